What follows belongs to an exercise in optimizing a design on an open flow for small area; a production flow would make more cautious choices. Only simulation tests tie the RTL to the original design; equivalence was not proved. Runs are listed by start time; runs that overlapped did not see each other's results, and the first one shown may already differ from the original design. Not every run is shown, and edits may drop behaviour that the tests do not exercise. The clock cells of runs 5 to 9 come from the design's own scripts or RTL, not from TritonCTS. The flow treats the clock pin as an ideal source. Dropping or thinning the clock tree relies on that and would not hold on a real chip.

==> flow/design.v <==
module traffic_light_controller(
  input clk, reset, e_str_sensor, w_str_sensor, e_left_sensor, 
        w_left_sensor, ns_sensor,              
  output logic [1:0] e_str_light, w_str_light, e_left_light, w_left_light, ns_light);      
  localparam logic [1:0] red = 2'b00, yellow = 2'b01, green = 2'b10;
  logic s, sb, e, eb, w, wb, l, lb, n, nb;	  
  assign s  = e_str_sensor || w_str_sensor;					  
  assign sb = e_left_sensor || w_left_sensor || ns_sensor;			      
  assign e  = e_left_sensor || e_str_sensor;					      
  assign eb = w_left_sensor || w_str_sensor || ns_sensor;			  
  assign w  = w_left_sensor || w_str_sensor;
  assign wb = e_left_sensor || e_str_sensor || ns_sensor;
  assign l  = e_left_sensor || w_left_sensor;
  assign lb = e_str_sensor || w_str_sensor || ns_sensor;
  assign n  = ns_sensor;
  assign nb = s || l; 
  typedef enum {GRRRR, YRRRR, ZRRRR, HRRRR, 	            
  	            RGRRR, RYRRR, RZRRR, RHRRR, 			    
	            RRGRR, RRYRR, RRZRR, RRHRR,				    
	            RRRGR, RRRYR, RRRZR, RRRHR, 			    
	            RRRRG, RRRRY, RRRRZ, RRRRH} tlc_states;     
	tlc_states    present_state, next_state;
	int     ctr5, next_ctr5,        
			ctr10, next_ctr10;      
  logic      ctr5en,      ctr10en;
  logic next_ctr5en, next_ctr10en;
  logic change_light;
  assign change_light = (next_ctr5 >= 5) || (next_ctr10 >= 10);
  always_ff @(posedge clk)
	if(reset) begin
	  present_state <= RRRRH;
	  ctr5          <= 'd0;
	  ctr10         <= 'd0;
      ctr5en        <= 0;
      ctr10en       <= 0;
	end  
	else begin
	  present_state <= next_state;
	  ctr5          <= next_ctr5;
	  ctr10         <= next_ctr10;
      ctr5en        <= next_ctr5en;
      ctr10en       <= next_ctr10en;
	end  
  always_comb begin
	next_state = RRRRH;                             
	next_ctr5  = 'd0; 							    
	next_ctr10 = 'd0;
    next_ctr5en  = 0;
    next_ctr10en = 0;
	case (present_state)
	GRRRR: begin
		next_ctr5en  = ctr5en  || (!s);
		next_ctr10en = ctr10en || (sb);
		next_ctr5  = next_ctr5en  ? ctr5  + 1 : ctr5;
		next_ctr10 = next_ctr10en ? ctr10 + 1 : ctr10;
		if ((next_ctr5 >= 5) || (next_ctr10 >= 10)) begin
			next_state = YRRRR;
			next_ctr5 = 0;
			next_ctr10 = 0;
		end else next_state = GRRRR;
	end
	RGRRR: begin
		next_ctr5en  = ctr5en  || (!e);
		next_ctr10en = ctr10en || (eb);
		next_ctr5  = next_ctr5en  ? ctr5  + 1 : ctr5;
		next_ctr10 = next_ctr10en ? ctr10 + 1 : ctr10;
		if ((next_ctr5 >= 5) || (next_ctr10 >= 10)) begin
			next_state = RYRRR;
			next_ctr5 = 0;
			next_ctr10 = 0;
		end else next_state = RGRRR;
	end
	RRGRR: begin
		next_ctr5en  = ctr5en  || (!w);
		next_ctr10en = ctr10en || (wb);
		next_ctr5  = next_ctr5en  ? ctr5  + 1 : ctr5;
		next_ctr10 = next_ctr10en ? ctr10 + 1 : ctr10;
		if ((next_ctr5 >= 5) || (next_ctr10 >= 10)) begin
			next_state = RRYRR;
			next_ctr5 = 0;
			next_ctr10 = 0;
		end else next_state = RRGRR;
	end
	RRRGR: begin
		next_ctr5en  = ctr5en  || (!l);
		next_ctr10en = ctr10en || (lb);
		next_ctr5  = next_ctr5en  ? ctr5  + 1 : ctr5;
		next_ctr10 = next_ctr10en ? ctr10 + 1 : ctr10;
		if ((next_ctr5 >= 5) || (next_ctr10 >= 10)) begin
			next_state = RRRYR;
			next_ctr5 = 0;
			next_ctr10 = 0;
		end else next_state = RRRGR;
	end
	RRRRG: begin
		next_ctr5en  = ctr5en  || (!n);
		next_ctr10en = ctr10en || (nb);
		next_ctr5  = next_ctr5en  ? ctr5  + 1 : ctr5;
		next_ctr10 = next_ctr10en ? ctr10 + 1 : ctr10;
		if ((next_ctr5 >= 5) || (next_ctr10 >= 10)) begin
			next_state = RRRRY;
			next_ctr5 = 0;
			next_ctr10 = 0;
		end else next_state = RRRRG;
	end
	  YRRRR: next_state = ZRRRR;
	  ZRRRR: next_state = HRRRR;
	  RYRRR: next_state = RZRRR;
	  RZRRR: next_state = RHRRR;
	  RRYRR: next_state = RRZRR;
	  RRZRR: next_state = RRHRR;
	  RRRYR: next_state = RRRZR;
	  RRRZR: next_state = RRRHR;
	  RRRRY: next_state = RRRRZ;
	  RRRRZ: next_state = RRRRH;
    HRRRR:
           if (e) next_state = RGRRR;
      else if (w) next_state = RRGRR;
      else if (l) next_state = RRRGR;
      else if (n) next_state = RRRRG;
	  else if (s) next_state = GRRRR;
      else        next_state = RRRRH;
    RHRRR:
           if (w) next_state = RRGRR;
      else if (l) next_state = RRRGR;
      else if (n) next_state = RRRRG;
	  else if (s) next_state = GRRRR;
	  else if (e) next_state = RGRRR;
      else        next_state = RRRRH;
    RRHRR:
           if (l) next_state = RRRGR;
      else if (n) next_state = RRRRG;
	  else if (s) next_state = GRRRR;
	  else if (e) next_state = RGRRR;
      else if (w) next_state = RRGRR;
      else        next_state = RRRRH;
    RRRHR:
           if (n) next_state = RRRRG;
	  else if (s) next_state = GRRRR;
	  else if (e) next_state = RGRRR;
      else if (w) next_state = RRGRR;
      else if (l) next_state = RRRGR;
      else        next_state = RRRRH;
    RRRRH:
           if (s) next_state = GRRRR;
      else if (e) next_state = RGRRR;
      else if (w) next_state = RRGRR;
      else if (l) next_state = RRRGR;
      else if (n) next_state = RRRRG;
      else        next_state = RRRRH;
    endcase
  end
	always_comb begin
	  e_str_light  = red;                 
	  w_str_light  = red;				  
	  e_left_light = red;
	  w_left_light = red;
	  ns_light     = red;
	  case(present_state)       
		GRRRR: begin
			e_str_light = green;
			w_str_light = green;
		end
		YRRRR,ZRRRR: begin
			e_str_light = yellow;
			w_str_light = yellow;
		end
		RGRRR: begin
			e_left_light = green;
			e_str_light  = green;
		end
		RYRRR,RZRRR: begin
			e_left_light = yellow;
			e_str_light  = yellow;
		end
		RRGRR: begin
			w_left_light = green;
			w_str_light  = green;
		end
		RRYRR,RRZRR: begin
			w_left_light = yellow;
			w_str_light  = yellow;
		end
		RRRGR: begin
			e_left_light = green;
			w_left_light = green;
		end
		RRRYR,RRRZR: begin
			e_left_light = yellow;
			w_left_light = yellow;
		end
		RRRRG: begin
			ns_light = green;
		end
		RRRRY,RRRRZ: begin
			ns_light = yellow;
		end
	  endcase
	end
endmodule
==> flow/run.sh <==
#!/bin/bash
# synth_recipe.tcl (not shown) runs the flow's synth.tcl, then flattens the netlist and writes it again
# the make line also repeats each setting of config.mk as NAME=value (left out here)
make -C /OpenROAD-flow-scripts/flow DESIGN_CONFIG=/design/flow/config.mk WORK_HOME=/design/flow/orfs CLKGATE_MAP_FILE= SYNTH_SCRIPT=/design/flow/synth_recipe.tcl finish
==> flow/config.mk <==
export PLATFORM = sky130hd
export DESIGN_NAME = traffic_light_controller
export DESIGN_NICKNAME = traffic_light_controller
export VERILOG_FILES = /design/flow/design.v
export SDC_FILE = /design/flow/constraint.sdc
export NUM_CORES = 4
export LEC_CHECK = 0
export CAP_MARGIN = 20
export CORE_MARGIN = 2
export CORE_UTILIZATION = 40
export SLEW_MARGIN = 20
==> flow/constraint.sdc <==
create_clock -name core_clock -period 10.0 [get_ports {clk}]
set_input_delay 2.0000 -clock core_clock [delete_from_list [all_inputs] [get_ports {clk}]]
set_output_delay 2.0000 -clock core_clock [all_outputs]
set_load 0.01 [all_outputs]
==> results of run 1 <==
[placed cells by master (no fill, tap or decap), types with 13 or more instances in the layout]
| cell type | count |
|---|---|
| xnor2_1 | 54 |
| nor2_1 | 163 |
| a21oi_1 | 134 |
| clkdlybuf4s50_1 | 16 |
| o211ai_1 | 16 |
| buf_4 | 68 |
| and2_1 | 22 |
| a22oi_1 | 16 |
| a211oi_1 | 42 |
| dfxtp_1 | 81 |
| or4_1 | 34 |
| and4_1 | 19 |
| nand2_1 | 146 |
| nor3_1 | 93 |
| nand3_1 | 87 |
| or3_1 | 42 |
| mux2i_1 | 14 |
| a31oi_1 | 45 |
| nor4_1 | 57 |
| nand4_1 | 82 |
| o22ai_1 | 21 |
| a311oi_1 | 13 |
| o41ai_1 | 14 |
| inv_1 | 28 |
| and3_1 | 23 |
| o21ai_0 | 85 |
| o31ai_1 | 25 |
[registers in the layout (all words and copies together), names as in the netlist]
name,cells
present_state,5
e_left_light,2
ctr5,32
w_str_light,2
ctr10,32
e_str_light,2
ctr10en,1
ctr5en,1
ns_light,2
w_left_light,2
[per-layer routing]
metal,wire length (um),global-route usage [%],vias to the layer above
met5,0,0,-
met4,6788,34.81,0
met3,7108,8.656,408
met2,28940,66.93,1304
met1,23720,49.33,7445
li1,-,-,6813
[layout make-up]
| cell class | count | share of cell area [%] |
|---|---|---|
| clock buffers | 11 | 1.942 |
| clock inverters | 4 | 0.4303 |
| inverters | 29 | 0.8707 |
| multi-input cells | 1506 | 74.58 |
| flip-flops and latches | 81 | 12.97 |
| well taps | 384 | 3.843 |
| repair buffers | 84 | 5.364 |
[worst max-delay path, cell delays in order]
cell and delay [ps]:
clkdlybuf4s50_1 860, or4_1 740, o21ai_0 490, nor3_1 280, o211ai_1 110, nor3_1 290, nor4bb_1 380, a31oi_1 360
nor3_2 760, a22oi_1 480, or3b_1 830, nand2_1 170, o32ai_1 240
[path summary, 6_finish.rpt]
kind                        from                   end  cells past startpoint
min reg2reg  ctr10[6]$_SDFF_PP0_   ctr10[6]$_SDFF_PP0_                      2
max                e_left_sensor  ctr10[26]$_SDFF_PP0_                     13
min          ctr10[6]$_SDFF_PP0_   ctr10[6]$_SDFF_PP0_                      2
max reg2reg   ctr5[4]$_SDFF_PP0_  ctr10[26]$_SDFF_PP0_                     12
[synth_stat cells (all sizes together) (26+ instances only)]
master	number	share of area, %
a21oi	135	5.7
clkbuf	162	5.2
inv	28	0.89
nand4	85	4.7
o31ai	26	1.6
nand2	147	4.7
nor3	96	4.2
o21ai	93	3.9
nor2	164	5.2
xnor2	54	4.0
nand3	90	4.0
or3	42	2.2
nor4	69	3.9
a211oi	42	2.7
or4	36	2.3
dfxtp	81	14
buf	44	2.1
a31oi	46	2.6
[kinds of logic (layout without fill, tap and decap cells)]
logic type	count (synthesis)	count (layout)	synth area share (%)
DFF	81	81	13.70
xor gates and xnor gates	65	65	4.810
buffers and inverters	235	128	8.140
AOI/OAI and AO/OA	567	567	32.84
and+or+nand+nor	856	856	38.91
muxes	15	15	1.279
adders and majority gates	3	3	0.3172
[per-stage QoR]
step	setup slack, ps	util [%]	cell area (um2)
after floorplan	4624	-	11840
after global placement	2491	42.12	12190
after detailed placement	2329	42.14	12190
after CTS	2683	43.16	12490
after global routing	2221	43.21	12500
final	2255	43.21	12500
==> results.txt, run 1 <==
gr usage total=between 40% and 50%; Slew headroom=28.55%; via count=15,970; final setup violation count=0; outcome=no timing/DRC/antenna violations; initial DRC count=around 2,500; CTS Buffer Depth=2; share of cells above drive strength 1=between 8 and 9%; Total Nets Final=approximately 1,700; final hold viol count=0; Hold Crit Class=reg2reg; Initial Utilization=between 40% and 50%; vias in the first global route=around 15,000; DRC Markers=0; area grow syn2layout=5.624%; cts repair resizes=0; gpl congestion=about 1.1; Port-buffer cells=16; #FFs+latches synth=just over 80; Syn Inst Count=1,822; multi-input logic area=~9300 um2; Final ANT Viol Nets=0; DIE AREA=just over 30,000 um2; worst hold margin=659.5 ps; unrepaired setup endpoints after global routing=no; Slew Viols, Final=0; Post-CTS Setup Inserts=0; Max Clk Rate=approximately 0.13 GHz; DIE WIDTH=about 180 um; CTS tree=yes; crit path capture type=flop; n_diodes=0; Post-Syn Area=around 12,000 um2; syn_nets=around 1,800; synth warn=1; root buf cell=clkbuf_16; first-pass GRT wire length=98,310 um; Worst Skew=approximately 20 ps; Final Non-Filler Cells=~2,100; CTS Sinks=approximately 80; Data required, critical path=10,280 ps; Layout fillers=~3,100; num rows=62; sequential cell area fraction in the yosys report=~14%; synth unique cells=approximately 100; kind of critical path=in2reg; area taken by flip-flops and latches=~1600 um2; Async S/R FF share, synth=0%; WL/cell=31.71 um; Critical Path Start Type=input pin; Placeable Area=slightly below 30,000 um2; dpl cells=2,083; Sum Neg Setup Slack=0 ps; grt total ovfl=0; clock latency (worst-skew pair)=between 300 and 400 ps; clk slew on worst S/H paths=approximately 70 ps; worst-margin pin slew=1066 ps; Detailed Place HPWL=approximately 47,000 um; fin crit period=approximately 7700 ps; Post-synth EDFFs=0; syn_area_per_cell=approximately 6.5 um2; fin crit share=77.45%; hold_buf cts=0; router iterations before antenna repair=6; H-tree depth=3; num ports=17; largest net degree at the start of global routing=between 40 and 50; height of the die=roughly 180 um; DR vias/cell=7.608; TritonCTS Buffers=9; crit path DAT=~8000 ps; Worst Path Max Fanout=16; FF-to-FF setup slack=roughly 3200 ps; ys flop type=dfxtp_1; max cap viols=0; initial antenna violation count=0; routed wire length=between 60,000 and 70,000 um
Power of run 1 is not shown: the default activity estimate is doubtful for this run.
==> run 2: changes to the inputs <==
==> flow/design.v (replaced) <==
module traffic_light_controller(
  input clk, reset, e_str_sensor, w_str_sensor, e_left_sensor,
        w_left_sensor, ns_sensor,
  output logic [1:0] e_str_light, w_str_light, e_left_light, w_left_light, ns_light);
  logic [3:0] t;
  logic [2:0] ph;
  logic les, lws, lel, lwl, lns;
  assign les = ~ph[2] & ~ph[1];
  assign lws = ~ph[2] & ~ph[0];
  assign lel = ph[0];
  assign lwl = ph[1];
  assign lns = ph[2];
  logic own, conf, any;
  assign own  = (les & e_str_sensor) | (lws & w_str_sensor) | (lel & e_left_sensor) |
                (lwl & w_left_sensor) | (lns & ns_sensor);
  assign conf = (~les & e_str_sensor) | (~lws & w_str_sensor) | (~lel & e_left_sensor) |
                (~lwl & w_left_sensor) | (~lns & ns_sensor);
  assign any  = e_str_sensor | w_str_sensor | e_left_sensor | w_left_sensor | ns_sensor;
  logic s, e, w, l, n;
  assign s = e_str_sensor | w_str_sensor;
  assign e = e_str_sensor | e_left_sensor;
  assign w = w_str_sensor | w_left_sensor;
  assign l = e_left_sensor | w_left_sensor;
  assign n = ns_sensor;
  logic is_h, yel, grn, early;
  assign is_h  = ~t[3] & ~t[2];
  assign yel   = t[3] & t[2] & t[1];
  assign grn   = ~is_h & ~yel;
  assign early = (~t[3] & t[2]) | (t[3] & ~t[2] & ~t[1]);
  logic [2:0] arb;
  always_comb begin
    arb = 3'b100;
    case (ph)
      3'b000:      if (e) arb = 3'b001; else if (w) arb = 3'b010; else if (l) arb = 3'b011;
                   else if (n) arb = 3'b100; else if (s) arb = 3'b000;
      3'b001:      if (w) arb = 3'b010; else if (l) arb = 3'b011; else if (n) arb = 3'b100;
                   else if (s) arb = 3'b000; else if (e) arb = 3'b001;
      3'b010:      if (l) arb = 3'b011; else if (n) arb = 3'b100; else if (s) arb = 3'b000;
                   else if (e) arb = 3'b001; else if (w) arb = 3'b010;
      3'b011:      if (n) arb = 3'b100; else if (s) arb = 3'b000; else if (e) arb = 3'b001;
                   else if (w) arb = 3'b010; else if (l) arb = 3'b011;
      default:     if (s) arb = 3'b000; else if (e) arb = 3'b001; else if (w) arb = 3'b010;
                   else if (l) arb = 3'b011; else if (n) arb = 3'b100;
    endcase
  end
  always_ff @(posedge clk) begin
    if (reset) begin
      t  <= 4'd0;
      ph <= 3'b100;
    end else if (is_h) begin
      t  <= any ? 4'd4 : 4'd0;
      ph <= arb;
    end else if (early && !own) begin
      t  <= 4'd10;
    end else if (t == 4'd4 && !conf) begin
      t  <= 4'd4;
    end else begin
      t  <= t + 4'd1;
    end
  end
  assign e_str_light  = {grn & les, yel & les};
  assign w_str_light  = {grn & lws, yel & lws};
  assign e_left_light = {grn & lel, yel & lel};
  assign w_left_light = {grn & lwl, yel & lwl};
  assign ns_light     = {grn & lns, yel & lns};
endmodule
--- a/flow/config.mk
+++ b/flow/config.mk
@@ -8,4 +8,4 @@
 export CAP_MARGIN = 20
-export CORE_MARGIN = 2
-export CORE_UTILIZATION = 40
+export CORE_AREA = 5 5 65 65
+export DIE_AREA = 0 0 70 70
 export SLEW_MARGIN = 20
==> run 2 against run 1 <==
Against the previous run:
- synthesized area is 95% lower
- register-to-register slack better by 5200 ps
- synthesized cell count is 95% lower
- core utilization is 19 points lower
- first-iteration DRC count is 99% lower
- maximum frequency is 100% higher
- worst hold slack worse by 160 ps
- clock skew is 19 ps lower
- still clean
- critical endpoint is now e_str_light[1]
- final cell count is 93% lower
- highest routed layer unchanged
- cell area is 93% lower
- critical path depth is 9 lower
==> results.txt, run 2 <==
outcome=no timing/DRC/antenna violations; Slew headroom=a little under three quarters; pre-CTS WS=6419 ps; Post-CTS Setup Inserts=0; Hold Path Origin=t[0]$_SDFF_PP0_; sequential cell area fraction in the yosys report=22.00%; crit path cell chain=nand3_1, o21ai_1, nor3_1, clkdlybuf4s50_1; ys flop type=dfxtp_1; Detailed Place HPWL=~1400 um; DR vias/cell=approximately 4.8; Worst Slack Setup Final=approximately 6000 ps; Post-synth EDFFs=0; routed wire length=~1800 um; syn_area_per_cell=roughly 6.8 um2; top cells by area, synth=dfxtp_1, nor2_1, nor3_1; Syn Inst Count=93; unrepaired setup endpoints after global routing=no; Total Nets Final=roughly 120; initial antenna violation count=0; #FFs+latches synth=7; FF-to-FF setup slack=around 8400 ps; final core utilization=~25%; fin crit share=38.36%; area taken by flip-flops and latches=roughly 140 um2; Hold Crit Class=reg2reg; final hold viol count=0; Slew Viols, Final=0; Crit path largest cell delay=about 500 ps; CTS tree=yes; max reg flops=4; clock latency (worst-skew pair)=between 200 and 250 ps; CTS Sinks=7; Worst Path Max Fanout=9; worst-margin pin slew=~430 ps; num rows=21; RR Startpoint=ph[1]$_SDFFE_PP0P_; crit path DAT=1840 ps; Post-Syn Area=about 640 um2; area leader, netlist=dfxtp_1; via count=733; largest net degree at the start of global routing=14; cts repair resizes=0; n_diodes=0; final setup violation count=0; hold_buf cts=0; CTS Buffer Depth=2; synth warn=1; multi-input logic area=434.2 um2; DIE WIDTH=about 70 um; grt total ovfl=0; clk slew on worst S/H paths=50 ps; Async S/R FF share, synth=0%; fin crit period=between 3000 and 4000 ps; router iterations before antenna repair=4; Sum Neg Setup Slack=0 ps; initial DRC count=32; commonest cells in the netlist=nor2_1, dfxtp_1, nor3_1; share of cells above drive strength 1=3.774%; area grow syn2layout=32.02%; H-tree depth=1; DRC Markers=0; CP Launch Point=t[2]$_SDFF_PP0_; max cap viols=0; synth unique cells=36; Layout fillers=about 400; Final ANT Viol Nets=0; Max Clk Rate=~0.26 GHz; crit path capture type=output port; most numerous cell in the Yosys netlist=nor2_1; most common cell after layout, fill and taps aside=clkdlybuf4s50_1; TritonCTS Buffers=3; Worst path slowest cell=dfxtp_1; height of the die=70 um; Port-buffer cells=16; Critical Path Start Type=flop; root buf cell=clkbuf_4; syn_nets=~100; gpl congestion=between 0.8 and 0.9; largest registers=t x4, ph x3; Worst Skew=around 0.9 ps; Initial Utilization=between 10% and 20%; first-pass GRT wire length=slightly below 3000 um; num ports=17; gr usage total=7.132%; commonest non-fill, non-tap cells in the layout=clkdlybuf4s50_1, nor2_1, nor3_1, dfxtp_1; Data required, critical path=8000 ps; DIE AREA=between 4000 and 5000 um2; WL/cell=around 12 um; Placeable Area=about 3400 um2; Largest Register=t; Yosys top cell area share=between 20% and 30%; vias in the first global route=640; kind of critical path=reg2out
[run 2: cell types whose count changed in the layout (fill, tap and decap cells not counted), moves of 41 or more]
cell / change
nor2_1: -150
nand2_1: -141
a21oi_1: -128
nor3_1: -86
nand3_1: -85
o21ai_0: -83
nand4_1: -81
dfxtp_1: -74
buf_4: -68
nor4_1: -57
xnor2_1: -52
a31oi_1: -43
or3_1: -42
a211oi_1: -41
[run 2: per-layer routing]
layer / global-route usage, % / vias to the layer above / routed length [um]
met1: 9.153 / 344 / 804
li1: - / 366 / -
met2: 11.12 / 21 / 871
met4: 2.553 / 0 / 10
met5: 0 / - / 0
met3: 2.296 / 2 / 116
[run 2: kinds of logic after synthesis]
logic type                 count (synthesis)  synth area share (%)
adders and majority gates                  2                 3.929
DFF                                        7                 22.00
and+or+nand+nor                           39                 30.26
buffers and inverters                     13                 9.822
AOI/OAI and AO/OA                         30                 31.24
xor gates and xnor gates                   2                 2.751
[run 2: critical path: cells and delay by family, from the launching register on]
kind | cells | cell delay (ps)
AO/OA/AOI/OAI | 1 | 270
buffers and inverters | 1 | 500
flip-flops | 1 | 500
AND/OR/NAND/NOR | 2 | 330
[run 2: layout make-up]
type	count	area share (%)
clock buffer	4	3.125
inverter	6	2.679
multi-input combinational	73	51.64
sequential	7	16.67
tap	46	6.845
timing repair buffer	16	19.05
[run 2: final timing paths]
path	end	cells past startpoint
setup / recovery	e_str_light[1]	4
hold / removal	t[0]$_SDFF_PP0_	1
setup reg to reg	t[2]$_SDFF_PP0_	4
hold reg to reg	t[0]$_SDFF_PP0_	1
[run 2: stage by stage]
stage / std cells / hold slack, ps / area (um2)
after floorplan: 93 / 450.3 / 636.9
after global placement: 148 / 479.5 / 814.5
after detailed placement: 148 / 497.8 / 814.5
after CTS: 152 / 504.9 / 840.8
after global routing: 152 / 525.6 / 840.8
final: 152 / 498.8 / 840.8
Power of run 2 is not shown: the default activity estimate is doubtful for this run.
==> run 3: changes to the inputs <==
==> flow/design.v (replaced) <==
module traffic_light_controller(
  input clk, reset, e_str_sensor, w_str_sensor, e_left_sensor,
        w_left_sensor, ns_sensor,
  output logic [1:0] e_str_light, w_str_light, e_left_light, w_left_light, ns_light);
  logic [3:0] t;
  logic [2:0] ph;
  wire a = e_str_sensor, b = w_str_sensor, c = e_left_sensor, d = w_left_sensor, n = ns_sensor;
  wire own  = (~ph[1] & ~ph[2] & a) | (~ph[0] & ~ph[2] & b) | (ph[0] & c) | (ph[1] & ph[2] & c) | (ph[1] & d) | (~ph[1] & ph[2] & n);
  wire conf = (ph[1] & a) | (ph[2] & a) | (ph[0] & b) | (ph[2] & b) | (~ph[1] & d) | (~ph[2] & n) | (ph[1] & n) | (~ph[0] & ~ph[2] & c) | (~ph[0] & ~ph[1] & c);
  wire anys = a | b | c | d | n;
  wire ish  = (~t[2] & ~t[3]);
  wire tn0 = ~((~t[1] & ~t[2]) | (~t[1] & ~t[3] & ~conf) | (t[0] & t[1]) | (~t[3] & ~own) | (t[0] & ~own) | (t[0] & ~t[3]) | (reset));
  wire tn1 = ~((~t[2] & ~t[3]) | (t[0] & t[1] & t[3]) | (~t[0] & ~t[3] & own) | (t[0] & t[3] & own) | (reset));
  wire tn2 = (t[0] & t[1] & ~t[3] & ~reset) | (t[0] & t[1] & ~t[2] & ~reset) | (~t[0] & t[2] & t[3] & ~reset) | (~t[3] & own & ~reset) | (~t[2] & ~t[3] & anys & ~reset);
  wire tn3 = ~((~t[2] & ~t[3]) | (~t[0] & ~t[1] & t[2] & t[3]) | (t[0] & t[1] & t[2] & t[3]) | (~t[1] & ~t[3] & own) | (reset));
  wire pn0 = ~((~ph[0] & ~ish) | (ph[0] & ish) | (ph[1] & ~ph[2]) | (ph[2] & a) | (ph[2] & b) | (ph[1] & n) | (reset) | (~a & ~c & ish));
  wire pn1 = ~((~ph[1] & ~ish) | (ph[1] & ~c & ~d & ish) | (~ph[0] & ~ph[1] & c) | (~ph[0] & ~ph[1] & a) | (ph[2] & a & ish) | (ph[2] & b & ish) | (ph[2] & c & ish) | (ph[1] & ph[2] & n & ish) | (reset) | (~b & ~c & ~d & ish));
  wire pn2 = (ph[2] & ~ish) | (~a & ~b & ~c & ~d & ish) | (ph[0] & ~b & c & ~d & ish) | (ph[1] & ~ph[2] & c & ish) | (ph[1] & ~ph[2] & d & ish) | (ph[0] & ~b & ~d & n & ish) | (ph[1] & n & ish) | (reset);
  always_ff @(posedge clk) begin
    t  <= {tn3, tn2, tn1, tn0};
    ph <= {pn2, pn1, pn0};
  end
  assign e_str_light = {~((~t[2] & ~t[3]) | (t[1] & t[2] & t[3]) | (ph[1]) | (ph[2])), (t[1] & t[2] & t[3] & ~ph[1] & ~ph[2])};
  assign w_str_light = {~((~t[2] & ~t[3]) | (t[1] & t[2] & t[3]) | (ph[0]) | (ph[2])), (t[1] & t[2] & t[3] & ~ph[0] & ~ph[2])};
  assign e_left_light = {~((~t[2] & ~t[3]) | (t[1] & t[2] & t[3]) | (~ph[0] & ~ph[2]) | (~ph[0] & ~ph[1])), (t[1] & t[2] & t[3] & ph[1] & ph[2]) | (t[1] & t[2] & t[3] & ph[0])};
  assign w_left_light = {~((~ph[1]) | (~t[2] & ~t[3]) | (t[1] & t[2] & t[3])), (t[1] & t[2] & t[3] & ph[1])};
  assign ns_light = {~((~ph[2]) | (~t[2] & ~t[3]) | (t[1] & t[2] & t[3]) | (ph[1])), (t[1] & t[2] & t[3] & ~ph[1] & ph[2])};
endmodule
==> flow/flow/run.sh (new file) <==
#!/bin/bash
# The standard ORFS layout, except that the port buffers use the smallest buffer cell
# (sky130_fd_sc_hd__buf_1) rather than the one buffer_ports picks by default.
set -euo pipefail
bash standard.sh 'BUFFER_PORTS_ARGS=-buffer_cell sky130_fd_sc_hd__buf_1' finish > orfs_make.log 2>&1
==> flow/standard.sh (new file) <==
#!/bin/bash
# synth_recipe.tcl (not shown) runs the flow's synth.tcl, then flattens the netlist and writes it again
# the make line also repeats each setting of config.mk as NAME=value (left out here)
make -C /OpenROAD-flow-scripts/flow DESIGN_CONFIG=/design/flow/config.mk WORK_HOME=/design/flow/orfs CLKGATE_MAP_FILE= SYNTH_SCRIPT=/design/flow/synth_recipe.tcl "${@:-finish}"
--- a/flow/config.mk
+++ b/flow/config.mk
@@ -9,2 +9,3 @@
 export CORE_AREA = 5 5 65 65
+export CTS_BUF_LIST = sky130_fd_sc_hd__clkbuf_2
 export DIE_AREA = 0 0 70 70
removed: flow/run.sh
==> run 3 against run 2 <==
Against the previous run:
- clock-buffer cell count unchanged
- global-route usage fell by 0.41 points
- cell area down 21%
- final cell count decreased by 4.6%
- register-to-register slack got worse by 610 ps
- synthesized cell count down 12%
- synthesized area shrank 16%
- die area is the same
- critical path depth is the same
- highest routed layer unchanged
- critical path type unchanged
- first-iteration DRC count is 150% higher
- setup slack improved by 400 ps
==> results.txt, run 3 <==
Port-buffer cells=16; Data required, critical path=~8000 ps; CTS Sinks=7; num rows=21; gpl congestion=~0.81; area leader, netlist=dfxtp_1; Largest Register=t; Detailed Place HPWL=around 1200 um; hold_buf cts=0; initial DRC count=about 80; synth warn=1; root buf cell=clkbuf_2; Async S/R FF share, synth=0%; clk slew on worst S/H paths=roughly 70 ps; top cells by area, synth=dfxtp_1, nor2_1, a21oi_1; kind of critical path=reg2out; multi-input logic area=~370 um2; WL/cell=about 11 um; largest registers=t x4, ph x3; gr usage total=under 10%; clock latency (worst-skew pair)=roughly 230 ps; area grow syn2layout=23.60%; Hold Crit Class=reg2reg; syn_area_per_cell=between 6 and 7 um2; largest net degree at the start of global routing=15; Final ANT Viol Nets=0; area taken by flip-flops and latches=about 140 um2; Post-synth EDFFs=0; crit path DAT=1430 ps; router iterations before antenna repair=5; Worst Path Max Fanout=10; unrepaired setup endpoints after global routing=no; commonest cells in the netlist=nor2_1, a21oi_1, dfxtp_1, nand2_1, nor3_1; most numerous cell in the Yosys netlist=nor2_1; DIE AREA=roughly 5000 um2; num ports=17; Critical Path Start Type=flop; DRC Markers=0; max reg flops=4; Post-CTS Setup Inserts=0; height of the die=around 70 um; routed wire length=around 1500 um; CTS Buffer Depth=2; Worst Skew=1.420 ps; most common cell after layout, fill and taps aside=nor2_1; max cap viols=0; sequential cell area fraction in the yosys report=a little over a quarter; worst-margin pin slew=between 400 and 500 ps; Sum Neg Setup Slack=0 ps; Slew headroom=~70%; via count=around 650; ys flop type=dfxtp_1; crit path capture type=output port; final setup violation count=0; commonest non-fill, non-tap cells in the layout=nor2_1, buf_1, a21oi_1; Layout fillers=396; Placeable Area=between 3000 and 4000 um2; fin crit period=about 3400 ps; Max Clk Rate=between 0.2 and 0.3 GHz; initial antenna violation count=0; vias in the first global route=between 500 and 600; cts repair resizes=0; Total Nets Final=107; DR vias/cell=approximately 4.5; Slew Viols, Final=0; final hold viol count=0; Syn Inst Count=82; Yosys top cell area share=a little over a quarter; grt total ovfl=0; #FFs+latches synth=7; H-tree depth=1; n_diodes=0; DIE WIDTH=around 70 um; first-pass GRT wire length=2622 um; CTS tree=yes; share of cells above drive strength 1=under 10%; synth unique cells=28; Initial Utilization=between 10% and 20%; outcome=no timing/DRC/antenna violations; syn_nets=around 90; TritonCTS Buffers=3; Post-Syn Area=around 540 um2; fin crit share=between 30% and 40%
==> run 3: cell count changes after synthesis, moves of 3 or more <==
| cell | before | now |
|---|---|---|
| buf_2 | 5 | 0 |
| inv_1 | 6 | 3 |
| nor2_1 | 13 | 17 |
| o21ai_0 | 2 | 6 |
| o21ai_1 | 6 | 1 |
==> run 3: area by class of cell <==
| class | instances | area share (%) |
|---|---|---|
| Sequential cell | 7 | 21.17 |
| Timing Repair Buffer | 16 | 9.074 |
| Inverter | 5 | 2.836 |
| Tap cell | 46 | 8.696 |
| Multi-Input combinational cell | 67 | 55.20 |
| Clock buffer | 4 | 3.025 |
==> run 3: worst paths after layout <==
path               endpoint     startpoint  depth (start not counted)  slack (ps)
min            t[3]$_DFF_P_   t[1]$_DFF_P_                          2         590
max          w_str_light[1]   t[3]$_DFF_P_                          4        6570
min reg2reg    t[3]$_DFF_P_   t[1]$_DFF_P_                          2         590
max reg2reg    t[3]$_DFF_P_  ph[1]$_DFF_P_                          5        7790
==> run 3: metal layers <==
metal	track usage, %	up-vias	share of wire, %
li1	-	332	-
met1	7.877	291	46
met2	10.18	27	43
met3	4.161	2	11
met4	1.915	0	0.46
met5	0	-	0
==> run 3: per-stage QoR <==
| stage | instances | util [%] | setup slack [ps] | cell area [um2] | hold slack (ps) |
|---|---|---|---|---|---|
| after floorplan | 82 | - | 6723 | 535.5 | 526.4 |
| after global placement | 141 | 18.79 | 6480 | 641.9 | 582.0 |
| after detailed placement | 141 | 18.79 | 6425 | 641.9 | 580.8 |
| after CTS | 145 | 19.38 | 6535 | 661.9 | 591.3 |
| after global routing | 145 | 19.38 | 6371 | 661.9 | 631.4 |
| final | 145 | 19.38 | 6568 | 661.9 | 585.0 |
==> run 3: kinds of logic after synthesis <==
| family | count (synthesis) | share of synthesized area [%] |
|---|---|---|
| compound gates | 28 | 35.75 |
| buf+inv | 8 | 5.608 |
| flops | 7 | 26.17 |
| simple gates | 39 | 32.48 |
==> run 3: worst max-delay path: stages (launching register included) <==
cell and delay, ps:
dfxtp_1 490, nand3_1 280, nand2_1 230, nor3_1 70, buf_1 140
Power of run 3 is not shown: the default activity estimate is doubtful for this run.
==> run 4: changes to the inputs <==
==> flow/flow/run.sh (replaced) <==
#!/bin/bash
# The standard ORFS layout, except: the port buffers use the smallest buffer cell
# (sky130_fd_sc_hd__buf_1) rather than the one buffer_ports picks by default, and the
# clock tree is built from sky130_fd_sc_hd__clkbuf_2 without dummy loads.
set -euo pipefail
bash standard.sh 'BUFFER_PORTS_ARGS=-buffer_cell sky130_fd_sc_hd__buf_1' \
  'CTS_ARGS=-sink_clustering_enable -repair_clock_nets -buf_list sky130_fd_sc_hd__clkbuf_2 -root_buf sky130_fd_sc_hd__clkbuf_2 -dont_use_dummy_load' \
  finish > orfs_make.log 2>&1
--- a/flow/config.mk
+++ b/flow/config.mk
@@ -9,4 +9,4 @@
 export CORE_AREA = 5 5 65 65
-export CTS_BUF_LIST = sky130_fd_sc_hd__clkbuf_2
 export DIE_AREA = 0 0 70 70
+export PLACE_DENSITY = 0.7
 export SLEW_MARGIN = 20
==> run 4 against run 3 <==
Against the previous run:
- still clean on timing, DRC and antenna
- final cell count down 0.69%
- core utilization fell by 0.15 points
- die area did not move
- clock skew is 10 ps higher
- synthesized cell count did not move
- worst hold slack improved by 23 ps
- setup slack better by 38 ps
- clock-buffer cell count is 1 lower
- global-route usage shrank 0.12 points
- critical path type unchanged
- critical endpoint unchanged
- largest cell class unchanged
- highest routed layer unchanged
==> results.txt, run 4 <==
#FFs+latches synth=7; ys flop type=dfxtp_1; WL/cell=between 10 and 15 um; CTS tree=yes; crit path cell chain=or2_1, nand2_1, nor3_1, buf_1; initial antenna violation count=0; Largest Register=t; Syn Inst Count=between 80 and 90; Total Nets Final=~110; Placeable Area=between 3000 and 4000 um2; Hold Crit Class=reg2reg; n_diodes=0; Critical Path Start Type=flop; crit path DAT=approximately 1400 ps; Post-CTS Setup Inserts=0; R2R cell count=5; sequential cell area fraction in the yosys report=between 20% and 30%; Slew headroom=about two thirds; Reg2Reg Capture Point=t[3]$_DFF_P_; cts repair resizes=0; final setup violation count=0; fin crit period=between 3000 and 4000 ps; TritonCTS Buffers=3; worst-margin pin slew=approximately 480 ps; Slew Viols, Final=0; final instance area=656.9 um2; Initial Utilization=between 15 and 20%; Final ANT Viol Nets=0; multi-input logic area=approximately 370 um2; Async S/R FF share, synth=0%; RR Startpoint=ph[1]$_DFF_P_; Placed Instance Area=between 600 and 700 um2; area grow syn2layout=22.66%; Worst Skew=11.81 ps; CTS Buffer Depth=2; Port-buffer cells=16; most numerous cell in the Yosys netlist=nor2_1; Detailed Place HPWL=1175 um; DR vias/cell=4.458; syn_nets=89; via count=642; hold_buf cts=0; routed wire length=about 1500 um; Hold EP=t[3]$_DFF_P_; largest net degree at the start of global routing=15; num ports=17; syn_area_per_cell=between 6 and 7 um2; Data required, critical path=roughly 8000 ps; largest registers=t x4, ph x3; max cap viols=0; most common cell after layout, fill and taps aside=nor2_1; share of cells above drive strength 1=between 6 and 7%; synth unique cells=28; grt total ovfl=0; Hold Path Origin=t[1]$_DFF_P_; commonest non-fill, non-tap cells in the layout=nor2_1, buf_1, a21oi_1; vias in the first global route=602; clock latency (worst-skew pair)=230 ps; initial DRC count=between 100 and 150; Max Clk Rate=0.2946 GHz; router iterations before antenna repair=4; final hold viol count=0; gr usage total=~6.6%; Crit path largest cell delay=a little under 500 ps; kind of critical path=reg2out; area leader, netlist=dfxtp_1; outcome=no timing/DRC/antenna violations; CTS Sinks=7; Worst Path Max Fanout=10; Yosys top cell area share=between 20% and 30%; num rows=21; commonest cells in the netlist=nor2_1, a21oi_1, dfxtp_1, nand2_1, nor3_1; clk slew on worst S/H paths=~70 ps; DRC Markers=0; worst hold margin=607.5 ps; WHS Path Cells=2; DIE AREA=roughly 4900 um2; fin crit share=approximately 34%; FF-to-FF setup slack=a little under 8000 ps; synth warn=1; root buf cell=clkbuf_2; max reg flops=4; gpl congestion=0.8706; Layout fillers=about 400; crit path capture type=output port; Post-synth EDFFs=0; Sum Neg Setup Slack=0 ps; top cells by area, synth=dfxtp_1, nor2_1, a21oi_1; DIE WIDTH=70 um; height of the die=70 um; H-tree depth=1; first-pass GRT wire length=2587 um; Worst path slowest cell=dfxtp_1; Post-Syn Area=535.5 um2; area taken by flip-flops and latches=approximately 140 um2; unrepaired setup endpoints after global routing=no
run 4: cell count changes in the layout (fill, tap and decap cells not counted):
cell,previous run,this run
clkbuf_2,4,3
run 4: per-layer routing:
layer | share of wire [%] | up-vias | track usage (%) | wire, um
met5 | 0 | - | 0 | 0
met4 | 2.3 | 0 | 6.596 | 34
met3 | 6.5 | 2 | 1.722 | 95
met2 | 46 | 16 | 9.969 | 675
met1 | 45 | 289 | 7.259 | 659
li1 | - | 335 | - | -
run 4: through the flow:
| step | cells | utilization (%) | setup slack [ps] |
|---|---|---|---|
| 2_1_floorplan | 82 | - | 6723 |
| 3_5_place_dp | 141 | 18.79 | 6445 |
| 3_3_place_gp | 141 | 18.79 | 6518 |
| 4_1_cts | 144 | 19.23 | 6568 |
| 6_report | 144 | 19.23 | 6606 |
| 5_1_grt | 144 | 19.23 | 6423 |
run 4: worst max path at each step:
| stage | startpoint | endpoint | slack [ps] | cells after the start |
|---|---|---|---|---|
| after detailed placement | e_str_sensor | t[3]$_DFF_P_ | 6450 | 5 |
| final | t[3]$_DFF_P_ | w_str_light[1] | 6610 | 4 |
| after CTS | t[3]$_DFF_P_ | w_str_light[1] | 6570 | 4 |
| after global placement | e_str_sensor | t[3]$_DFF_P_ | 6520 | 5 |
| after global routing | t[3]$_DFF_P_ | w_str_light[1] | 6420 | 4 |
| after floorplan | e_str_sensor | t[3]$_DFF_P_ | 6720 | 4 |
run 4: layout make-up:
type	instances	area share, %
clock buffers	3	2.286
well taps	46	8.762
flip-flops and latches	7	21.33
repair buffers	16	9.143
inverters	5	2.857
multi-input cells	67	55.62
run 4: logic make-up (layout without fill, tap and decap cells):
group           after synthesis  count (layout)  share of synthesized area (%)
buf+inv                       8              24                          5.608
compound gates               28              28                          35.75
simple gates                 39              39                          32.48
flops                         7               7                          26.17
run 4: worst max-delay path: cells and delay by family, from the launching register on:
family	cells	cell delay, ps
and+or+nand+nor	3	510
DFF	1	490
buffers and inverters	1	170
Power of run 4 is not shown: the default activity estimate is doubtful for this run.
==> run 5: changes to the inputs <==
==> flow/flow/run.sh (replaced) <==
#!/bin/bash
# The standard ORFS layout, except:
#  - the port buffers use the smallest buffer cell (sky130_fd_sc_hd__buf_1) rather than the
#    one buffer_ports picks by default;
#  - the clock tree is a single clock buffer driving every flip-flop (flow/cts.tcl), in place
#    of ORFS's cts step, which builds a root buffer and two leaf buffers for these few flops.
# Each tool's output goes to a log file of its own in this folder.
set -euo pipefail
BP='BUFFER_PORTS_ARGS=-buffer_cell sky130_fd_sc_hd__buf_1'
bash standard.sh "$BP" place > orfs_place.log 2>&1
export RESULTS="$PWD/orfs/results/$FLOW_PLATFORM/traffic_light_controller/base"
export CLKBUF_CELL=sky130_fd_sc_hd__clkbuf_4
export CLK_PORT=clk
openroad -no_init -exit flow/cts.tcl > openroad_cts.log 2>&1
bash standard.sh "$BP" finish > orfs_finish.log 2>&1
==> flow/flow/cts.tcl (new file) <==
# Clock tree of one buffer: the clock port drives a single clock buffer, which drives every
# flip-flop clock pin.  Reads 3_place.odb and writes 4_1_cts.odb / 4_cts.sdc in place of
# ORFS's cts step.
set P $::env(FLOW_HOME)/platforms/$::env(FLOW_PLATFORM)
set R $::env(RESULTS)
set bufcell $::env(CLKBUF_CELL)
read_lef $P/lef/sky130_fd_sc_hd.tlef
read_lef $P/lef/sky130_fd_sc_hd_merged.lef
read_liberty $P/lib/sky130_fd_sc_hd__tt_025C_1v80.lib
read_db $R/3_place.odb
read_sdc $R/3_place.sdc
source $P/setRC.tcl

set block [ord::get_db_block]
set clkport [$block findBTerm $::env(CLK_PORT)]
set clknet [$clkport getNet]
set master [[ord::get_db] findMaster $bufcell]
set buf [odb::dbInst_create $block $master clkbuf_0_clk]
set newnet [odb::dbNet_create $block clknet_0_clk]
$newnet setSigType CLOCK
$clknet setSigType CLOCK
set sx 0; set sy 0; set k 0
foreach it [$clknet getITerms] {
  set inst [$it getInst]
  if {$inst == $buf} { continue }
  set loc [$inst getLocation]
  set sx [expr {$sx + [lindex $loc 0]}]
  set sy [expr {$sy + [lindex $loc 1]}]
  incr k
  $it disconnect
  $it connect $newnet
}
[$buf findITerm A] connect $clknet
[$buf findITerm X] connect $newnet
puts "clock buffer $bufcell drives $k sinks"
$buf setLocation [expr {$sx / $k}] [expr {$sy / $k}]
$buf setPlacementStatus PLACED
global_connect
detailed_placement
check_placement -verbose
set_propagated_clock [all_clocks]
estimate_parasitics -placement
report_clock_skew
write_db $R/4_1_cts.odb
write_sdc -no_timestamp $R/4_cts.sdc
==> run 5 against run 4 <==
Against the previous run:
- maximum frequency shrank 2.0%
- first-iteration DRC count grew 5.9%
- critical path type is now in2reg
- still clean on timing, DRC and antenna
- worst hold slack barely moved
==> results.txt, run 5 <==
share of cells above drive strength 1=4.167%; Placeable Area=approximately 3400 um2; final hold viol count=0; area leader, netlist=dfxtp_1; Post-Syn Area=roughly 540 um2; gr usage total=about 5.8%; Final ANT Viol Nets=0; initial antenna violation count=0; sequential cell area fraction in the yosys report=between 20% and 30%; most common cell after layout, fill and taps aside=nor2_1; Slew headroom=roughly two thirds; largest net degree at the start of global routing=15; Hold Crit Class=reg2reg; synth unique cells=28; fin crit share=between 30 and 40%; Max Clk Rate=~0.29 GHz; gpl congestion=0.8706; initial DRC count=about 130; via count=632; Yosys top cell area share=26.17%; routed wire length=roughly 1400 um; Syn Inst Count=approximately 80; kind of critical path=in2reg; DIE WIDTH=~70 um; most numerous cell in the Yosys netlist=nor2_1; unrepaired setup endpoints after global routing=no; multi-input logic area=~370 um2; Data required, critical path=10,040 ps; outcome=no timing/DRC/antenna violations; clock latency (worst-skew pair)=between 100 and 150 ps; grt total ovfl=0; Async S/R FF share, synth=0%; Critical Path Start Type=input pin; Largest Register=t; Layout fillers=~400; final setup violation count=0; top cells by area, synth=dfxtp_1, nor2_1, a21oi_1; num rows=21; commonest non-fill, non-tap cells in the layout=nor2_1, buf_1, a21oi_1; synth warn=1; n_diodes=0; DIE AREA=4900 um2; worst-margin pin slew=476.8 ps; Total Nets Final=roughly 110; Post-synth EDFFs=0; ys flop type=dfxtp_1; num ports=17; max cap viols=0; WL/cell=between 10 and 15 um; largest registers=t x4, ph x3; crit path capture type=flop; Initial Utilization=about 16%; DR vias/cell=4.451; router iterations before antenna repair=4; #FFs+latches synth=7; clk slew on worst S/H paths=80 ps; FF-to-FF setup slack=7740 ps; commonest cells in the netlist=nor2_1, a21oi_1, dfxtp_1, nand2_1, nor3_1; syn_area_per_cell=about 6.5 um2; first-pass GRT wire length=around 2600 um; Detailed Place HPWL=1175 um; area grow syn2layout=21.26%; area taken by flip-flops and latches=140.1 um2; fin crit period=around 3500 ps; Sum Neg Setup Slack=0 ps; Worst Skew=around 0.15 ps; Worst Path Max Fanout=5; height of the die=~70 um; R2R cell count=5; max reg flops=4; crit path DAT=around 3500 ps; Slew Viols, Final=0; Port-buffer cells=16; syn_nets=between 80 and 90; WHS Path Cells=2; DRC Markers=0; vias in the first global route=around 580
-- run 5: cell families (layout without fill, tap and decap cells) --
logic type             after synthesis  count (layout)  synth area share, %
buffers and inverters                8              22                5.608
AO/OA/AOI/OAI                       28              28                35.75
AND/OR/NAND/NOR                     39              39                32.48
flip-flops                           7               7                26.17
-- run 5: final timing paths --
| path | start | to |
|---|---|---|
| worst max-delay path | e_str_sensor | t[3]$_DFF_P_ |
| worst max register to register | ph[1]$_DFF_P_ | t[3]$_DFF_P_ |
| worst min-delay path | t[1]$_DFF_P_ | t[3]$_DFF_P_ |
| worst min register to register | t[1]$_DFF_P_ | t[3]$_DFF_P_ |
-- run 5: cell type report --
class	count	area share, %
Buffer	1	1.156
Timing Repair Buffer	16	9.249
Sequential cell	7	21.58
Tap cell	46	8.863
Inverter	5	2.890
Multi-Input combinational cell	67	56.26
-- run 5: metrics by stage --
| step | setup slack [ps] | cell area [um2] | hold slack [ps] | cells | utilization [%] |
|---|---|---|---|---|---|
| floorplan | 6723 | 535.5 | 526.4 | 82 | - |
| global placement | 6518 | 641.9 | 582.6 | 141 | 18.79 |
| detailed placement | 6445 | 641.9 | 584.7 | 141 | 18.79 |
| global route | 6437 | 649.4 | 623.5 | 142 | 19.01 |
| finish | 6537 | 649.4 | 608.0 | 142 | 19.01 |
-- run 5: metal layers --
metal	GRT usage [%]	routed length (um)	vias up
li1	-	-	330
met1	7.259	651	284
met2	10.18	669	16
met3	0.8608	80	2
met4	1.915	29	0
met5	0	0	-
-- run 5: critical path, stage by stage --
cell       delay, ps
buf_1            120
a221o_1          330
a222oi_1         440
o22ai_1          210
a2111oi_2        400
Power of run 5 is not shown: the default activity estimate is doubtful for this run.
==> run 6: changes to the inputs <==
--- a/flow/flow/cts.tcl
+++ b/flow/flow/cts.tcl
@@ -14,2 +14,25 @@
 set block [ord::get_db_block]
+
+# Resize every logic cell to the smallest cell of its family (same function and pins): the
+# design has several ns of slack, so the larger drive strengths synthesis picked are not needed.
+set db [ord::get_db]
+set masters {}
+foreach lib [$db getLibs] { foreach m [$lib getMasters] { lappend masters $m } }
+foreach inst [$block getInsts] {
+  set m [$inst getMaster]
+  set name [$m getName]
+  if {![regexp {^(sky130_fd_sc_hd__[a-z0-9]+)_([0-9]+)$} $name -> fam drive]} { continue }
+  if {[string match *df* $fam] || [string match *tap* $fam] || [string match *fill* $fam]} { continue }
+  set best $m
+  set area [expr {[$m getWidth] * [$m getHeight]}]
+  foreach c $masters {
+    if {![regexp "^${fam}_\\d+$" [$c getName]]} { continue }
+    set a [expr {[$c getWidth] * [$c getHeight]}]
+    if {$a < $area} { set best $c; set area $a }
+  }
+  if {$best != $m} {
+    puts "resize [$inst getName] $name -> [$best getName]"
+    $inst swapMaster $best
+  }
+}
 set clkport [$block findBTerm $::env(CLK_PORT)]
==> run 6 against run 5 <==
Against the previous run:
- via count fell by 0.32%
- synthesized area did not move
- sequential cell count did not move
- final cell count did not move
- critical path type unchanged
- global-route usage did not move
- register-to-register slack got worse by 20 ps
- still clean
- core utilization fell by 0.18 points
- worst hold slack got worse by 0.64 ps
- maximum frequency fell by 0.52%
==> results.txt, run 6 <==
Final ANT Viol Nets=0; max cap viols=0; Sum Neg Setup Slack=0 ps; Hold Path Origin=t[1]$_DFF_P_; WL/cell=approximately 10 um; syn_nets=between 80 and 90; Data required, critical path=around 10,000 ps; Worst Skew=approximately 0.16 ps; final hold viol count=0; fin crit share=approximately a third; Detailed Place HPWL=~1200 um; first-pass GRT wire length=2573 um; Layout fillers=between 400 and 500; DIE AREA=4900 um2; gr usage total=5.827%; fin crit period=roughly 3500 ps; commonest cells in the netlist=nor2_1, a21oi_1, dfxtp_1, nand2_1, nor3_1; Post-synth EDFFs=0; Slew Viols, Final=0; dpl cells=141; crit path cell chain=buf_1, a221o_1, a222oi_1, o22ai_1, a2111oi_0; num rows=21; Worst path slowest cell=a222oi_1; Worst Path Max Fanout=5; area leader, netlist=dfxtp_1; final instance area=between 600 and 700 um2; max reg flops=4; Worst Slack Setup Final=~6500 ps; Hold Crit Class=reg2reg; Yosys top cell area share=26.17%; RR Startpoint=ph[1]$_DFF_P_; num ports=17; via count=630; largest registers=t x4, ph x3; top cells by area, synth=dfxtp_1, nor2_1, a21oi_1; most numerous cell in the Yosys netlist=nor2_1; outcome=no timing/DRC/antenna violations; Total Nets Final=105; DR vias/cell=roughly 4.4; commonest non-fill, non-tap cells in the layout=nor2_1, buf_1, a21oi_1; DIE WIDTH=roughly 70 um; sequential cell area fraction in the yosys report=26.17%; Syn Inst Count=between 80 and 90; router iterations before antenna repair=4; Max Clk Rate=0.2872 GHz; largest net degree at the start of global routing=15; DRC Markers=0; gpl congestion=a little under 0.9; Largest Register=t; Crit path largest cell delay=between 400 and 500 ps; Critical Path Start Type=input pin; unrepaired setup endpoints after global routing=no; kind of critical path=in2reg; Slew headroom=68.40%; syn_area_per_cell=about 6.5 um2; Placed Instance Area=about 640 um2; grt total ovfl=0; crit path capture type=flop; final setup violation count=0; pre-CTS WS=around 6400 ps; synth warn=1; clock latency (worst-skew pair)=roughly 140 ps; Async S/R FF share, synth=0%; crit path DAT=around 3500 ps; Post-Syn Area=about 540 um2; CP Launch Point=e_str_sensor; #FFs+latches synth=7; Final Non-Filler Cells=around 140; Placeable Area=approximately 3400 um2; synth unique cells=28; Initial Utilization=15.68%; most common cell after layout, fill and taps aside=nor2_1; routed wire length=1426 um; share of cells above drive strength 1=around 3.1%; n_diodes=0; height of the die=70 um; clk slew on worst S/H paths=about 80 ps; initial DRC count=101; worst-margin pin slew=about 470 ps; initial antenna violation count=0; Port-buffer cells=16; vias in the first global route=585; area grow syn2layout=20.09%; ys flop type=dfxtp_1
run 6: cell types whose count changed in the layout (fill, tap and decap cells not counted):
| cell | before | now |
|---|---|---|
| a2111oi_2 | 1 | 0 |
| a2111oi_0 | 1 | 2 |
run 6: final timing paths:
check | to | slack [ps] | cells after the start
min | t[3]$_DFF_P_ | 610 | 2
max | t[3]$_DFF_P_ | 6520 | 5
min reg2reg | t[3]$_DFF_P_ | 610 | 2
max reg2reg | t[3]$_DFF_P_ | 7720 | 5
run 6: cell families (layout without fill, tap and decap cells):
family,Yosys count,count (layout),synth area share (%)
flip-flops,7,7,26.17
buffers and inverters,8,22,5.608
AO/OA/AOI/OAI,28,28,35.75
AND/OR/NAND/NOR,39,39,32.48
run 6: worst max-delay path, delay by kind of cell:
| family | cells | cell delay [ps] |
|---|---|---|
| AOI/OAI and AO/OA | 4 | 1380 |
| buffers and inverters | 1 | 120 |
run 6: area by class of cell:
type,instances,area [um2],area share (%)
multi-input combinational,67,359.1,55.84
sequential,7,140.1,21.79
buffer,1,7.507,1.167
tap,46,57.56,8.949
inverter,5,18.77,2.918
timing repair buffer,16,60.06,9.339
run 6: metrics by stage:
step                utilization (%)  hold slack, ps
floorplan                         -           526.4
global placement              18.79           582.6
detailed placement            18.79           584.7
global route                  18.83           639.5
finish                        18.83           607.4
run 6: layer usage:
metal,track usage [%],up-vias,share of wire (%)
met1,7.259,284,45
met4,1.915,0,2.0
met2,10.18,14,47
li1,-,330,-
met5,0,-,0
met3,0.8608,2,5.4
Power of run 6 is not shown: the default activity estimate is doubtful for this run.
==> run 7: changes to the inputs <==
==> flow/flow/run.sh (replaced) <==
#!/bin/bash
# The standard ORFS layout, except:
#  - synthesis is the standard one (synth_recipe.tcl and ORFS's synth.tcl, same registers and
#    names) but ABC maps the logic for area (flow/area.abc: deepsyn, then area-oriented
#    mapping) instead of with ORFS's speed script; the design has several ns of slack;
#  - the port buffers use the smallest buffer cell (sky130_fd_sc_hd__buf_1) rather than the
#    one buffer_ports picks by default;
#  - after placement, logic cells are resized to the smallest cell of their family and the
#    clock tree is a single clock buffer driving every flip-flop (flow/cts.tcl), in place of
#    ORFS's cts step, which builds a root buffer and two leaf buffers for these few flops.
# Each tool's output goes to a log file of its own in this folder.
set -euo pipefail
W="$PWD"
mkdir -p synth_area
sed "s|  log_cmd abc {\*}\$abc_args|  log_cmd abc {*}[lreplace \$abc_args 1 1 $W/flow/area.abc]|" \
  "$FLOW_HOME/scripts/synth.tcl" > synth_area/synth.tcl
grep -q "flow/area.abc" synth_area/synth.tcl
sed "s|source \$::env(SCRIPTS_DIR)/synth.tcl|source $W/synth_area/synth.tcl|" synth_recipe.tcl \
  > synth_area/synth_recipe_area.tcl
grep -q "synth_area/synth.tcl" synth_area/synth_recipe_area.tcl
SY="SYNTH_SCRIPT=$W/synth_area/synth_recipe_area.tcl"
BP='BUFFER_PORTS_ARGS=-buffer_cell sky130_fd_sc_hd__buf_1'
bash standard.sh "$SY" "$BP" place > orfs_synth_place.log 2>&1
export RESULTS="$W/orfs/results/$FLOW_PLATFORM/traffic_light_controller/base"
export CLKBUF_CELL=sky130_fd_sc_hd__clkbuf_4
export CLK_PORT=clk
openroad -no_init -exit flow/cts.tcl > openroad_cts.log 2>&1
bash standard.sh "$SY" "$BP" finish > orfs_finish.log 2>&1
==> flow/flow/area.abc (new file) <==
strash
&get -n
&deepsyn -T 20 -S 1
&dch -f
&nf -R 1000
&put
topo
==> run 7 against run 6 <==
Against the previous run:
- sequential share of layout area up 2.3 points
- maximum frequency is 2.9% higher
- cell area shrank 9.5%
- critical path type is now reg2out
- core utilization fell by 1.8 points
- register-to-register slack improved by 270 ps
- first-iteration DRC count down 46%
- global-route usage fell by 0.83 points
- critical path depth unchanged
- setup slack better by 97 ps
- worst hold slack got worse by 82 ps
- sequential cell count unchanged
- final cell count down 7.7%
- highest routed layer is now met3
- still clean on timing, DRC and antenna
==> results.txt, run 7 <==
outcome=no timing/DRC/antenna violations; largest registers=t x4, ph x3; unrepaired setup endpoints after global routing=no; kind of critical path=reg2out; DRC Markers=0; crit path cell chain=nor2_1, clkinv_1, nand2_1, nor3_1, buf_1; final instance area=slightly below 600 um2; crit path DAT=1380 ps; Sum Neg Setup Slack=0 ps; Post-Syn Area=between 400 and 500 um2; Hold Crit Class=reg2reg; num ports=17; Crit path largest cell delay=about 400 ps; initial DRC count=55; Worst Path Buf+Inv=2; clk slew on worst S/H paths=~70 ps; crit path capture type=output port; vias in the first global route=485; share of cells above drive strength 1=1.176%; syn_nets=75; grt total ovfl=0; via count=569; synth unique cells=21; initial antenna violation count=0; #FFs+latches synth=7; Hold EP=t[0]$_DFF_P_; top cells by area, synth=dfxtp_1, nor2_1, a21oi_1; most numerous cell in the Yosys netlist=nor2_1; commonest cells in the netlist=nor2_1, a21oi_1, dfxtp_1, nor3_1; Largest Register=t; RR Startpoint=ph[2]$_DFF_P_; Final ANT Viol Nets=0; largest net degree at the start of global routing=14; Slew headroom=around 73%; Total Nets Final=94; fin crit share=between 30 and 40%; routed wire length=about 1300 um; Detailed Place HPWL=between 1000 and 1500 um; most common cell after layout, fill and taps aside=nor2_1; Hold Path Origin=t[0]$_DFF_P_; num rows=21; Layout fillers=about 400; router iterations before antenna repair=4; Async S/R FF share, synth=0%; area grow syn2layout=27.40%; clock latency (worst-skew pair)=between 100 and 150 ps; syn_area_per_cell=~6.7 um2; Worst Path Max Fanout=10; synth warn=1; Yosys top cell area share=between 30% and 40%; max cap viols=0; critical path's top delay family=simple AND/OR/NAND/NOR gates; gr usage total=under 10%; final setup violation count=0; final hold viol count=0; DIE AREA=between 4000 and 5000 um2; max reg flops=4; Reg2Reg Capture Point=t[3]$_DFF_P_; ys flop type=dfxtp_1; FF-to-FF setup slack=approximately 8000 ps; Critical Path Start Type=flop; first-pass GRT wire length=approximately 2200 um; Slew Viols, Final=0; CP Launch Point=t[3]$_DFF_P_; Initial Utilization=13.37%; Placeable Area=roughly 3400 um2; Placed Instance Area=roughly 570 um2; Data required, critical path=~8000 ps; height of the die=roughly 70 um; R2R cell count=8; sequential cell area fraction in the yosys report=a little under a third; worst-margin pin slew=between 300 and 400 ps; Max Clk Rate=approximately 0.3 GHz; Worst Skew=between 0.2 and 0.3 ps; Syn Inst Count=68; WL/cell=9.954 um; gpl congestion=a little over 0.8; commonest non-fill, non-tap cells in the layout=nor2_1, buf_1, a21oi_1; Port-buffer cells=16; WHS Path Cells=1; DR vias/cell=4.344; n_diodes=0; area leader, netlist=dfxtp_1; DIE WIDTH=~70 um; Worst path slowest cell=dfxtp_1; Post-synth EDFFs=0; fin crit period=between 3000 and 4000 ps
run 7: changes by cell type after synthesis, sizes merged, moves of 3 or more:
cell	before	now
nand2	7	4
clkbuf	3	0
nor2b	4	1
clkinv	0	4
inv	5	0
o21ai	7	3
run 7: area by class of cell:
type	instances	area [um2]	area share, %
plain buffers	1	7.507	1.290
inverters	4	15.01	2.581
multi-input cells	57	301.5	51.83
flip-flops and latches	7	140.1	24.09
well taps	46	57.56	9.892
repair buffers	16	60.06	10.32
run 7: worst max-delay path by stage:
stage,end,slack (ps),cells past startpoint
floorplan,e_str_light[1],7000,4
finish,w_str_light[1],6620,5
global route,e_str_light[1],6450,5
global placement,t[3]$_DFF_P_,6720,7
detailed placement,t[3]$_DFF_P_,6730,7
run 7: cell families (layout without fill, tap and decap cells):
logic type / Yosys count / in the layout / share of synthesized area [%]
and+or+nand+nor: 34 / 34 / 32.05
AOI/OAI and AO/OA: 23 / 23 / 33.98
DFF: 7 / 7 / 30.68
buffers and inverters: 4 / 21 / 3.287
run 7: metrics by stage:
step,hold slack [ps],worst slack (ps),cells,util (%)
global route,547.9,6447,131,17.03
detailed placement,513.5,6726,130,16.81
global placement,515.9,6722,130,16.81
finish,525.8,6615,131,17.03
floorplan,480.5,6996,68,-
run 7: routing by layer:
metal  part of all wire [%]  up-vias  global-route usage, %
met5                      0        -                      0
met1                     47      248                  7.082
li1                       -      289                      -
met2                     39       32                  7.660
met3                     14        0                  1.865
met4                      0        0                      0
Power of run 7 is not shown: the default activity estimate is doubtful for this run.
==> run 8: changes to the inputs <==
--- a/flow/flow/run.sh
+++ b/flow/flow/run.sh
@@ -24,3 +24,3 @@
 export RESULTS="$W/orfs/results/$FLOW_PLATFORM/traffic_light_controller/base"
-export CLKBUF_CELL=sky130_fd_sc_hd__clkbuf_4
+export CLKBUF_CELL=sky130_fd_sc_hd__clkbuf_2
 export CLK_PORT=clk
--- a/flow/config.mk
+++ b/flow/config.mk
@@ -10,3 +10,3 @@
 export DIE_AREA = 0 0 70 70
-export PLACE_DENSITY = 0.7
+export PLACE_DENSITY = 0.95
 export SLEW_MARGIN = 20
==> run 8 against run 7 <==
Against the previous run:
- highest routed layer unchanged
- final cell count did not move
- via count grew 0.18%
- maximum frequency rose by 0.25%
- first-iteration DRC count is 55% higher
- still clean on timing, DRC and antenna
==> results.txt, run 8 <==
final setup violation count=0; commonest non-fill, non-tap cells in the layout=nor2_1, buf_1, a21oi_1; Post-Syn Area=around 460 um2; initial DRC count=between 80 and 90; kind of critical path=reg2out; Detailed Place HPWL=between 1000 and 1500 um; clock latency (worst-skew pair)=150 ps; ys flop type=dfxtp_1; crit path capture type=output port; unrepaired setup endpoints after global routing=no; Worst path slowest cell=dfxtp_1; final hold viol count=0; Async S/R FF share, synth=0%; Hold Crit Class=reg2reg; critical path's top delay family=simple AND/OR/NAND/NOR gates; crit path DAT=roughly 1400 ps; commonest cells in the netlist=nor2_1, a21oi_1, dfxtp_1, nor3_1; Critical Path Start Type=flop; dpl cells=130; Final Non-Filler Cells=~130; Hold EP=t[0]$_DFF_P_; Data required, critical path=roughly 8000 ps; largest net degree at the start of global routing=14; Crit path largest cell delay=about 420 ps; most common cell after layout, fill and taps aside=nor2_1; synth unique cells=21; Reg2Reg Capture Point=t[3]$_DFF_P_; max reg flops=4; router iterations before antenna repair=4; sequential cell area fraction in the yosys report=30.68%; Total Nets Final=between 90 and 100; num ports=17; Largest Register=t; Worst Path Max Fanout=10; worst-margin pin slew=392.7 ps; WL/cell=just over 10 um; gpl congestion=0.9207; DIE WIDTH=~70 um; top cells by area, synth=dfxtp_1, nor2_1, a21oi_1; first-pass GRT wire length=~2100 um; crit path cell chain=nor2_1, clkinv_1, nand2_1, nor3_1, buf_1; clk slew on worst S/H paths=between 100 and 150 ps; n_diodes=0; Slew Viols, Final=0; Post-synth EDFFs=0; routed wire length=between 1000 and 1500 um; fin crit share=between 30 and 40%; Worst Skew=around 0.28 ps; area leader, netlist=dfxtp_1; Final ANT Viol Nets=0; via count=570; height of the die=70 um; Placed Instance Area=around 570 um2; Max Clk Rate=slightly below 0.3 GHz; FF-to-FF setup slack=around 8000 ps; Worst Path Buf+Inv=2; DIE AREA=~4900 um2; DRC Markers=0; share of cells above drive strength 1=~1.2%; vias in the first global route=492; Placeable Area=between 3000 and 4000 um2; Slew headroom=73.79%; grt total ovfl=0; R2R cell count=8; area grow syn2layout=26.85%; syn_area_per_cell=about 6.7 um2; Sum Neg Setup Slack=0 ps; fin crit period=3377 ps; initial antenna violation count=0; Hold Path Origin=t[0]$_DFF_P_; gr usage total=under 10%; Syn Inst Count=68; most numerous cell in the Yosys netlist=nor2_1; syn_nets=75; WHS Path Cells=1; Yosys top cell area share=between 30% and 40%; outcome=no timing/DRC/antenna violations; DR vias/cell=~4.4; final instance area=roughly 580 um2; Port-buffer cells=16; #FFs+latches synth=7; largest registers=t x4, ph x3; max cap viols=0; num rows=21; Initial Utilization=around an eighth; synth warn=1; RR Startpoint=ph[2]$_DFF_P_
-- run 8: cell count changes in the layout (fill, tap and decap cells not counted) --
cell      delta
clkbuf_4     -1
clkbuf_2     +1
-- run 8: layer usage --
layer  share of wire, %  global-route usage [%]
met1                 46                   6.576
met2                 42                   7.975
met3                 12                   1.865
met4                  0                  0.6383
met5                  0                       0
-- run 8: final cells by class --
class,count,area [um2]
inverters,4,15.01
flip-flops and latches,7,140.1
multi-input cells,57,301.5
plain buffers,1,5.005
repair buffers,16,60.06
fillers,403,2836
well taps,46,57.56
-- run 8: per-stage QoR --
stage	setup slack (ps)	util (%)	hold WS, ps
after global routing	6482	16.96	571.6
after global placement	6756	16.81	506.1
after detailed placement	6723	16.81	519.6
after floorplan	6996	-	480.5
final	6623	16.96	537.2
-- run 8: worst max-delay path by stage --
stage | depth (start not counted) | slack, ps | from | end
floorplan | 4 | 7000 | t[3]$_DFF_P_ | e_str_light[1]
global placement | 7 | 6760 | w_left_sensor | t[3]$_DFF_P_
detailed placement | 7 | 6720 | w_left_sensor | t[3]$_DFF_P_
global route | 5 | 6480 | t[3]$_DFF_P_ | w_str_light[1]
finish | 5 | 6620 | t[3]$_DFF_P_ | e_str_light[1]
-- run 8: kinds of logic (layout without fill, tap and decap cells) --
kind of cell	Yosys count	count (layout)	share of synthesized area, %
buf+inv	4	21	3.287
simple gates	34	34	32.05
compound gates	23	23	33.98
flops	7	7	30.68
Power of run 8 is not shown: the default activity estimate is doubtful for this run.
==> run 9: changes to the inputs <==
--- a/flow/flow/run.sh
+++ b/flow/flow/run.sh
@@ -3,4 +3,5 @@
 #  - synthesis is the standard one (synth_recipe.tcl and ORFS's synth.tcl, same registers and
-#    names) but ABC maps the logic for area (flow/area.abc: deepsyn, then area-oriented
-#    mapping) instead of with ORFS's speed script; the design has several ns of slack;
+#    names) but ABC maps the logic for area (flow/abc_best.tcl: deepsyn with a few seeds, then
+#    area-oriented mapping, keeping the smallest) instead of with ORFS's speed script; the
+#    design has several ns of slack;
 #  - the port buffers use the smallest buffer cell (sky130_fd_sc_hd__buf_1) rather than the
@@ -14,5 +15,6 @@
 mkdir -p synth_area
-sed "s|  log_cmd abc {\*}\$abc_args|  log_cmd abc {*}[lreplace \$abc_args 1 1 $W/flow/area.abc]|" \
+export AREA_SYNTH_DIR="$W/synth_area" AREA_SEEDS="1 2 3" AREA_DEEPSYN_S=20
+sed "s|  log_cmd abc {\*}\$abc_args|  source $W/flow/abc_best.tcl; abc_best \$abc_args \$lib_args|" \
   "$FLOW_HOME/scripts/synth.tcl" > synth_area/synth.tcl
-grep -q "flow/area.abc" synth_area/synth.tcl
+grep -q "abc_best.tcl" synth_area/synth.tcl
 sed "s|source \$::env(SCRIPTS_DIR)/synth.tcl|source $W/synth_area/synth.tcl|" synth_recipe.tcl \
@@ -24,3 +26,3 @@
 export RESULTS="$W/orfs/results/$FLOW_PLATFORM/traffic_light_controller/base"
-export CLKBUF_CELL=sky130_fd_sc_hd__clkbuf_2
+export CLKBUF_CELL=sky130_fd_sc_hd__clkbuf_4
 export CLK_PORT=clk
==> flow/flow/abc_best.tcl (new file) <==
# Maps the logic with ABC several times, each with an area script (deepsyn with another seed,
# then one of two area-oriented mappings), and keeps the smallest result.
proc abc_best { abc_args lib_args } {
  set dir $::env(AREA_SYNTH_DIR)
  design -save abc_best_start
  set best -1
  set maps [list "&nf -R 1000" "&nf -R 1000 -C 32 -F 8 -A 4"]
  foreach seed $::env(AREA_SEEDS) {
   foreach m [list 0 1] {
    design -load abc_best_start
    set script $dir/area_${seed}_$m.abc
    set f [open $script w]
    puts $f "strash\n&get -n\n&deepsyn -T $::env(AREA_DEEPSYN_S) -S $seed\n&dch -f\n[lindex $maps $m]\n&put\ntopo"
    close $f
    log_cmd abc {*}[lreplace $abc_args 1 1 $script]
    tee -q -o $dir/stat_${seed}_$m.txt stat {*}$lib_args
    set fh [open $dir/stat_${seed}_$m.txt r]
    set txt [read $fh]
    close $fh
    regexp {Chip area for module[^:]*:\s*([0-9.]+)} $txt -> area
    puts "abc_best: seed $seed mapping $m area $area"
    if { $best < 0 || $area < $best } {
      set best $area
      design -save abc_best_keep
    }
   }
  }
  design -load abc_best_keep
  puts "abc_best: kept area $best"
}
--- a/flow/config.mk
+++ b/flow/config.mk
@@ -10,3 +10,3 @@
 export DIE_AREA = 0 0 70 70
-export PLACE_DENSITY = 0.95
+export PLACE_DENSITY = 0.7
 export SLEW_MARGIN = 20
removed: flow/flow/area.abc
==> run 9 against run 8 <==
Against the previous run:
- final cell count is 0.76% lower
- first-iteration DRC count down 22%
- sequential cell count unchanged
- sequential share of layout area unchanged
- clock skew barely moved
- critical path depth unchanged
- cell area unchanged
- setup slack worse by 26 ps
- largest cell class unchanged
- critical endpoint unchanged
- core utilization stayed put
==> results.txt, run 9 <==
router iterations before antenna repair=4; height of the die=70 um; DRC Markers=0; first-pass GRT wire length=between 2000 and 2500 um; Final ANT Viol Nets=0; Detailed Place HPWL=between 1000 and 1500 um; WL/cell=around 11 um; num ports=17; Largest Register=t; FF-to-FF setup slack=between 7000 and 8000 ps; largest registers=t x4, ph x3; Slew Viols, Final=0; initial DRC count=66; share of cells above drive strength 1=1.190%; Worst Path Max Fanout=10; routed wire length=1424 um; DIE AREA=~4900 um2; max cap viols=0; clk slew on worst S/H paths=90 ps; most common cell after layout, fill and taps aside=nor2_1; Worst Path Buf+Inv=2; commonest cells in the netlist=nor2_1, a21oi_1, dfxtp_1, nor3_1; crit path capture type=output port; initial antenna violation count=0; Critical Path Start Type=flop; syn_nets=74; Total Nets Final=93; Async S/R FF share, synth=0%; final setup violation count=0; Max Clk Rate=0.2939 GHz; Initial Utilization=13.30%; Hold Crit Class=reg2reg; most numerous cell in the Yosys netlist=nor2_1; synth unique cells=21; ys flop type=dfxtp_1; Post-Syn Area=roughly 450 um2; clock latency (worst-skew pair)=roughly 150 ps; Yosys top cell area share=30.85%; Crit path largest cell delay=about 410 ps; Sum Neg Setup Slack=0 ps; Placeable Area=3416 um2; largest net degree at the start of global routing=13; Port-buffer cells=16; final hold viol count=0; vias in the first global route=about 480; sequential cell area fraction in the yosys report=between 30% and 40%; Worst path slowest cell=dfxtp_1; commonest non-fill, non-tap cells in the layout=nor2_1, buf_1, a21oi_1; syn_area_per_cell=6.779 um2; kind of critical path=reg2out; crit path cell chain=nor2_1, clkinv_1, nand2_1, nor3_1, buf_1; worst-margin pin slew=around 500 ps; area grow syn2layout=27.55%; gpl congestion=~0.87; critical path's top delay family=simple AND/OR/NAND/NOR gates; fin crit share=around a third; crit path DAT=roughly 1400 ps; DIE WIDTH=about 70 um; synth warn=1; via count=576; #FFs+latches synth=7; DR vias/cell=4.431; top cells by area, synth=dfxtp_1, nor2_1, a21oi_1; Syn Inst Count=67; grt total ovfl=0; outcome=no timing/DRC/antenna violations; Slew headroom=around two thirds; Worst Skew=roughly 0.3 ps; gr usage total=roughly 5.4%; Data required, critical path=about 8000 ps; fin crit period=roughly 3400 ps; Post-synth EDFFs=0; unrepaired setup endpoints after global routing=no; n_diodes=0; area leader, netlist=dfxtp_1; num rows=21; max reg flops=4
## run 9: changes by cell type after synthesis, sizes merged
cell	delta
nand3	-1
or3	-1
o311ai	+1
## run 9: logic make-up after synthesis
group | share of synthesized area [%]
DFF | 30.85
AOI/OAI and AO/OA | 36.09
buffers and inverters | 3.305
and+or+nand+nor | 29.75
## run 9: routing by layer
layer,vias to the layer above,share of wire (%),track usage (%)
met2,45,36,6.716
li1,289,-,-
met5,-,0,0
met1,242,54,9.666
met4,0,0,0.2128
met3,0,9.3,0.5739
## run 9: layout make-up
class                           instances  area, um2
Tap cell                               46      57.56
Buffer                                  1      7.507
Sequential cell                         7      140.1
Inverter                                4      15.01
Fill cell                             404       2836
Multi-Input combinational cell         56      299.0
Timing Repair Buffer                   16      60.06
## run 9: final timing paths
kind	start	end	cells past startpoint
setup / recovery	t[3]$_DFF_P_	e_str_light[1]	5
hold reg to reg	t[0]$_DFF_P_	t[0]$_DFF_P_	1
setup reg to reg	ph[2]$_DFF_P_	t[3]$_DFF_P_	8
hold / removal	t[0]$_DFF_P_	t[0]$_DFF_P_	1
## run 9: per-stage QoR
step	util (%)	instances	setup slack, ps	hold WS [ps]	area [um2]
3_3_place_gp	16.74	129	6669	515.7	571.8
2_1_floorplan	-	67	6996	480.5	454.2
6_report	16.96	130	6597	534.7	579.3
3_5_place_dp	16.74	129	6658	525.6	571.8
5_1_grt	16.96	130	6478	567.9	579.3
## run 9: worst register-to-register path: stages, from the launching register on
cell and delay (ps):
dfxtp_1 430, a21oi_1 370, clkinv_1 120, a222oi_1 320, o31a_1 210, nor2_1 40, a31oi_1 190, o21ai_0 100
a41oi_1 170
Power of run 9 is not shown: the default activity estimate is doubtful for this run.

## what the ideal ports hide
The flow's constraints put no driver on any port. The routed layouts listed below were extracted and timed again, unchanged, in two steps. Step 1: set_driving_cell puts a clkbuf_16 on clk and a buf_2 on each other input, an assumption about the parent block. Step 2 times the ports against the registers' clock, not the clock port: input delays grow and output delays shrink by t, the midpoint of the rising clock arrivals with the driver on. Three values: no drivers, after step 1, after step 2; two values: the first two.
run	t (ns)	slack for setup (ns)	hold slack, ns
run 1	0.428	2.255 / 2.287 / 1.859	0.659 / 0.659 / 0.659
run 2	0.260	6.164 / 6.144 / 6.404	0.499 / 0.499 / 0.499
run 3	0.245	6.568 / 6.549 / 6.411	0.585 / 0.585 / 0.585
run 4	0.242	6.606 / 6.583 / 6.378	0.608 / 0.608 / 0.608
run 5	0.164	6.537 / 6.537 / 6.373	0.608 / 0.608 / 0.608
run 6	0.164	6.518 / 6.519 / 6.355	0.607 / 0.607 / 0.607
run 7	0.155	6.615 / 6.597 / 6.688	0.526 / 0.526 / 0.526
run 8	0.166	6.623 / 6.605 / 6.727	0.537 / 0.537 / 0.537
run 9	0.168	6.597 / 6.579 / 6.649	0.535 / 0.535 / 0.535
After both steps setup and hold are still met in every run listed. For run 1, which loses most, drivers alone change the setup slack by +0.032 ns; drivers and shift together by -0.396 ns.
